This design comes from an exercise in tuning for small area on the open sky130 flow, not from production work. In this exercise RTL edits were held to simulation tests only and were not proved equivalent to the original. The runs stand in the order in which they began. Some may have run side by side, so a run need not build on the results above it, and the first need not be the original design. Some runs may be left out. An edit can pass the tests and still lose a function that they never use. The flow treats the clock pin as an ideal source, which a real chip does not have.

$ cat flow/design.v
module Lab3_140L (
		input wire       rst,              
		input wire       clk,              
		input wire       bu_rx_data_rdy,   
		input wire [7:0] bu_rx_data,       
		output wire 	 L3_tx_data_rdy,   
		output wire[7:0] L3_tx_data,       
		output wire[4:0] L3_led,           
		output wire      oneSecPluse,      
		output wire[6:0] L3_segment1,      
		output wire[6:0] L3_segment2,      
		output wire[6:0] L3_segment3,      
		output wire[6:0] L3_segment4,      
		output wire[3:0] di_Mtens,         
		output wire[3:0] di_Mones,         
		output wire[3:0] di_Stens,         
		output wire[3:0] di_Sones,         
		output wire[3:0] di_AMtens,        
		output wire[3:0] di_AMones,        
		output wire[3:0] di_AStens,        
		output wire[3:0] di_ASones         
    );
    wire[7:0] rx_data;
    wire rx_data_rdy;
    wire alarm_ena;
    regrce #(8) Lab3U00 (
    .q(rx_data),
    .d(bu_rx_data),
    .ce(bu_rx_data_rdy),     
    .rst(rst),               
    .clk(clk)
    );
    regrce #(1) Lab3U01 (
    .q(rx_data_rdy),
    .d(bu_rx_data_rdy),
    .ce(1'b1),            
    .rst(rst),            
    .clk(clk)
    );
    wire l_oneSecPluse, l_oneSecStrb;
    Half_Sec_Pulse_Per_Sec #(.CLK_FREQ(12000)) secuu0 (
			.i_rst (rst),        
			.i_clk (clk),        
            .o_sec_tick (l_oneSecPluse),
			.o_sec_enab (l_oneSecStrb)
        );
    wire alarm_triggered;
    wire dicSelectLEDdisp, dicRun;
    wire dicDspMtens, dicDspMones, dicDspStens, dicDspSones;  
    wire dicStrMtens, dicStrMones, dicStrStens, dicStrSones;  
    wire dicLdMtens, dicLdMones, dicLdStens, dicLdSones;      
    wire dicAMtens, dicAMones, dicAStens, dicASones;
    dictrl dictrluu0(
        .dicSelectLEDdisp(dicSelectLEDdisp),
	    .dicRun(dicRun),              
	    .dicDspMtens(dicDspMtens),    
	    .dicDspMones(dicDspMones),    
	    .dicDspStens(dicDspStens),    
	    .dicDspSones(dicDspSones),    
	    .dicStrMtens(dicStrMtens),    
	    .dicStrMones(dicStrMones),    
	    .dicStrStens(dicStrStens),    
	    .dicStrSones(dicStrSones),    
        .dicLdMtens(dicLdMtens),
        .dicLdMones(dicLdMones),
        .dicLdStens(dicLdStens),
        .dicLdSones(dicLdSones),
	.dicAMtens(dicAMtens),
	.dicAMones(dicAMones),
	.dicAStens(dicAStens),
	.dicASones(dicASones),
	.alarm_ena(alarm_ena),	
        .rx_data_rdy(rx_data_rdy), 
        .rx_data(rx_data),         
        .rst(rst),
	    .clk(clk)
    );
   didp didpuu0(
	    .di_iMtens(di_Mtens),  
	    .di_iMones(di_Mones),  
	    .di_iStens(di_Stens),  
	    .di_iSones(di_Sones),  
	    .di_AMtens(di_AMtens),
	    .di_AMones(di_AMones),
	    .di_AStens(di_AStens),
	    .di_ASones(di_ASones),
        .o_oneSecPluse(oneSecPluse),
        .L3_led(L3_led),
        .ldMtens(dicLdMtens),  
        .ldMones(dicLdMones),  
        .ldStens(dicLdStens),  
        .ldSones(dicLdSones),  
	.aMtens(dicAMtens),
	.aMones(dicAMones),
	.aStens(dicAStens),
	.aSones(dicASones),
	.alarm_ena(alarm_ena),
	.alarm_triggered(alarm_triggered),
	    .ld_num(rx_data[3:0]), 
        .dicSelectLEDdisp(dicSelectLEDdisp),		
	    .dicRun(dicRun),                 
        .i_oneSecPluse(l_oneSecPluse),	 
	    .i_oneSecStrb(l_oneSecStrb),     
	    .rst(rst),
	    .clk(clk) 	  
	);
    bcd2segment dec0 (.segment(L3_segment1), .num(di_Sones), .enable( (alarm_triggered) ? (dicDspSones & oneSecPluse) : dicDspSones ) );
    bcd2segment dec1 (.segment(L3_segment2), .num(di_Stens), .enable( (alarm_triggered) ? (dicDspStens & oneSecPluse) : dicDspStens ) );
    bcd2segment dec2 (.segment(L3_segment3), .num(di_Mones), .enable( (alarm_triggered) ? (dicDspMones & oneSecPluse) : dicDspMones ) );
    bcd2segment dec3 (.segment(L3_segment4), .num(di_Mtens), .enable( (alarm_triggered) ? (dicDspMtens & oneSecPluse) : dicDspMtens ) );
    wire [7:0] c1 = (alarm_ena | dicStrMtens) ? {4'h3, di_AMtens} 		: "-";
    wire [7:0] c2 = (alarm_ena | dicStrMones) ? {4'h3, di_AMones} 		: "-";
    wire [7:0] c3 = (alarm_ena | dicStrMones) ? ":"               		: "-";
    wire [7:0] c4 = (alarm_ena | dicStrStens) ? {4'h3, di_AStens} 		: "-";
    wire [7:0] c5 = (alarm_ena | dicStrSones) ? {4'h3, di_ASones} 		: "-";
    wire [7:0] c6 = (alarm_ena)               ? (alarm_triggered ? "T" : "@")   : "-";
    wire delayStrb;
    delay16clks delay(
		.rdy(delayStrb)
		,.go(bu_rx_data[0])
		,.rst(rst)
		,.clk(clk));
    dispString dspStr (
		  .rdy(L3_tx_data_rdy)
        , .dOut(L3_tx_data)
		, .b0("A") 
		, .b1(c1)
		, .b2(c2)
		, .b3(c3)
		, .b4(c4) 
		, .b5(c5)
		, .b6(c6)
		, .b7(8'h0d)
		, .go(delayStrb)	
		, .rst(rst)
		, .clk(clk)
    );
endmodule  
module dictrl(
        output    dicSelectLEDdisp,  
	output 	  dicRun,            
	output 	  dicDspMtens,
	output 	  dicDspMones,
	output    dicDspStens,
	output 	  dicDspSones,
	output 	  dicStrMtens,
	output 	  dicStrMones,
	output    dicStrStens,
	output 	  dicStrSones,
        output    dicLdMtens,
        output    dicLdMones,
        output    dicLdStens,
        output    dicLdSones,
	output    dicAMtens,
	output    dicAMones,
	output    dicAStens,
	output    dicASones,
	output    alarm_ena,
        input 	    rx_data_rdy, 
        input [7:0] rx_data,     
        input 	  rst,
	input 	  clk
    );
    wire   det_cr;
    wire   det_S;
    wire   det_L;
    wire   det_A;
    wire   det_num0to5;
    wire   det_num0to9;
    wire   det_atSign;
    decodeKeys dek ( 
        .det_cr(det_cr),
	.det_S(det_S),      
	.det_L(det_L),
	.det_A(det_A),
	.det_num0to5(det_num0to5),
	.det_num(det_num0to9),  
        .det_N(dicSelectLEDdisp),
        .det_atSign(det_atSign),
	.charData(rx_data),      .charDataValid(rx_data_rdy)
    );
    dicClockFsm dicfsm (
            .dicRun(dicRun),
            .dicDspMtens(dicDspMtens), .dicDspMones(dicDspMones),
            .dicDspStens(dicDspStens), .dicDspSones(dicDspSones),
            .dicStrMtens(dicStrMtens), .dicStrMones(dicStrMones),
            .dicStrStens(dicStrStens), .dicStrSones(dicStrSones),
            .det_cr(det_cr),
            .det_S(det_S), 
	    .det_L(det_L),
	    .det_A(det_A),
            .det_num0to5(det_num0to5),
	    .det_num0to9(det_num0to9),
	    .det_atSign(det_atSign),
	    .dicLdMTens(dicLdMtens),
	    .dicLdMOnes(dicLdMones),
	    .dicLdSTens(dicLdStens),
	    .dicLdSOnes(dicLdSones),
	    .dicAMTens(dicAMtens),
	    .dicAMOnes(dicAMones),
	    .dicASTens(dicAStens),
	    .dicASOnes(dicASones),
	    .alarm_ena(alarm_ena),
            .rst(rst),
            .clk(clk)
    );
endmodule
module didp (
	    output [3:0] di_iMtens,   
	    output [3:0] di_iMones,   
	    output [3:0] di_iStens,   
	    output [3:0] di_iSones,   
	    output wire[3:0] di_AMtens,        
	    output wire[3:0] di_AMones,        
	    output wire[3:0] di_AStens,        
	    output wire[3:0] di_ASones,        
            output       o_oneSecPluse,
            output [4:0] L3_led,      
	    output reg alarm_triggered,
            input        ldMtens,
            input        ldMones,
            input        ldStens,
            input        ldSones,
	    input	 aMtens,
	    input	 aMones,
	    input	 aStens,
	    input	 aSones,
	    input [3:0]  ld_num,
	    input	 alarm_ena,
            input        dicSelectLEDdisp,
	    input 	     dicRun,       
            input        i_oneSecPluse,  
	    input 	     i_oneSecStrb,   
	    input 	     rst,
	    input 	     clk 	  
	);
    assign o_oneSecPluse = i_oneSecPluse & dicRun;
    wire clkSecStrb = i_oneSecStrb & dicRun;
    wire SonesIs9 = ~|(di_iSones ^ 4'd9);
    wire StensIs5 = ~|(di_iStens ^ 4'd5);
    wire MonesIs9 = ~|(di_iMones ^ 4'd9);
    wire MtensIs5 = ~|(di_iMtens ^ 4'd5);
    wire rollSones = SonesIs9;
    wire rollStens = StensIs5 & SonesIs9;
    wire rollMones = MonesIs9 & StensIs5 & SonesIs9;
    wire rollMtens = MtensIs5 & MonesIs9 & StensIs5 & SonesIs9;
    wire countEnSones = clkSecStrb;  
    wire countEnStens = clkSecStrb & SonesIs9;
    wire countEnMones = clkSecStrb & StensIs5 & SonesIs9;
    wire countEnMtens = clkSecStrb & MonesIs9 & StensIs5 & SonesIs9;
    wire [3:0] sOnesDin = ldSones ? ld_num : 4'b0;
    wire [3:0] sTensDin = ldStens ? ld_num : 4'b0;
    wire [3:0] mOnesDin = ldMones ? ld_num : 4'b0;
    wire [3:0] mTensDin = ldMtens ? ld_num : 4'b0;
    wire [3:0] asOnesDin = aSones ? ld_num : 4'b0;
    wire [3:0] asTensDin = aStens ? ld_num : 4'b0;
    wire [3:0] amOnesDin = aMones ? ld_num : 4'b0;
    wire [3:0] amTensDin = aMtens ? ld_num : 4'b0;
    countrce didpsones (.q(di_iSones),          .d(sOnesDin), 
                        .ld(rollSones|ldSones), .ce(countEnSones|ldSones), 
                        .rst(rst),              .clk(clk));
    countrce didpstens (.q(di_iStens),          .d(sTensDin), 
                        .ld(rollStens|ldStens), .ce(countEnStens|ldStens), 
                        .rst(rst),              .clk(clk));
    countrce didpmones (.q(di_iMones),          .d(mOnesDin), 
                        .ld(rollMones|ldMones), .ce(countEnMones|ldMones), 
                        .rst(rst),              .clk(clk));
    countrce didpmtens (.q(di_iMtens),          .d(mTensDin), 
                        .ld(rollMtens|ldMtens), .ce(countEnMtens|ldMtens), 
                        .rst(rst),              .clk(clk));
    regrce #(4) regdpsones (.q(di_ASones),          .d(asOnesDin), 
                       	    .ce(aSones), 
                       	    .rst(rst),              .clk(clk));
    regrce #(4) regdpstens (.q(di_AStens),          .d(asTensDin), 
                       	    .ce(aStens), 
                       	    .rst(rst),              .clk(clk));
    regrce #(4) regdpmones (.q(di_AMones),          .d(amOnesDin), 
                       	    .ce(aMones), 
                       	    .rst(rst),              .clk(clk));
    regrce #(4) regdpmtens (.q(di_AMtens),          .d(amTensDin), 
                       	    .ce(aMtens), 
                       	    .rst(rst),              .clk(clk));
    reg alarm_held;
    wire alarm_time_reached = ~rst & alarm_ena &
        ((~|(di_iMtens ^ di_AMtens) & ~|(di_iMones ^ di_AMones) & ~|(di_iStens ^ di_AStens) & ~|(di_iSones ^ di_ASones)) | alarm_held);
    always @(*) alarm_triggered = alarm_time_reached;
    always @(posedge clk)
        alarm_held <= alarm_time_reached;
    ledDisplay ledDisp00 (
        .L3_led(L3_led),
        .di_Mtens(di_iMtens),
        .di_Mones(di_iMones),
        .di_Stens(di_iStens),
        .di_Sones(di_iSones),
	.alarm_triggered(alarm_time_reached),
        .dicSelectLEDdisp(dicSelectLEDdisp),
        .oneSecPluse(o_oneSecPluse),
        .rst(rst),
        .clk(clk)
    );
endmodule
module ledDisplay (
        output[4:0] L3_led,
        input [3:0] di_Mtens,
        input [3:0] di_Mones,
        input [3:0] di_Stens,
        input [3:0] di_Sones,
	input  alarm_triggered,
        input  dicSelectLEDdisp,  
        input  oneSecPluse,
        input  rst,
        input  clk
    );
    wire [1:0] selLed;
    countrce #(2) blah(.q(selLed), .d(2'b00), .ld(1'b0), .ce(dicSelectLEDdisp), .rst(rst), .clk(clk));
    assign L3_led = (alarm_triggered) ? {oneSecPluse, oneSecPluse, oneSecPluse, oneSecPluse, oneSecPluse} :
    	            (( ~|(selLed ^ 2'b00) ) ? {oneSecPluse, di_Sones} :
    		    ( ~|(selLed ^ 2'b01) ) ? {oneSecPluse, di_Stens} :
    		    ( ~|(selLed ^ 2'b10) ) ? {oneSecPluse, di_Mones} :
      	                     		     {oneSecPluse, di_Mtens}) ;
endmodule
module dicClockFsm (
		output reg dicRun,      
		output reg dicDspMtens,
		output reg dicDspMones,
		output reg dicDspStens,
		output reg dicDspSones,
		output reg dicStrMtens,
		output reg dicStrMones,
		output reg dicStrStens,
		output reg dicStrSones,
		output reg dicLdMTens,  
		output reg dicLdMOnes,  
		output reg dicLdSTens,  
		output reg dicLdSOnes,  
		output reg dicAMTens,  
		output reg dicAMOnes,
		output reg dicASTens,
		output reg dicASOnes,
		output reg alarm_ena,
        	input      det_cr,
        	input      det_S,       
                input      det_L,       
		input      det_A,       
		input      det_num0to5,  
		input      det_num0to9,  
		input      det_atSign,  
		input      rst,
		input      clk
    );
    localparam
    STOP             = 4'b0000, 
    RUN              = 4'b0001,
    LOAD_TIME_1      = 4'b0010,
    LOAD_TIME_2      = 4'b0011,
    LOAD_TIME_3      = 4'b0100,
    LOAD_TIME_4      = 4'b0101,
    LOAD_TIME_5      = 4'b0110,
    LOAD_ALARM_1     = 4'b0111,
    LOAD_ALARM_2     = 4'b1000,
    LOAD_ALARM_3     = 4'b1001,
    LOAD_ALARM_4     = 4'b1010,
    LOAD_ALARM_5     = 4'b1011,
    LOAD_ALARM_6     = 4'b1100,
    DEACTIVATE_ALARM = 4'b1101,
    ACTIVATE_ALARM   = 4'b1110;
    reg [3:0] cState;
    reg [3:0] nState;
    reg [3:0] currentAlarmState;
    reg [3:0] nextAlarmState;
    reg runFlag;
    always @(*) begin
        if (rst)
	    begin
                nState = STOP;
	    end
        else begin
        case (cState)
            RUN:
   	    begin
		if(det_cr)
		   nState = STOP;
		else if(det_S)
		   nState = RUN;
		else if(det_L)
		   nState = LOAD_TIME_1;
		else if(det_A)
		   nState = LOAD_ALARM_1;
		else
		   nState = RUN;
   	    end
     	    STOP:
            begin
		if(det_S)
		   nState = RUN;
		else if(det_cr)
		   nState = STOP;
		else if(det_L)
		   nState = LOAD_TIME_1;
		else if(det_A)
		   nState = LOAD_ALARM_1;
		else
		   nState = STOP;
            end
	    LOAD_TIME_1:
	    begin
		if(det_num0to5)
		    nState = LOAD_TIME_2;
		else
		    nState = LOAD_TIME_1;
	    end
	    LOAD_TIME_2:
	    begin
		if(det_num0to9)
		    nState = LOAD_TIME_3;
		else
		    nState = LOAD_TIME_2;
	    end
	    LOAD_TIME_3:
	    begin
		if(det_num0to5)
		    nState = LOAD_TIME_4;
		else
		    nState = LOAD_TIME_3;
	    end
	    LOAD_TIME_4:
	    begin
		if(det_num0to9)
		    nState = LOAD_TIME_5;
		else
		    nState = LOAD_TIME_4;
	    end
	    LOAD_TIME_5:
	    begin
	        if(det_S)
		    nState = RUN;
		else if(det_cr)
		    nState = STOP;
		else
		    nState = LOAD_TIME_5;
	    end
	    LOAD_ALARM_1:
	    begin
	    	if(det_num0to5)
		    nState = LOAD_ALARM_2;
		else
		    nState = LOAD_ALARM_1;
	    end
	    LOAD_ALARM_2:
	    begin
	    	if(det_num0to9)
		    nState = LOAD_ALARM_3;
		else
		    nState = LOAD_ALARM_2;
	    end
	    LOAD_ALARM_3:
	    begin
	    	if(det_num0to5)
		    nState = LOAD_ALARM_4;
		else
		    nState = LOAD_ALARM_3;
	    end
	    LOAD_ALARM_4:
	    begin
	    	if(det_num0to9)
		    nState = LOAD_ALARM_5;
		else
		    nState = LOAD_ALARM_4;
	    end
	    LOAD_ALARM_5:
	    begin
	    	if(det_atSign)
		    nState = LOAD_ALARM_5;
		if(det_S)
		    nState = RUN;
		else if(det_cr)
		    nState = STOP;
		else if(det_A)
		    nState = LOAD_ALARM_1;
		else
		    nState = LOAD_ALARM_5;
	    end
	    default:
	    begin
		nState = STOP;
	    end
        endcase
        end
   end
    always @(*) begin
	dicRun = runFlag;
	dicDspMtens = 1;
	dicDspMones = 1;
	dicDspStens = 1;
	dicDspSones = 1;
	dicLdMTens = 0;
	dicLdMOnes = 0;
	dicLdSTens = 0;
	dicLdSOnes = 0;
	dicAMTens = 0;
	dicAMOnes = 0;
	dicASTens = 0;
	dicASOnes = 0;
	dicStrMtens = 0;
	dicStrMones = 0;
	dicStrStens = 0;
	dicStrSones = 0;
        case (cState)
        STOP:
	   begin
	        dicRun = 0;
	        dicDspSones = 1;
		dicDspStens = 1;
           	dicDspMones = 1;
           	dicDspMtens = 1;
           end
        RUN:
	   begin
           	dicRun = 1;
           	dicDspSones = 1;
           	dicDspStens = 1;
           	dicDspMones = 1;
           	dicDspMtens = 1;
           end
	LOAD_TIME_1:
	    begin
		dicLdMTens = det_num0to5;
		dicLdMOnes = 0;
		dicLdSTens = 0;
		dicLdSOnes = 0;
           	dicDspSones = 0;
           	dicDspStens = 0;
           	dicDspMones = 0;
           	dicDspMtens = 1;
	    end
	LOAD_TIME_2:
	    begin
		dicLdMTens = 0;
		dicLdMOnes = det_num0to9;
		dicLdSTens = 0;
		dicLdSOnes = 0;
           	dicDspSones = 0;
           	dicDspStens = 0;
           	dicDspMones = 1;
           	dicDspMtens = 1;
	    end
	LOAD_TIME_3:
	    begin
		dicLdMTens = 0;
		dicLdMOnes = 0;
		dicLdSTens = det_num0to5;
		dicLdSOnes = 0;
           	dicDspSones = 0;
           	dicDspStens = 1;
           	dicDspMones = 1;
           	dicDspMtens = 1;
	    end
	LOAD_TIME_4:
	    begin
		dicLdMTens = 0;
		dicLdMOnes = 0;
		dicLdSTens = 0;
		dicLdSOnes = det_num0to9;
           	dicDspSones = 1;
           	dicDspStens = 1;
           	dicDspMones = 1;
           	dicDspMtens = 1;
	    end
	LOAD_TIME_5:
	    begin
		dicLdMTens = 0;
		dicLdMOnes = 0;
		dicLdSTens = 0;
		dicLdSOnes = 0;
           	dicDspSones = 1;
           	dicDspStens = 1;
           	dicDspMones = 1;
           	dicDspMtens = 1;
	    end
	LOAD_ALARM_1:
	    begin
		dicAMTens = det_num0to5;
		dicAMOnes = 0;
		dicASTens = 0;
		dicASOnes = 0;
		dicStrMtens = 1;
		dicStrMones = 0;
		dicStrStens = 0;
		dicStrSones = 0;
           	dicDspSones = 1;
           	dicDspStens = 1;
           	dicDspMones = 1;
           	dicDspMtens = 1;
	    end
	LOAD_ALARM_2:
	    begin
		dicAMTens = 0;
		dicAMOnes = det_num0to9;
		dicASTens = 0;
		dicASOnes = 0;
		dicStrMtens = 1;
		dicStrMones = 1;
		dicStrStens = 0;
		dicStrSones = 0;
           	dicDspSones = 1;
           	dicDspStens = 1;
           	dicDspMones = 1;
           	dicDspMtens = 1;
	    end
	LOAD_ALARM_3:
	    begin
		dicAMTens = 0;
		dicAMOnes = 0;
		dicASTens = det_num0to5;
		dicASOnes = 0;
		dicStrMtens = 1;
		dicStrMones = 1;
		dicStrStens = 1;
		dicStrSones = 0;
           	dicDspSones = 1;
           	dicDspStens = 1;
           	dicDspMones = 1;
           	dicDspMtens = 1;
	    end
	LOAD_ALARM_4:
	    begin
		dicAMTens = 0;
		dicAMOnes = 0;
		dicASTens = 0;
		dicASOnes = det_num0to9;
		dicStrMtens = 1;
		dicStrMones = 1;
		dicStrStens = 1;
		dicStrSones = 1;
           	dicDspSones = 1;
           	dicDspStens = 1;
           	dicDspMones = 1;
           	dicDspMtens = 1;
	    end
	LOAD_ALARM_5:
	    begin
		dicAMTens = 0;
		dicAMOnes = 0;
		dicASTens = 0;
		dicASOnes = 0;
		dicStrMtens = 1;
		dicStrMones = 1;
		dicStrStens = 1;
		dicStrSones = 1;
           	dicDspSones = 1;
           	dicDspStens = 1;
           	dicDspMones = 1;
           	dicDspMtens = 1;
	    end
	LOAD_ALARM_6:
	    begin
		dicAMTens = 0;
		dicAMOnes = 0;
		dicASTens = 0;
		dicASOnes = 0;
		dicStrMtens = 1;
		dicStrMones = 1;
		dicStrStens = 1;
		dicStrSones = 1;
           	dicDspSones = 1;
           	dicDspStens = 1;
           	dicDspMones = 1;
           	dicDspMtens = 1;
	    end
       endcase
   end
   always @(*) begin
	if(rst)
	     nextAlarmState = DEACTIVATE_ALARM;
	else
	case(currentAlarmState)
	   default:
	     nextAlarmState = DEACTIVATE_ALARM;
	   DEACTIVATE_ALARM:
	     begin
	     if(det_atSign)
		nextAlarmState = ACTIVATE_ALARM;
	     else
		nextAlarmState = DEACTIVATE_ALARM;
	     end
	   ACTIVATE_ALARM:
	     begin
	     if(det_atSign)
		nextAlarmState = DEACTIVATE_ALARM;
	     else
		nextAlarmState = ACTIVATE_ALARM;
	     end
	endcase
   end
   always @(*) begin
	case(currentAlarmState)
	   default:
		alarm_ena = 0;
	   DEACTIVATE_ALARM:
	     begin
		alarm_ena = 0;
	     end
	   ACTIVATE_ALARM:
	     begin
		alarm_ena = 1;
	     end
	endcase
   end
   always @(posedge clk) begin
      cState <= nState;
      if (nState == STOP)
         runFlag <= 1'b0;
      else if (nState == RUN)
         runFlag <= 1'b1;
      currentAlarmState <= nextAlarmState;
   end
endmodule
module decodeKeys(
        output wire     det_esc,
        output wire     det_num,
        output wire     det_num0to5, 
        output wire     det_cr,
        output wire     det_atSign,
        output wire     det_A,
        output wire     det_L,
        output wire     det_N,
        output wire     det_S,
        input wire[7:0] charData,
        input wire      charDataValid
    );
   assign det_esc = ( ~|(charData ^ 8'd27) ) & charDataValid;
   assign det_num0to5 = ( (~|(charData ^ "0")) | (~|(charData ^ "1")) | (~|(charData ^ "2")) | (~|(charData ^ "3")) |
			  (~|(charData ^ "4")) | (~|(charData ^ "5")) ) & charDataValid;
   assign det_num = ( (~|(charData ^ "0")) | (~|(charData ^ "1")) | (~|(charData ^ "2")) | (~|(charData ^ "3")) |
		      (~|(charData ^ "4")) | (~|(charData ^ "5")) | (~|(charData ^ "6")) | (~|(charData ^ "7")) |
                      (~|(charData ^ "8")) | (~|(charData ^ "9")) ) & charDataValid;   
   assign det_cr =  ( ~|(charData ^ 8'd13) ) & charDataValid;
   assign det_A = ( (~|(charData ^ "a")) | (~|(charData ^ "A")) ) & charDataValid;
   assign det_L = ( (~|(charData ^ "L")) | (~|(charData ^ "l")) ) & charDataValid;
   assign det_N = ( (~|(charData ^ "n")) | (~|(charData ^ "N")) ) & charDataValid;
   assign det_S = ( (~|(charData ^ "s")) | (~|(charData ^ "S")) ) & charDataValid;
   assign det_atSign = ( ~|(charData ^ "@") ) & charDataValid;
endmodule
module countrce #(parameter WIDTH = 4)
   (
    output reg [WIDTH-1:0] q,
    input wire [WIDTH-1:0] d,
    input wire             ld,  
    input wire       ce,  
    input wire       rst,  
    input wire       clk
    );
    wire[WIDTH-1:0] temp;
    N_bit_counter #(WIDTH) counter(.result(temp), .r1(q), .up(1'b1));
    always @(posedge clk) begin
        if (rst)
            q <= {WIDTH{1'b0}};
        else begin
        if (~ce)
            q <= q;
        else
        if (ld)
            q <= d;
        else
            q <= temp;           
        end
   end
endmodule
module regrce #(parameter WIDTH = 1)
   (
    output reg [WIDTH-1:0] q,
    input wire [WIDTH-1:0] d,
    input wire		   ce,     
    input wire         rst,    
    input wire		   clk);
    always @(posedge clk) begin
        if (rst)
	        q <= {WIDTH{1'b0}};
        else begin
	    if (ce)
	        q <= d;
	    else
	        q <= q;
        end
    end
endmodule
module N_bit_counter #(parameter N = 4)(
output [N-1:0] result ,  
input  [N-1:0] r1     ,  
input          up
);
wire     [N-1:0]      ci       ;
assign result[0] = ~r1[0];
genvar i;
generate
    for (i = 1; i < N; i=i+1) 
    begin : counter_gen_label	
        assign ci[i] = (up)? &r1[i-1:0] : ~|r1[i-1:0];
        xor (result[i], r1[i], ci[i]);
    end
endgenerate
endmodule 
module Half_Sec_Pulse_Per_Sec(
			      input wire  i_rst,  
			      input wire  i_clk,  
			      output wire o_sec_tick,  
			      output wire o_sec_enab
			      );
parameter CLK_FREQ = 12000000;
localparam CLK_CYCLES_PER_HALF_SEC = CLK_FREQ/2;
localparam COUNTER_WIDTH = $clog2(CLK_CYCLES_PER_HALF_SEC+15);
reg [4-1:0] l_precount;
reg [COUNTER_WIDTH-1-4:0] l_count;    
reg [1:0] delay_line;								   
reg  sec_clk;    
assign o_sec_tick = sec_clk;
   reg sec_clkD;
   always @(posedge i_clk) begin
      sec_clkD <= sec_clk;
   end
   assign o_sec_enab = sec_clk & ~ sec_clkD;
wire [4-1:0] o_adder_div_precntr11;
defparam vbuf_precount_cntrl1.N = 4;
N_bit_counter vbuf_precount_cntrl1(
.result (o_adder_div_precntr11[4-1:0])       ,  
.r1 (l_precount[4-1:0])                      ,  
.up (1'b1)
);
wire [COUNTER_WIDTH-1-4:0] o_adder_div_cntr11;
defparam vbuf_count_cntrl1.N = COUNTER_WIDTH-4;
N_bit_counter vbuf_count_cntrl1(
.result (o_adder_div_cntr11[COUNTER_WIDTH-1-4:0])       ,  
.r1 (l_count[COUNTER_WIDTH-1-4:0])                      ,  
.up (1'b1)
);
wire [COUNTER_WIDTH-1:0] l_count_test = {l_count, l_precount} ^ (CLK_CYCLES_PER_HALF_SEC);
always@(posedge i_clk) begin
    if(i_rst) begin
        l_count <= 0;
		l_precount<=0;
        sec_clk <= 0;
		delay_line <= 2'b00;
    end
    else begin
        l_precount[3:0] <= o_adder_div_precntr11[3:0];
		delay_line[1:0] <= {delay_line[0], &l_precount};
	    l_count <= (~|(l_count_test))?                0: 
		           (delay_line[0] & ~delay_line[1])? o_adder_div_cntr11: l_count;
		sec_clk <= (~|(l_count_test))? ~sec_clk : sec_clk;
    end
end
endmodule
module bcd2segment (
 output wire [6:0] segment,   
 input  wire [3:0] num,       
 input wire enable            
 );
   wire [6:0] segmentUQ;
   assign segmentUQ[0] = ( (~|(num ^ 4'd0)) | (~|(num ^ 4'd2)) | (~|(num ^ 4'd3)) | (~|(num ^ 4'd5)) | (~|(num ^4'd6)) |
                         (~|(num ^ 4'd7)) | (~|(num ^ 4'd8)) | (~|(num ^ 4'd9)) | (~|(num ^ 4'd10))  | (~|(num ^ 4'd12)) |
                         (~|(num ^ 4'd14)) | (~|(num ^ 4'd15)) );
   assign segmentUQ[1] = ( (~|(num ^ 4'd0)) | (~|(num ^ 4'd1)) | (~|(num ^ 4'd2)) | (~|(num ^ 4'd3)) | (~|(num ^ 4'd4)) |
                           (~|(num ^ 4'd7)) | (~|(num ^ 4'd8)) | (~|(num ^ 4'd9)) | (~|(num ^ 4'd10)) | (~|(num ^ 4'd13)) );
   assign segmentUQ[2] = ( (~|(num ^ 4'd0))  | (~|(num ^ 4'd1))  | (~|(num ^ 4'd3))  | (~|(num ^ 4'd4)) |
                           (~|(num ^ 4'd5))  | (~|(num ^ 4'd6))  | (~|(num ^ 4'd7))  | (~|(num ^ 4'd8)) |
                           (~|(num ^ 4'd9))  | (~|(num ^ 4'd10)) | (~|(num ^ 4'd11)) | (~|(num ^ 4'd13)) );
   assign segmentUQ[3] = ( (~|(num ^ 4'd0)) | (~|(num ^ 4'd2)) | (~|(num ^ 4'd3)) | (~|(num ^ 4'd5)) | (~|(num ^ 4'd6)) |
                           (~|(num ^ 4'd8)) | (~|(num ^ 4'd11)) | (~|(num ^ 4'd12)) | (~|(num ^ 4'd13)) |
                           (~|(num ^ 4'd14)) );
   assign segmentUQ[4] = ( (~|(num ^ 4'd0)) | (~|(num ^ 4'd2)) | (~|(num ^ 4'd6)) | (~|(num ^ 4'd8)) | (~|(num ^ 4'd10)) |
                           (~|(num ^ 4'd11)) | (~|(num ^ 4'd12)) | (~|(num ^ 4'd13)) | (~|(num ^ 4'd14)) | (~|(num ^ 4'd15)) );
   assign segmentUQ[5] = ( (~|(num ^ 4'd0)) | (~|(num ^ 4'd4)) | (~|(num ^ 4'd5)) | (~|(num ^ 4'd6)) | (~|(num ^ 4'd8)) |
                           (~|(num ^ 4'd9)) | (~|(num ^ 4'd10)) | (~|(num ^ 4'd11)) | (~|(num ^ 4'd12)) | (~|(num ^ 4'd14)) |
                           (~|(num ^ 4'd15)) );
   assign segmentUQ[6] = ( (~|(num ^ 4'd2)) | (~|(num ^ 4'd3)) | (~|(num ^ 4'd4)) | (~|(num ^ 4'd5)) | (~|(num ^ 4'd6)) |
                           (~|(num ^ 4'd8)) | (~|(num ^ 4'd9)) | (~|(num ^ 4'd10)) | (~|(num ^ 4'd11)) | (~|(num ^ 4'd13)) |
                           (~|(num ^ 4'd14)) | (~|(num ^ 4'd15)) );
   assign segment = {7{enable}} & segmentUQ;
endmodule
module dispString(
		  output reg 	   rdy,
		  output wire [7:0] dOut,
		  input wire [7:0] b0,
		  input wire [7:0] b1,
		  input wire [7:0] b2,
		  input wire [7:0] b3,
		  input wire [7:0] b4,
		  input wire [7:0] b5,
		  input wire [7:0] b6,
		  input wire [7:0] b7,
		  input wire       go,
		  input wire 	   rst,
		  input wire 	   clk);
   reg [3:0] 			   cnt;
   always @(posedge clk) begin
    if (rst)
	   cnt <= 4'b0000;
    else begin
	if (go | (cnt != 4'b0000))
	   cnt <= cnt + 1;
	else
	   cnt <= cnt;
    end
    rdy <= cnt[0];
   end
   assign dOut = 
		  (cnt[3:1]==3'b000) ? b0 :
		  (cnt[3:1]==3'b001) ? b1 :
		  (cnt[3:1]==3'b010) ? b2 :
		  (cnt[3:1]==3'b011) ? b3 :
		  (cnt[3:1]==3'b100) ? b4 :
		  (cnt[3:1]==3'b101) ? b5 :
		  (cnt[3:1]==3'b110) ? b6 : b7;
endmodule  
module delay16clks(
		  output reg 	   rdy,
		  input wire       go,
		  input wire 	   rst,
		  input wire 	   clk);
   parameter WIDTH = 8;
   reg  [WIDTH-1:0] count;
   wire [WIDTH-1:0] count_next;   
   defparam uu0.N = WIDTH;
   N_bit_counter uu0(
   .result (count_next[WIDTH-1:0])       ,  
   .r1 (count[WIDTH-1:0])                  ,  
   .up (1'b1)
   );
   always @(posedge clk) begin
    if (rst)
	   count <= {WIDTH{1'b0}};
    else begin
	if (go)
	   count <= count_next;
	else if(|count)
	   count <= count_next;
    else 
       count <= {WIDTH{1'b0}};
    end
    rdy <= &count;
   end
endmodule  
$ cat flow/run.sh
#!/bin/bash
# synth_recipe.tcl (not shown) runs the flow's synth.tcl, then flattens the netlist and writes it again
# the make line also repeats each setting of config.mk as NAME=value (left out here)
make -C /OpenROAD-flow-scripts/flow DESIGN_CONFIG=/design/flow/config.mk WORK_HOME=/design/flow/orfs CLKGATE_MAP_FILE= SYNTH_SCRIPT=/design/flow/synth_recipe.tcl finish
$ cat flow/config.mk
export PLATFORM = sky130hd
export DESIGN_NAME = Lab3_140L
export DESIGN_NICKNAME = Lab3_140L
export VERILOG_FILES = /design/flow/design.v
export SDC_FILE = /design/flow/constraint.sdc
export NUM_CORES = 4
export LEC_CHECK = 0
export CAP_MARGIN = 20
export CORE_MARGIN = 2
export CORE_UTILIZATION = 40
export SLEW_MARGIN = 20
$ cat flow/constraint.sdc
create_clock -name core_clock -period 10.0 [get_ports {clk}]
set_input_delay 2.0000 -clock core_clock [delete_from_list [all_inputs] [get_ports {clk}]]
set_output_delay 2.0000 -clock core_clock [all_outputs]
set_load 0.01 [all_outputs]
==> results of run 1 <==
==> worst max-delay path by stage <==
stage,cells after the start,from,end
after CTS,6,rst,L3_tx_data[2]
after global placement,6,rst,L3_tx_data[2]
after global routing,6,rst,L3_tx_data[2]
after detailed placement,6,rst,L3_tx_data[2]
after floorplan,5,rst,L3_tx_data[2]
final,6,rst,L3_tx_data[2]
==> synthesized netlist by cell type, drive strengths merged (4+ instances only) <==
master | instances | share of area (%)
xnor2 | 16 | 2.3
o22a | 5 | 0.71
a31oi | 13 | 1.3
nor3b | 5 | 0.61
nand3 | 15 | 1.2
a311oi | 7 | 1.0
nand4 | 9 | 0.92
clkbuf | 43 | 2.6
nand3b | 4 | 0.49
and3b | 6 | 0.86
buf | 29 | 2.2
o31ai | 7 | 0.86
a211oi | 21 | 2.6
nand2 | 65 | 4.0
o22ai | 7 | 0.81
nor2 | 141 | 8.7
nor4 | 13 | 1.3
ha | 36 | 7.3
dfxtp | 82 | 27
a21oi | 66 | 5.4
and2 | 5 | 0.51
o211ai | 7 | 0.86
mux2i | 28 | 4.6
a21o | 4 | 0.49
nand2b | 10 | 1.0
nor2b | 22 | 2.2
o21ai | 45 | 3.7
inv | 25 | 1.5
xor2 | 21 | 3.0
and3 | 7 | 0.71
nor3 | 17 | 1.4
==> metrics by stage <==
step	worst slack (ns)	utilization (%)	hold slack, ns	cells	area, um2
after CTS	3.61	47.9	0.401	1056	7230
after global routing	3.50	47.9	0.408	1056	7230
after global placement	3.73	45.9	0.390	1041	6930
after detailed placement	3.63	45.9	0.393	1041	6930
final	3.61	47.9	0.397	1056	7230
after floorplan	4.74	-	0.368	839	6140
==> state kept, by name, summed over array words and instances (netlist names), 4 cells and up <==
signal / count
dictrluu0.dicfsm.cState: 4
dspStr.cnt: 4
didpuu0.regdpstens.q: 4
didpuu0.didpmones.q: 4
secuu0.l_count: 9
didpuu0.regdpsones.q: 4
didpuu0.regdpmtens.q: 4
didpuu0.didpsones.q: 4
didpuu0.regdpmones.q: 4
delay.count: 8
didpuu0.didpmtens.q: 4
secuu0.l_precount: 4
Lab3U00.q: 8
didpuu0.didpstens.q: 4
==> logic make-up after synthesis <==
| family | after synthesis | share of synthesized area [%] |
|---|---|---|
| AO/OA/AOI/OAI | 209 | 21.6 |
| XOR/XNOR | 37 | 5.28 |
| adder cells (fa/ha/maj) | 36 | 7.33 |
| buffers and inverters | 99 | 6.52 |
| flip-flops | 82 | 26.7 |
| multiplexers | 30 | 4.99 |
| other | 1 | 0.0611 |
| AND/OR/NAND/NOR | 345 | 27.5 |
==> metal layers <==
| metal | wire [um] | global-route usage [%] | part of all wire (%) |
|---|---|---|---|
| met3 | 901 | 2.84 | 5.2 |
| met1 | 7800 | 27.4 | 45 |
| met4 | 295 | 6.72 | 1.7 |
| met2 | 8310 | 35.0 | 48 |
| met5 | 0 | 0 | 0 |
==> cell type report <==
class / instances / area [um2] / share of cell area [%]
sequential: 82 / 1640 / 22.7
timing repair buffer: 86 / 851 / 11.8
clock buffer: 12 / 236 / 3.27
tap: 188 / 235 / 3.25
clock inverter: 3 / 65.1 / 0.900
inverter: 27 / 101 / 1.40
multi-input combinational: 658 / 4100 / 56.7
==> run_results.csv, run 1 <==
group,metric,value,unit
outcome,outcome,"timing/DRC/antenna clean",
floorplanning,row_count,45,
clocking,cts_resized,0,
final_layout,n_antenna_cell,0,
setup_path,crit_arrival,4.39,ns
synthesis,ys_warn_count,10,
setup_path,worstRegToRegCells,6,
sta,finalHoldViolCount,0,
sta,drv_slew,0,
route,via_per_inst,5.79,
clocking,clkSlewWorstSetupHoldPaths,0.06,ns
sta,tightestPinTransition,1.03,ns
route,firstDrtPassIters,5,
clocking,cts_hold_buf,0,
setup_path,critPathKind,"in2out",
final_layout,nNetsFinal,911,
clocking,cts_tree,"done",
route,wl,17.3,mm
setup_path,critPathSlowestCell,"or3_1",
setup_path,r2r_end,"dictrluu0.dicfsm.runFlag",
worst_hold_path,hold_path_end,"dspStr.rdy",
route,drtIter0Drc,448,
sta,fin_crit,6.39,ns
setup_path,worstSetupStartpointType,"input pin",
synthesis,syn_area,0.00614,mm2
place,hpwl,12.3,mm
worst_hold_path,holdPathStages,0,
floorplanning,dieArea,0.0164,mm2
floorplanning,top_level_ports,86,
synthesis,yosysUniqueCellTypes,72,
global_route,grt_pass1_vias,5559,
clocking,clk_path_buf_depth,2,
floorplanning,fp.dieH,128,um
worst_hold_path,hold_class,"reg2reg",
worst_hold_path,worstHoldStart,"dspStr.cnt[0]",
sta,rsz0062_at_grt,"no",
sta,max_freq,0.156,GHz
clocking,cts_sinks,82,
clocking,cts_max_level,3,
sta,tns,0,ns
sta,finClkSkew,0.00391,ns
global_route,grt_max_degree,64,
setup_path,reg2reg_from,"Lab3U00.q[0]",
final_layout,final_cell_mix,"140 x nor2_1, 83 x clkdlybuf4s50_1, 82 x dfxtp_1, 66 x a21oi_1, 65 x nand2_1",
sta,setup_viol,0,
final_layout,layout-area-overhead-vs-synth,17.7,%
place,io_buffers,84,
clocking,tritoncts.num_buffers,9,
synthesis,synth-edff-count,0,
synthesis,syn_avg_cell_area,7.32,um2
final_layout,final_common_cell,"nor2_1",
floorplanning,coreArea,0.0151,mm2
clocking,postCtsSetupBuffers,0,
synthesis,synthCells,839,
clocking,clockRootBuffer,"clkbuf_16",
setup_path,path_delay_family,"simple AND/OR/NAND/NOR gates",
global_route,grt_pass1_wl,27.8,mm
route,routed-via-count,6116,
route,wl_per_cell,16.4,um
global_route,grtUsageTotal,20.7,%
sta,fin_crit_sh,63.9,%
setup_path,crit_fanout,63,
final_layout,drive_gt1_share,2.88,%
synthesis,synth-seq-area-share,26.7,%
route,antenna_left,0,
run,maxCapViolations,0,
setup_path,worst-r2r-setup-slack,7.23,ns
setup_path,slowest_delay,0.65,ns
sta,slew_headroom,31.3,%
floorplanning,start_util,40.7,%
global_route,overflow,0,
synthesis,ys_ff_latch,82,
synthesis,ys.flop_type,"dfxtp_1",
synthesis,postSynth.asyncResetShare,0,%
clocking,clk_latency,0.34,ns
global_route,grt_antenna_before_repair,0,
route,route.detailed.drc,0,
setup_path,path_cells,"buf_2, buf_4, or3_1, and4_1, nor4_1, clkdlybuf4s50_1",
place,gp_congestion,0.921,
setup_path,worst-path-buf-inv,3,
floorplanning,fp.dieW,128,um
final_layout,fill_cells,1545,
setup_path,end_kind,"output port",
setup_path,cp.required,8.00,ns
Power of run 1 is not shown: the default activity estimate is doubtful for this run.
==> inputs of run 2 (changes only) <==
==> flow/design.v (replaced) <==
module Lab3_140L (
    input  wire       rst,
    input  wire       clk,
    input  wire       bu_rx_data_rdy,
    input  wire [7:0] bu_rx_data,
    output wire       L3_tx_data_rdy,
    output wire [7:0] L3_tx_data,
    output wire [4:0] L3_led,
    output wire       oneSecPluse,
    output wire [6:0] L3_segment1,
    output wire [6:0] L3_segment2,
    output wire [6:0] L3_segment3,
    output wire [6:0] L3_segment4,
    output wire [3:0] di_Mtens,
    output wire [3:0] di_Mones,
    output wire [3:0] di_Stens,
    output wire [3:0] di_Sones,
    output wire [3:0] di_AMtens,
    output wire [3:0] di_AMones,
    output wire [3:0] di_AStens,
    output wire [3:0] di_ASones
);
    wire [7:0] b = bu_rx_data;
    wire b_cmd = (b == 8'h0d) | (b == 8'h40) |
                 ((b[7:6] == 2'b01) & (b[4] == 1'b0) &
                  ((b[3:0] == 4'h1) | (b[3:0] == 4'hc) | (b[3:0] == 4'he))) |    
                 ((b[7:6] == 2'b01) & (b[4] == 1'b1) & (b[3:0] == 4'h3));        
    wire b_dig = (b[7:4] == 4'h3) & ~(b[3] & (b[2] | b[1]));
    reg [3:0] nib;
    reg       is_cmd, is_dig;
    always @(posedge clk) begin
        nib    <= b[3:0];
        is_cmd <= ~rst & bu_rx_data_rdy & b_cmd;
        is_dig <= ~rst & bu_rx_data_rdy & b_dig;
    end
    wire det_cr = is_cmd & (nib == 4'hd);
    wire det_S  = is_cmd & (nib == 4'h3);
    wire det_L  = is_cmd & (nib == 4'hc);
    wire det_A  = is_cmd & (nib == 4'h1);
    wire det_N  = is_cmd & (nib == 4'he);
    wire det_at = is_cmd & (nib == 4'h0);
    wire det_09 = is_dig;
    wire det_05 = is_dig & ~nib[3] & ~(nib[2] & nib[1]);
    reg [12:0] cnt;
    reg        sec_clk, sec_clkD;
    wire       wrap = cnt[12] & cnt[10] & cnt[9] & cnt[8] & cnt[7];    
    always @(posedge clk) begin
        if (rst) begin
            cnt     <= 13'd0;
            sec_clk <= 1'b0;
        end else begin
            cnt     <= wrap ? 13'd1 : cnt + 13'd1;
            sec_clk <= sec_clk ^ wrap;
        end
        sec_clkD <= sec_clk;
    end
    reg [2:0] step;
    reg       mode;
    reg       run;
    reg       ena;
    wire s_idle = (step == 3'd0);
    wire s1 = (step == 3'd1);
    wire s2 = (step == 3'd2);
    wire s3 = (step == 3'd3);
    wire s4 = (step == 3'd4);
    wire s5 = (step == 3'd5);
    wire dig_ok = (s1 | s3) ? det_05 : det_09;
    wire leave  = (s_idle | s5) & (det_S | det_cr);
    always @(posedge clk) begin
        if (rst) begin
            step <= 3'd0;
            mode <= 1'b0;
            run  <= 1'b0;
            ena  <= 1'b0;
        end else begin
            if (leave) begin
                step <= 3'd0;
                run  <= det_S;
            end else if (s_idle & det_L) begin
                step <= 3'd1;
                mode <= 1'b0;
            end else if ((s_idle | (s5 & mode)) & det_A) begin
                step <= 3'd1;
                mode <= 1'b1;
            end else if (~s_idle & ~s5 & dig_ok) begin
                step <= step + 3'd1;
            end
            if (det_at)
                ena <= ~ena;
        end
    end
    wire tl = ~mode & ~s_idle;    
    wire al =  mode & ~s_idle;    
    wire ldMt = ~mode & s1 & det_05;
    wire ldMo = ~mode & s2 & det_09;
    wire ldSt = ~mode & s3 & det_05;
    wire ldSo = ~mode & s4 & det_09;
    wire aMt  =  mode & s1 & det_05;
    wire aMo  =  mode & s2 & det_09;
    wire aSt  =  mode & s3 & det_05;
    wire aSo  =  mode & s4 & det_09;
    wire dspMo = ~(tl & s1);
    wire dspSt = ~(tl & (s1 | s2));
    wire dspSo = ~(tl & (s1 | s2 | s3));
    wire strMt = al;
    wire strMo = al & ~s1;
    wire strSt = al & ~s1 & ~s2;
    wire strSo = al & (s4 | s5);
    reg [3:0] so, mo, aso, amo;
    reg [2:0] st, mt, ast, amt;
    wire strb = sec_clk & ~sec_clkD & run;
    wire so9 = so[3] & so[0];
    wire st5 = st[2] & st[0];
    wire mo9 = mo[3] & mo[0];
    wire mt5 = mt[2] & mt[0];
    wire [3:0] so_inc = {(so[3] & ~so[0]) | (so[2] & so[1] & so[0]), so[2] ^ (so[1] & so[0]),
                         ~so[3] & (so[1] ^ so[0]), ~so[0]};
    wire [3:0] mo_inc = {(mo[3] & ~mo[0]) | (mo[2] & mo[1] & mo[0]), mo[2] ^ (mo[1] & mo[0]),
                         ~mo[3] & (mo[1] ^ mo[0]), ~mo[0]};
    wire [2:0] st_inc = {st[2] ? ~st[0] : (st[1] & st[0]), ~st[2] & (st[1] ^ st[0]), ~st[0]};
    wire [2:0] mt_inc = {mt[2] ? ~mt[0] : (mt[1] & mt[0]), ~mt[2] & (mt[1] ^ mt[0]), ~mt[0]};
    always @(posedge clk) begin
        if (rst) begin
            so <= 4'd0; st <= 3'd0; mo <= 4'd0; mt <= 3'd0;
            aso <= 4'd0; ast <= 3'd0; amo <= 4'd0; amt <= 3'd0;
        end else begin
            if (ldSo)                    so <= nib;
            else if (strb)               so <= so_inc;
            if (ldSt)                    st <= nib[2:0];
            else if (strb & so9)         st <= st_inc;
            if (ldMo)                    mo <= nib;
            else if (strb & so9 & st5)   mo <= mo_inc;
            if (ldMt)                    mt <= nib[2:0];
            else if (strb & so9 & st5 & mo9) mt <= mt_inc;
            if (aSo) aso <= nib;
            if (aSt) ast <= nib[2:0];
            if (aMo) amo <= nib;
            if (aMt) amt <= nib[2:0];
        end
    end
    assign di_Sones  = so;
    assign di_Stens  = {1'b0, st};
    assign di_Mones  = mo;
    assign di_Mtens  = {1'b0, mt};
    assign di_ASones = aso;
    assign di_AStens = {1'b0, ast};
    assign di_AMones = amo;
    assign di_AMtens = {1'b0, amt};
    reg  held;
    wire eq   = (so == aso) & (st == ast) & (mo == amo) & (mt == amt);
    wire trig = ena & (eq | held);
    always @(posedge clk)
        held <= trig;
    wire pulse = sec_clk & run;
    assign oneSecPluse = pulse;
    wire blink = ~trig | pulse;
    wire [6:0] seg_so = {
        (so[2] & ~so[0]) | (~so[2] & so[1]) | (so[2] & ~so[1]) | so[3],
        (so[2] & ~so[1]) | (so[2] & ~so[0]) | (~so[1] & ~so[0]) | so[3],
        (~so[2] & ~so[0]) | (so[1] & ~so[0]),
        (~so[2] & so[1]) | (~so[2] & ~so[0]) | (so[1] & ~so[0]) | (so[2] & ~so[1] & so[0]),
        ~so[1] | so[2] | so[0],
        (~so[1] & ~so[0]) | ~so[2] | (so[1] & so[0]),
        so[3] | (so[2] & so[0]) | (~so[2] & ~so[0]) | so[1]};
    wire [6:0] seg_mo = {
        (mo[2] & ~mo[0]) | (~mo[2] & mo[1]) | (mo[2] & ~mo[1]) | mo[3],
        (mo[2] & ~mo[1]) | (mo[2] & ~mo[0]) | (~mo[1] & ~mo[0]) | mo[3],
        (~mo[2] & ~mo[0]) | (mo[1] & ~mo[0]),
        (~mo[2] & mo[1]) | (~mo[2] & ~mo[0]) | (mo[1] & ~mo[0]) | (mo[2] & ~mo[1] & mo[0]),
        ~mo[1] | mo[2] | mo[0],
        (~mo[1] & ~mo[0]) | ~mo[2] | (mo[1] & mo[0]),
        mo[3] | (mo[2] & mo[0]) | (~mo[2] & ~mo[0]) | mo[1]};
    wire [6:0] seg_st = {
        st[1] | st[2],
        (~st[1] & ~st[0]) | st[2],
        ~st[2] & ~st[0],
        (~st[2] & ~st[0]) | st[1] | (st[2] & st[0]),
        st[0] | ~st[1],
        ~st[2] | ~st[0],
        (~st[2] & ~st[0]) | st[1] | (st[2] & st[0])};
    wire [6:0] seg_mt = {
        mt[1] | mt[2],
        (~mt[1] & ~mt[0]) | mt[2],
        ~mt[2] & ~mt[0],
        (~mt[2] & ~mt[0]) | mt[1] | (mt[2] & mt[0]),
        mt[0] | ~mt[1],
        ~mt[2] | ~mt[0],
        (~mt[2] & ~mt[0]) | mt[1] | (mt[2] & mt[0])};
    assign L3_segment1 = {7{dspSo & blink}} & seg_so;
    assign L3_segment2 = {7{dspSt & blink}} & seg_st;
    assign L3_segment3 = {7{dspMo & blink}} & seg_mo;
    assign L3_segment4 = {7{blink}} & seg_mt;
    reg [1:0] sel;
    always @(posedge clk)
        if (rst)        sel <= 2'd0;
        else if (det_N) sel <= sel + 2'd1;
    wire [3:0] led_dig = (sel == 2'd0) ? so : (sel == 2'd1) ? {1'b0, st} :
                         (sel == 2'd2) ? mo : {1'b0, mt};
    assign L3_led = trig ? {5{pulse}} : {pulse, led_dig};
    reg [7:0] dly;
    reg       dly_rdy;
    always @(posedge clk) begin
        if (rst)
            dly <= 8'd0;
        else if (bu_rx_data[0] | (dly != 8'd0))
            dly <= dly + 8'd1;
        dly_rdy <= &dly;
    end
    reg [3:0] sc;
    reg       tx_rdy;
    always @(posedge clk) begin
        if (rst)
            sc <= 4'd0;
        else if (dly_rdy | (sc != 4'd0))
            sc <= sc + 4'd1;
        tx_rdy <= sc[0];
    end
    assign L3_tx_data_rdy = tx_rdy;
    wire on_mt = ena | strMt;
    wire on_mo = ena | strMo;
    wire on_st = ena | strSt;
    wire on_so = ena | strSo;
    reg [7:0] tx;
    always @(*) begin
        case (sc[3:1])
            3'd0: tx = 8'h41;
            3'd1: tx = on_mt ? {5'b00110, amt} : 8'h2d;
            3'd2: tx = on_mo ? {4'b0011, amo} : 8'h2d;
            3'd3: tx = on_mo ? 8'h3a : 8'h2d;
            3'd4: tx = on_st ? {5'b00110, ast} : 8'h2d;
            3'd5: tx = on_so ? {4'b0011, aso} : 8'h2d;
            3'd6: tx = ena ? (trig ? 8'h54 : 8'h40) : 8'h2d;
            default: tx = 8'h0d;
        endcase
    end
    assign L3_tx_data = tx;
endmodule
--- a/flow/config.mk
+++ b/flow/config.mk
@@ -5,6 +5,7 @@
 export SDC_FILE = /design/flow/constraint.sdc
 export NUM_CORES = 4
 export LEC_CHECK = 0
+export ABC_AREA = 1
 export CAP_MARGIN = 20
 export CORE_MARGIN = 2
 export CORE_UTILIZATION = 40
==> run 2 against run 1 <==
  * Still clean
  * Clock skew grew 0.0017 ns
  * Synthesized area shrank 27%
  * Worst setup slack improved by 1.8 ns
  * Global-route usage grew 1.2 points
  * Fmax up 39%
  * Hold slack got worse by 0.0061 ns
  * Final area fell by 20%
  * Sequential share of layout area increased by 2.4 points
  * Highest routed layer unchanged
==> run_results.csv, run 2 <==
group,metric,value,unit
synthesis,ys.flop_type,"dfxtp_1",
clocking,tritoncts.num_buffers,9,
floorplanning,row_count,38,
sta,finClkSkew,0.00557,ns
final_layout,reg_top3,"cnt: 13 flops, dly: 8 flops",
setup_path,cp.required,8.00,ns
place,io_buffers,80,
synthesis,synth-seq-area-share,31.9,%
global_route,grtUsageTotal,21.9,%
outcome,outcome,"timing/DRC/antenna clean",
sta,fin_crit,4.61,ns
synthesis,synth_compound_area_share,15.9,%
global_route,overflow,0,
synthesis,synthAdderAreaFrac,6.93,%
setup_path,end_kind,"output port",
synthesis,synth-edff-count,0,
synthesis,synthSimpleGateAreaFrac,31.2,%
setup_path,worst-path-buf-inv,3,
global_route,grt_pass1_vias,4162,
final_layout,final_common_cell,"nand2_1",
setup_path,cp_common_cell,"nand2_1",
final_layout,layout-area-overhead-vs-synth,27.4,%
sta,slew_headroom,53.8,%
global_route,grt_max_degree,40,
synthesis,synth_xor_area_share,2.33,%
place,gp_congestion,0.935,
worst_hold_path,hold_class,"reg2reg",
synthesis,synth_largest_area_cell,"dfxtp_1",
setup_path,crit_fanout,9,
final_layout,n_antenna_cell,0,
clocking,clkSlewWorstSetupHoldPaths,0.06,ns
clocking,cts_max_level,3,
route,route.detailed.drc,0,
sta,drv_slew,0,
setup_path,slowest_delay,0.55,ns
global_route,grt_antenna_before_repair,1,
sta,tns,0,ns
clocking,postCtsSetupBuffers,0,
floorplanning,coreArea,0.0109,mm2
final_layout,multi_input_area,0.00257,mm2
sta,tightestPinTransition,0.691,ns
floorplanning,fp.dieH,110,um
synthesis,synth_top_area_share,31.9,%
sta,fin_crit_sh,46.1,%
clocking,cts_sinks,72,
clocking,clk_latency,0.33,ns
sta,max_freq,0.217,GHz
setup_path,path_cells,"inv_2, nand2_1, nand2_1, nor2_1, nand2_1, nor2_1, nand2_1, nand2_2, nand2_2, inv_2, nand2_1, nand2_1, clkdlybuf4s50_1",
final_layout,top_register,"cnt",
route,drtIter0Drc,297,
final_layout,drive_gt1_share,5.69,%
setup_path,path_delay_family,"simple AND/OR/NAND/NOR gates",
floorplanning,start_util,41.3,%
sta,setup_viol,0,
route,wl_per_cell,14.3,um
sta,finalHoldViolCount,0,
setup_path,crit_arrival,2.61,ns
synthesis,synth_top_family_by_area,"simple AND/OR/NAND/NOR gates",
synthesis,syn_avg_cell_area,6.50,um2
floorplanning,dieArea,0.0122,mm2
synthesis,ys_top_cells_by_count,"152 x nand2_1, 94 x inv_1, 86 x nor2_1",
route,antenna_left,0,
route,wl,13.0,mm
run,maxCapViolations,0,
synthesis,synthMuxAreaShare,0,%
place,hpwl,10.1,mm
final_layout,fill_cells,1093,
setup_path,worstSetupStartpointType,"flop",
final_layout,largest_reg_flops,13,
clocking,cts_tree,"done",
synthesis,postSynth.asyncResetShare,0,%
global_route,grt_pass1_wl,20.2,mm
final_layout,nNetsFinal,804,
final_layout,register_area,0.00144,mm2
floorplanning,fp.dieW,110,um
synthesis,synth.top_cells.by_area,"dfxtp_1 32%, nand2_1 13%, inv_1 7.8%, nor2_1 7.2%, o21ai_0 7.0%",
route,firstDrtPassIters,7,
clocking,clockRootBuffer,"clkbuf_16",
floorplanning,top_level_ports,86,
synthesis,ys_ff_latch,72,
synthesis,yosysUniqueCellTypes,37,
final_layout,final_cell_mix,"152 x nand2_1, 93 x inv_1, 86 x nor2_1, 80 x clkdlybuf4s50_1, 72 x dfxtp_1",
route,routed-via-count,4718,
clocking,clk_path_buf_depth,2,
setup_path,critPathSlowestCell,"clkdlybuf4s50_1",
clocking,cts_resized,0,
route,via_per_inst,5.17,
synthesis,syn_area,0.00451,mm2
sta,rsz0062_at_grt,"no",
synthesis,synth_most_common_cell,"nand2_1",
setup_path,critPathKind,"reg2out",
synthesis,synthCells,694,
clocking,cts_hold_buf,0,
synthesis,ys_warn_count,1,
==> run 2: cells by family (layout without fill, tap and decap cells) <==
family | after synthesis | count (layout)
compound gates | 133 | 133
xor+xnor | 12 | 12
fa+ha+maj | 25 | 25
buf+inv | 125 | 200
flops | 72 | 72
other cells | 1 | 5
simple gates | 326 | 326
==> run 2: stage by stage <==
stage	util (%)	instances	hold slack, ns	worst slack, ns	cell area [um2]
global route	52.6	913	0.409	5.23	5750
CTS	52.4	912	0.393	5.40	5730
floorplan	-	698	0.373	6.46	4530
detailed placement	49.1	896	0.385	5.66	5370
finish	52.6	913	0.391	5.39	5750
global placement	49.1	896	0.382	5.76	5370
==> run 2: area by class of cell <==
type                    count  area share (%)
clock buffers              11            4.39
clock inverters             5            1.78
inverters                 103            6.72
multi-input cells         501            44.6
flip-flops and latches     72            25.1
well taps                 140            3.04
repair buffers             81            14.4
==> run 2: worst paths after layout <==
path	cells past startpoint	slack [ns]	startpoint	endpoint
max	13	5.39	so[1]	L3_tx_data[4]
min	0	0.39	sec_clk	sec_clkD
max reg2reg	9	8.24	step[0]	step[0]
min reg2reg	0	0.39	sec_clk	sec_clkD
==> run 2: worst reg2reg max path: stages (launching register included) <==
cell and delay (ns):
dfxtp_1 0.39, inv_1 0.08, ha_1 0.23, nand2_1 0.13, inv_1 0.07, nor2_1 0.27, o21a_1 0.23, nand2_1 0.06
o21ai_0 0.14, inv_1 0.05
==> run 2: routing by layer <==
layer	part of all wire, %	GRT usage (%)
met5	0	0
met4	3.0	8.66
met3	5.9	4.47
met2	46	37.0
met1	46	27.3
Power of run 2 is not shown: the default activity estimate is doubtful for this run.
==> inputs of run 3 (changes only) <==
--- a/flow/config.mk
+++ b/flow/config.mk
@@ -8,5 +8,6 @@
 export ABC_AREA = 1
 export CAP_MARGIN = 20
 export CORE_MARGIN = 2
-export CORE_UTILIZATION = 40
+export CORE_UTILIZATION = 70
+export PLACE_DENSITY = 0.8
 export SLEW_MARGIN = 20
==> run 3 against run 2 <==
  * Fmax decreased by 1.3%
  * Still clean on timing, DRC and antenna
  * Final area fell by 4.9%
  * Global-route usage grew 16 points
  * Die area fell by 42%
  * Synthesized area unchanged
  * Clock skew increased by 0.0055 ns
  * Highest routed layer unchanged
  * First-iteration DRC count rose by 88%
  * Hold slack improved by 0.033 ns
  * Final cell count is 7.0% lower
  * Largest cell class unchanged
  * Routed wire length increased by 1.6%
==> run_results.csv, run 3 <==
group,metric,value,unit
global_route,grtUsageTotal,37.7,%
synthesis,ys.flop_type,"dfxtp_1",
final_layout,reg_top3,"cnt: 13 flops, dly: 8 flops",
place,gp_congestion,1.08,
synthesis,ys_ff_latch,72,
synthesis,synth_largest_area_cell,"dfxtp_1",
sta,tightestPinTransition,1.06,ns
place,hpwl,9.90,mm
synthesis,synth_top_area_share,31.9,%
final_layout,drive_gt1_share,5.57,%
sta,finClkSkew,0.0110,ns
synthesis,synth-seq-area-share,31.9,%
route,route.detailed.drc,0,
worst_hold_path,holdPathStages,0,
global_route,overflow,0,
global_route,grt_antenna_before_repair,0,
floorplanning,coreArea,0.00628,mm2
clocking,clkSlewWorstSetupHoldPaths,0.08,ns
sta,slew_headroom,28.9,%
floorplanning,fp.dieH,84.3,um
outcome,outcome,"timing/DRC/antenna clean",
clocking,postCtsSetupBuffers,0,
setup_path,end_kind,"output port",
global_route,grt_max_degree,40,
synthesis,syn_area,0.00451,mm2
place,io_buffers,80,
final_layout,final_common_cell,"nand2_1",
route,drtIter0Drc,557,
sta,fin_crit,4.67,ns
sta,drv_slew,0,
global_route,grt_pass1_vias,4733,
clocking,cts_resized,0,
synthesis,syn_avg_cell_area,6.50,um2
clocking,clk_latency,0.36,ns
floorplanning,dieArea,0.00711,mm2
clocking,clk_path_buf_depth,2,
clocking,cts_max_level,3,
route,wl,13.3,mm
sta,rsz0062_at_grt,"no",
floorplanning,fp.dieW,84.3,um
route,via_per_inst,5.93,
setup_path,crit_arrival,2.67,ns
setup_path,cp.required,8.00,ns
route,firstDrtPassIters,6,
clocking,cts_hold_buf,0,
final_layout,n_antenna_cell,0,
final_layout,layout-area-overhead-vs-synth,21.2,%
synthesis,synth-edff-count,0,
floorplanning,start_util,71.9,%
route,wl_per_cell,15.6,um
synthesis,yosysUniqueCellTypes,37,
sta,finalHoldViolCount,0,
final_layout,largest_reg_flops,13,
synthesis,ys_warn_count,1,
sta,fin_crit_sh,46.7,%
synthesis,synth.top_cells.by_area,"dfxtp_1 32%, nand2_1 13%, inv_1 7.8%, nor2_1 7.2%, o21ai_0 7.0%",
floorplanning,row_count,29,
synthesis,ys_top_cells_by_count,"152 x nand2_1, 94 x inv_1, 86 x nor2_1",
global_route,grt_pass1_wl,21.6,mm
synthesis,synthCells,694,
setup_path,worstSetupStartpointType,"flop",
synthesis,synth_most_common_cell,"nand2_1",
floorplanning,top_level_ports,86,
setup_path,crit_fanout,10,
final_layout,nNetsFinal,803,
clocking,clockRootBuffer,"clkbuf_8",
sta,tns,0,ns
setup_path,worstRegToRegCells,9,
run,maxCapViolations,0,
clocking,cts_tree,"done",
synthesis,postSynth.asyncResetShare,0,%
sta,max_freq,0.214,GHz
setup_path,worst-r2r-setup-slack,8.19,ns
route,routed-via-count,5033,
clocking,cts_sinks,72,
final_layout,top_register,"cnt",
final_layout,final_util,87.2,%
setup_path,critPathKind,"reg2out",
sta,setup_viol,0,
worst_hold_path,hold_class,"reg2reg",
clocking,tritoncts.num_buffers,9,
route,antenna_left,0,
final_layout,final_cell_mix,"152 x nand2_1, 94 x inv_1, 86 x nor2_1, 80 x clkdlybuf4s50_1, 72 x dfxtp_1",
final_layout,fill_cells,375,
run 3: cell counts after synthesis:
No cell type changed its count.
run 3: layer usage:
metal  GRT usage, %  vias up  part of all wire, %
li1               -     2377                    -
met1           43.7     2273                   37
met2           62.6      321                   48
met3           9.05       62                   10
met4           23.2        0                  4.8
met5              0        -                    0
run 3: final timing paths:
| kind | endpoint | start |
|---|---|---|
| worst min-delay path | tx_rdy | sc[0] |
| worst max register to register | step[0] | step[0] |
| worst max-delay path | L3_led[3] | so[0] |
| worst min register to register | tx_rdy | sc[0] |
run 3: worst max-delay path, stage by stage (launching register included):
cell and delay, ns:
dfxtp_1 0.55, inv_1 0.18, nand2_1 0.10, nand2_1 0.05, nor2_1 0.10, nand2_1 0.06
nor2_1 0.15, nand2_1 0.09, nand2_2 0.12, nand2_2 0.11, inv_2 0.11, nand2_2 0.08
nand2_1 0.08, clkdlybuf4s50_1 0.54
run 3: through the flow:
stage / hold slack (ns) / area [um2] / std cells / worst slack, ns
finish: 0.425 / 5470 / 849 / 5.33
global route: 0.431 / 5470 / 849 / 5.17
CTS: 0.415 / 5470 / 849 / 5.39
detailed placement: 0.396 / 5290 / 833 / 5.72
global placement: 0.396 / 5290 / 833 / 5.88
floorplan: 0.373 / 4530 / 698 / 6.46
run 3: cells by family after synthesis:
| logic type | count (synthesis) | share of synthesized area [%] |
|---|---|---|
| compound gates | 133 | 15.9 |
| xor+xnor | 12 | 2.33 |
| fa+ha+maj | 25 | 6.93 |
| buf+inv | 125 | 11.6 |
| flops | 72 | 31.9 |
| other cells | 1 | 0.0831 |
| simple gates | 326 | 31.2 |
run 3: final cells by class:
cell class / count / area (um2) / area share [%]
tap: 77 / 96.3 / 1.76
timing repair buffer: 80 / 801 / 14.6
clock buffer: 10 / 138 / 2.52
inverter: 103 / 387 / 7.07
multi-input combinational: 501 / 2570 / 46.9
sequential: 72 / 1440 / 26.3
clock inverter: 6 / 42.5 / 0.777
Power of run 3 is not shown: the default activity estimate is doubtful for this run.
==> inputs of run 4 (changes only) <==
==> flow/flow/run.sh (new file) <==
#!/bin/bash
# Own layout flow: the standard synthesis, an area-oriented re-mapping of the combinational
# logic (registers kept as they are, proven equivalent), then the standard layout steps with
# buf_1 port buffers and a clock tree without dummy loads.
set -uo pipefail
W=$(pwd)
R=$W/orfs/results/$FLOW_PLATFORM/Lab3_140L/base
LIB=$FLOW_HOME/platforms/$FLOW_PLATFORM/lib/sky130_fd_sc_hd__tt_025C_1v80.lib
YOSYS=$(command -v yosys || echo $FLOW_HOME/../tools/install/yosys/bin/yosys)
source flow/knobs.sh

bash standard.sh synth > synth.log 2>&1 || exit 1

# area re-mapping of the combinational logic
DU=$(sed -n '/DONT_USE_CELLS/,/^#/p' $FLOW_HOME/platforms/$FLOW_PLATFORM/config.mk | grep -o "sky130_fd_sc_hd__[a-z0-9_]*" | sed 's/^/-dont_use /' | tr '\n' ' ')
cp $R/1_2_yosys.v $W/std_synth.v
echo "$ABC_SCRIPT" > $W/reabc.abc
cat > $W/reabc.ys <<EOY
read_liberty -ignore_miss_func -overwrite $LIB
read_verilog $W/std_synth.v
hierarchy -top $FLOW_TOP
setattr -mod -set keep_hierarchy 1 sky130_fd_sc_hd__dfxtp_1
flatten
delete t:\\\$scopeinfo
rename -hide w:*.* w:_*
opt -full
abc -liberty $LIB $DU -script $W/reabc.abc
opt_clean -purge
read_liberty -lib -overwrite $LIB
hilomap -hicell sky130_fd_sc_hd__conb_1 HI -locell sky130_fd_sc_hd__conb_1 LO
insbuf -buf sky130_fd_sc_hd__buf_1 A X
opt_clean -purge
check -assert -mapped $FLOW_TOP
stat -liberty $LIB
write_verilog -noattr -noexpr -nohex -nodec -selected $W/reabc.v
EOY
cat > $W/equiv.ys <<EOY
read_liberty -ignore_miss_func -overwrite $LIB
read_verilog $W/std_synth.v
rename $FLOW_TOP gold
read_verilog $W/reabc.v
rename $FLOW_TOP gate
flatten gold gate
delete t:\\\$scopeinfo
opt_clean
equiv_make gold gate eq
hierarchy -top eq
equiv_simple
equiv_induct
equiv_status -assert
EOY
if $YOSYS -l $W/reabc.log -q $W/reabc.ys > /dev/null 2>&1 && \
   $YOSYS -l $W/equiv.log -q $W/equiv.ys > /dev/null 2>&1 && \
   [ "$(grep -c 'dfxtp' $W/reabc.v)" = "$(grep -c 'dfxtp' $W/std_synth.v)" ]; then
  echo "re-mapped netlist used" > $W/reabc.status
  cp $W/reabc.v $R/1_2_yosys.v
  rm -f $R/1_synth.odb $R/1_synth.sdc
else
  echo "re-mapping failed: standard netlist kept" > $W/reabc.status
fi

bash standard.sh "${EXTRA[@]}" finish > layout.log 2>&1
==> flow/flow/knobs.sh (new file) <==
ABC_SCRIPT='strash; &get -n; &deepsyn -T 30; &put; dch -f; &get -n; &nf -R 1000; &put; topo'
EXTRA=("BUFFER_PORTS_ARGS=-buffer_cell sky130_fd_sc_hd__buf_1"
       "CTS_ARGS=-sink_clustering_enable -repair_clock_nets -dont_use_dummy_load")
==> flow/standard.sh (new file) <==
#!/bin/bash
# synth_recipe.tcl (not shown) runs the flow's synth.tcl, then flattens the netlist and writes it again
# the make line also repeats each setting of config.mk as NAME=value (left out here)
make -C /OpenROAD-flow-scripts/flow DESIGN_CONFIG=/design/flow/config.mk WORK_HOME=/design/flow/orfs CLKGATE_MAP_FILE= SYNTH_SCRIPT=/design/flow/synth_recipe.tcl "${@:-finish}"
removed: flow/run.sh
==> run 4 against run 3 <==
  * Still clean on timing, DRC and antenna
  * Critical path depth down 2
  * Global-route usage down 3.4 points
  * Sequential cell count unchanged
  * Worst setup slack lost 1.1 ns
  * Final area fell by 26%
  * Sequential share of layout area grew 9.5 points
  * First-iteration DRC count down 6.1%
  * Die area down 21%
  * Clock skew up 0.010 ns
  * Utilization decreased by 3.1 points
  * Hold slack worse by 0.044 ns
  * Largest cell class unchanged
==> run_results.csv, run 4 <==
group,metric,value,unit
worst_hold_path,hold_path_end,"sec_clkD",
clocking,cts_max_level,3,
sta,drv_slew,0,
run,maxCapViolations,0,
setup_path,worstRegToRegCells,9,
sta,finalHoldViolCount,0,
clocking,cts_sinks,72,
clocking,clkSlewWorstSetupHoldPaths,0.06,ns
route,wl,9.74,mm
final_layout,nNetsFinal,546,
setup_path,reg2reg_from,"sec_clk",
worst_hold_path,holdPathStages,0,
final_layout,n_antenna_cell,0,
global_route,grtUsageTotal,34.3,%
final_layout,final_cell_mix,"80 x buf_1, 72 x dfxtp_1, 56 x nor2_1, 48 x a21oi_1, 29 x nand2_1",
sta,rsz0062_at_grt,"no",
place,gp_congestion,0.948,
final_layout,top_register,"cnt",
route,antenna_left,0,
floorplanning,coreArea,0.00479,mm2
global_route,use_met3,7.63,%
clocking,cts_hold_buf,0,
floorplanning,top_level_ports,86,
setup_path,end_kind,"output port",
global_route,grt_pass1_vias,3223,
route,drtIter0Drc,523,
global_route,grt_antenna_before_repair,0,
synthesis,syn_avg_cell_area,7.84,um2
clocking,clk_latency,0.35,ns
global_route,use_met1,40.4,%
sta,fin_crit,5.77,ns
setup_path,critPathKind,"reg2out",
global_route,overflow,0,
sta,tns,0,ns
setup_path,crit_arrival,3.77,ns
final_layout,fill_cells,307,
final_layout,final_common_cell,"buf_1",
clocking,cts_resized,0,
setup_path,cp.required,8.00,ns
clocking,postCtsSetupBuffers,0,
final_layout,drive_gt1_share,1.88,%
setup_path,worst-r2r-setup-slack,7.48,ns
route,routed-via-count,3861,
synthesis,synthCells,451,
clocking,cts_tree,"done",
place,io_buffers,80,
route,route.detailed.drc,0,
worst_hold_path,worstHoldStart,"sec_clk",
clocking,tritoncts.num_buffers,9,
setup_path,crit_fanout,13,
floorplanning,fp.dieH,75.1,um
global_route,grt_max_degree,39,
final_layout,reg_top3,"cnt: 13 flops, dly: 8 flops",
global_route,grt_pass1_wl,14.7,mm
final_layout,largest_reg_flops,13,
sta,setup_viol,0,
outcome,outcome,"timing/DRC/antenna clean",
setup_path,r2r_end,"mt[2]",
sta,max_freq,0.173,GHz
final_layout,multi_input_area,0.00197,mm2
worst_hold_path,hold_class,"reg2reg",
synthesis,ys_warn_count,1,
final_layout,register_area,0.00144,mm2
global_route,grt_busiest_layer,"met2",
sta,finClkSkew,0.0211,ns
sta,slew_headroom,56.0,%
clocking,clk_path_buf_depth,2,
floorplanning,dieArea,0.00564,mm2
global_route,use_met2,59.1,%
setup_path,worstSetupStartpointType,"flop",
floorplanning,row_count,25,
sta,fin_crit_sh,57.7,%
floorplanning,fp.dieW,75.1,um
clocking,clockRootBuffer,"clkbuf_8",
route,wl_per_cell,16.2,um
place,hpwl,7.16,mm
route,via_per_inst,6.44,
floorplanning,start_util,73.9,%
synthesis,syn_area,0.00354,mm2
final_layout,layout-area-overhead-vs-synth,13.7,%
route,firstDrtPassIters,6,
sta,tightestPinTransition,0.658,ns
run 4: per-stage QoR:
step	area (um2)	utilization [%]	std cells	setup slack [ns]	hold slack, ns
2_1_floorplan	3540	-	451	5.10	0.363
3_3_place_gp	3900	81.5	591	4.79	0.371
3_5_place_dp	3900	81.5	591	4.67	0.378
4_1_cts	4020	84.1	600	4.32	0.384
5_1_grt	4020	84.1	600	3.92	0.400
6_report	4020	84.1	600	4.23	0.381
run 4: area by class of cell:
cell class / count / share of cell area (%)
Clock buffer: 9 / 3.08
Inverter: 25 / 2.33
Multi-Input combinational cell: 346 / 49.0
Sequential cell: 72 / 35.8
Tap cell: 67 / 2.08
Timing Repair Buffer: 81 / 7.65
run 4: worst max path at each step:
stage | start | to | slack [ns] | cells past startpoint
2_1_floorplan | mo[1] | L3_segment1[3] | 5.10 | 10
3_3_place_gp | flop | L3_segment1[3] | 4.79 | 11
3_5_place_dp | mo[1] | L3_segment1[3] | 4.67 | 11
4_1_cts | mo[1] | L3_segment1[3] | 4.32 | 11
5_1_grt | mo[1] | L3_segment1[3] | 3.92 | 11
6_report | mo[1] | L3_segment1[3] | 4.23 | 11
run 4: per-layer routing:
| layer | vias up | part of all wire, % |
|---|---|---|
| li1 | 1821 | - |
| met1 | 1756 | 39 |
| met2 | 242 | 48 |
| met3 | 42 | 10 |
| met4 | 0 | 3.3 |
| met5 | - | 0 |
run 4: critical path, stage by stage, from the launching register on:
cell and delay (ns):
dfxtp_1 0.57, clkinv_1 0.17, o2bb2ai_1 0.15, or4_1 0.50, nor4_1 0.18, a41oi_1 0.16, nand2b_1 0.26, nor2_1 0.56
a21o_1 0.31, or2_0 0.34, nor3_1 0.10, buf_1 0.14
Power of run 4 is not shown: the default activity estimate is doubtful for this run.
==> inputs of run 5 (changes only) <==
--- a/flow/design.v
+++ b/flow/design.v
@@ -29,7 +29,7 @@
     reg [3:0] nib;
     reg       is_cmd, is_dig;
     always @(posedge clk) begin
-        nib    <= b[3:0];
+        nib    <= rst ? 4'd0 : b[3:0];
         is_cmd <= ~rst & bu_rx_data_rdy & b_cmd;
         is_dig <= ~rst & bu_rx_data_rdy & b_dig;
     end
@@ -41,15 +41,16 @@
     wire det_at = is_cmd & (nib == 4'h0);
     wire det_09 = is_dig;
     wire det_05 = is_dig & ~nib[3] & ~(nib[2] & nib[1]);
-    reg [12:0] cnt;
+    reg [12:0] lf;
     reg        sec_clk, sec_clkD;
-    wire       wrap = cnt[12] & cnt[10] & cnt[9] & cnt[8] & cnt[7];    
+    wire       wrap = ((lf & 13'h1df9) == (13'h13e1 & 13'h1df9));
+    wire       lf_fb = lf[12] ^ lf[9] ^ lf[4] ^ lf[2] ^ wrap;
     always @(posedge clk) begin
         if (rst) begin
-            cnt     <= 13'd0;
+            lf      <= 13'h03e1;
             sec_clk <= 1'b0;
         end else begin
-            cnt     <= wrap ? 13'd1 : cnt + 13'd1;
+            lf      <= {lf[11:0], lf_fb};
             sec_clk <= sec_clk ^ wrap;
         end
         sec_clkD <= sec_clk;
@@ -119,24 +120,18 @@
                          ~mo[3] & (mo[1] ^ mo[0]), ~mo[0]};
     wire [2:0] st_inc = {st[2] ? ~st[0] : (st[1] & st[0]), ~st[2] & (st[1] ^ st[0]), ~st[0]};
     wire [2:0] mt_inc = {mt[2] ? ~mt[0] : (mt[1] & mt[0]), ~mt[2] & (mt[1] ^ mt[0]), ~mt[0]};
-    always @(posedge clk) begin
-        if (rst) begin
-            so <= 4'd0; st <= 3'd0; mo <= 4'd0; mt <= 3'd0;
-            aso <= 4'd0; ast <= 3'd0; amo <= 4'd0; amt <= 3'd0;
-        end else begin
-            if (ldSo)                    so <= nib;
-            else if (strb)               so <= so_inc;
-            if (ldSt)                    st <= nib[2:0];
-            else if (strb & so9)         st <= st_inc;
-            if (ldMo)                    mo <= nib;
-            else if (strb & so9 & st5)   mo <= mo_inc;
-            if (ldMt)                    mt <= nib[2:0];
-            else if (strb & so9 & st5 & mo9) mt <= mt_inc;
-            if (aSo) aso <= nib;
-            if (aSt) ast <= nib[2:0];
-            if (aMo) amo <= nib;
-            if (aMt) amt <= nib[2:0];
-        end
+    wire       l_so = ldSo | rst, l_st = ldSt | rst, l_mo = ldMo | rst, l_mt = ldMt | rst;
+    wire       c_so = strb, c_st = strb & so9, c_mo = strb & so9 & st5, c_mt = strb & so9 & st5 & mo9;
+    wire       l_aso = aSo | rst, l_ast = aSt | rst, l_amo = aMo | rst, l_amt = aMt | rst;
+    always @(posedge clk) begin
+        so  <= ({4{l_so}} & nib) | ({4{~l_so & c_so}} & so_inc) | ({4{~l_so & ~c_so}} & so);
+        st  <= ({3{l_st}} & nib[2:0]) | ({3{~l_st & c_st}} & st_inc) | ({3{~l_st & ~c_st}} & st);
+        mo  <= ({4{l_mo}} & nib) | ({4{~l_mo & c_mo}} & mo_inc) | ({4{~l_mo & ~c_mo}} & mo);
+        mt  <= ({3{l_mt}} & nib[2:0]) | ({3{~l_mt & c_mt}} & mt_inc) | ({3{~l_mt & ~c_mt}} & mt);
+        aso <= ({4{l_aso}} & nib) | ({4{~l_aso}} & aso);
+        ast <= ({3{l_ast}} & nib[2:0]) | ({3{~l_ast}} & ast);
+        amo <= ({4{l_amo}} & nib) | ({4{~l_amo}} & amo);
+        amt <= ({3{l_amt}} & nib[2:0]) | ({3{~l_amt}} & amt);
     end
     assign di_Sones  = so;
     assign di_Stens  = {1'b0, st};
@@ -199,12 +194,14 @@
     assign L3_led = trig ? {5{pulse}} : {pulse, led_dig};
     reg [7:0] dly;
     reg       dly_rdy;
+    wire      dly_z7 = ~|dly[6:0];
+    wire      dly_fb = dly_z7 ? (~dly[7] & bu_rx_data[0]) : (dly[7] ^ dly[3] ^ dly[2] ^ dly[1]);
     always @(posedge clk) begin
         if (rst)
             dly <= 8'd0;
-        else if (bu_rx_data[0] | (dly != 8'd0))
-            dly <= dly + 8'd1;
-        dly_rdy <= &dly;
+        else
+            dly <= {dly[6:0], dly_fb};
+        dly_rdy <= dly_z7 & dly[7];
     end
     reg [3:0] sc;
     reg       tx_rdy;
--- a/flow/flow/run.sh
+++ b/flow/flow/run.sh
@@ -19,7 +19,7 @@
 read_liberty -ignore_miss_func -overwrite $LIB
 read_verilog $W/std_synth.v
 hierarchy -top $FLOW_TOP
-setattr -mod -set keep_hierarchy 1 sky130_fd_sc_hd__dfxtp_1
+setattr -mod -set keep_hierarchy 1 sky130_fd_sc_hd__*df* sky130_fd_sc_hd__*dl*
 flatten
 delete t:\\\$scopeinfo
 rename -hide w:*.* w:_*
@@ -51,7 +51,7 @@
 EOY
 if $YOSYS -l $W/reabc.log -q $W/reabc.ys > /dev/null 2>&1 && \
    $YOSYS -l $W/equiv.log -q $W/equiv.ys > /dev/null 2>&1 && \
-   [ "$(grep -c 'dfxtp' $W/reabc.v)" = "$(grep -c 'dfxtp' $W/std_synth.v)" ]; then
+   [ "$(grep -cE '^ *sky130_fd_sc_hd__[a-z]*(df|dl)' $W/reabc.v)" = "$(grep -cE '^ *sky130_fd_sc_hd__[a-z]*(df|dl)' $W/std_synth.v)" ]; then
   echo "re-mapped netlist used" > $W/reabc.status
   cp $W/reabc.v $R/1_2_yosys.v
   rm -f $R/1_synth.odb $R/1_synth.sdc
==> flow/flow/knobs.sh (replaced) <==
ABC_SCRIPT='strash; &get -n; &deepsyn -T 30; &put; dch -f; &get -n; &nf -R 1000; &put; topo'
EXTRA=("BUFFER_PORTS_ARGS=-buffer_cell sky130_fd_sc_hd__buf_1"
       "CTS_ARGS=-sink_clustering_enable -repair_clock_nets -dont_use_dummy_load -buf_list sky130_fd_sc_hd__clkbuf_16 -sink_clustering_size 100 -sink_clustering_max_diameter 500")
==> run 5 against run 4 <==
  * Sequential cell count is the same
  * Final area hardly changed
  * Die area shrank 2.8%
  * Critical path depth down 1
  * Via count decreased by 6.3%
  * First-iteration DRC count is 9.0% lower
  * Final cell count fell by 7.3%
  * Sequential share of layout area grew 3.5 points
==> run_results.csv, run 5 <==
group,metric,value,unit
floorplanning,dieArea,0.00548,mm2
outcome,outcome,"timing/DRC/antenna clean",
final_layout,nNetsFinal,502,
sta,fin_crit_sh,53.9,%
sta,hold_ws,0.388,ns
run,maxCapViolations,0,
place,gp_congestion,0.954,
global_route,grt_pass1_vias,3185,
global_route,grt_antenna_before_repair,0,
setup_path,critPathKind,"reg2out",
sta,finalHoldViolCount,0,
floorplanning,start_util,72.7,%
synthesis,syn_area,0.00343,mm2
setup_path,crit_fanout,11,
global_route,grt_pass1_wl,15.2,mm
synthesis,syn_avg_cell_area,8.44,um2
synthesis,synthCells,407,
synthesis,ys_warn_count,1,
route,wl_per_cell,17.9,um
setup_path,path_cells,"xor2_1, a221oi_1, and3_1, a41o_1, nand2_1, nor2_1, a31oi_1, o21ai_0, a31oi_1, buf_1",
place,io_buffers,80,
setup_path,critPathSlowestCell,"dfxtp_1",
clocking,cts_resized,0,
clocking,clk_path_buf_depth,2,
route,wl,9.93,mm
clocking,cts_sinks,72,
worst_hold_path,hold_class,"reg2reg",
floorplanning,fp.dieH,74.0,um
setup_path,crit_arrival,3.39,ns
sta,slew_headroom,39.4,%
global_route,overflow,0,
setup_path,worst-r2r-setup-slack,7.37,ns
clocking,postCtsSetupBuffers,0,
sta,max_freq,0.185,GHz
setup_path,worstRegToRegCells,8,
route,route.detailed.drc,0,
sta,rsz0062_at_grt,"no",
worst_hold_path,worstHoldStart,"sec_clk",
route,firstDrtPassIters,6,
setup_path,cp.required,8.00,ns
global_route,grtUsageTotal,37.0,%
global_route,grt_max_degree,40,
sta,finClkSkew,0.0142,ns
worst_hold_path,holdPathStages,0,
floorplanning,row_count,25,
final_layout,drive_gt1_share,2.04,%
clocking,tritoncts.num_buffers,9,
clocking,clk_latency,0.33,ns
setup_path,end_kind,"output port",
clocking,clkSlewWorstSetupHoldPaths,0.05,ns
floorplanning,fp.dieW,74.0,um
floorplanning,coreArea,0.00472,mm2
setup_path,path_delay_family,"compound AO/OA/AOI/OAI gates",
sta,tightestPinTransition,0.902,ns
clocking,cts_hold_buf,0,
sta,setup_viol,0,
route,routed-via-count,3617,
route,via_per_inst,6.51,
setup_path,slowest_delay,0.57,ns
final_layout,n_antenna_cell,0,
setup_path,worstSetupStartpointType,"flop",
floorplanning,top_level_ports,86,
route,drtIter0Drc,476,
route,antenna_left,0,
setup_path,reg2reg_from,"step[0]",
final_layout,layout-area-overhead-vs-synth,17.1,%
setup_path,worst-path-buf-inv,1,
worst_hold_path,hold_path_end,"sec_clkD",
sta,drv_slew,0,
setup_path,cp_common_cell,"a31oi_1",
clocking,cts_tree,"done",
clocking,clockRootBuffer,"clkbuf_16",
sta,tns,0,ns
final_layout,final_cell_mix,"80 x buf_1, 58 x dfxtp_1, 48 x nor2_1, 38 x a21oi_1, 29 x nand2_1",
place,hpwl,6.45,mm
setup_path,r2r_end,"mt[2]",
final_layout,final_common_cell,"buf_1",
clocking,cts_max_level,3,
sta,fin_crit,5.39,ns
==> run 5: cell types whose count changed in the layout (fill, tap and decap cells not counted), moves of 10 or more <==
cell      delta
nor3_1      -14
a21oi_1     -10
dfxtp_1     -14
a22o_1      -10
and3_1      -11
edfxtp_1    +14
nor2b_1     +13
==> run 5: per-layer routing <==
metal / share of wire (%) / global-route usage, % / routed length, um
met4: 5.2 / 21.8 / 515
met2: 49 / 59.9 / 4820
met1: 36 / 44.9 / 3600
met5: 0 / 0 / 0
met3: 10 / 8.94 / 992
==> run 5: layout make-up <==
cell class,count,area [um2]
Multi-Input combinational cell,300,1720
Fill cell,280,703
Inverter,27,101
Sequential cell,72,1580
Tap cell,67,83.8
Clock buffer,9,225
Timing Repair Buffer,81,308
==> run 5: metrics by stage <==
stage / util (%) / setup WS [ns] / instances / cell area [um2]
after CTS: 85.1 / 4.65 / 556 / 4020
after floorplan: - / 5.35 / 407 / 3430
after detailed placement: 80.3 / 4.98 / 547 / 3790
after global placement: 80.3 / 5.22 / 547 / 3790
final: 85.1 / 4.61 / 556 / 4020
after global routing: 85.1 / 4.25 / 556 / 4020
==> run 5: worst reg2reg max path: stages, from the launching register on <==
cell and delay (ns):
dfxtp_1 0.55, clkinv_1 0.22, nor4b_1 0.38, nand2_1 0.19
o31ai_1 0.76, nor2_1 0.10, o21ai_0 0.10, a21oi_1 0.06
a21o_1 0.16
==> run 5: worst max-delay path by stage <==
stage	endpoint	startpoint	slack (ns)	depth (start not counted)
after detailed placement	L3_segment2[3]	mo[3]	4.98	10
after CTS	L3_segment2[3]	mo[3]	4.65	10
final	L3_segment2[0]	mo[3]	4.61	10
after floorplan	L3_segment2[3]	mo[3]	5.35	10
after global routing	L3_segment2[3]	mo[3]	4.25	10
after global placement	L3_segment2[3]	mo[3]	5.22	10
Power of run 5 is not shown: the default activity estimate is doubtful for this run.
==> inputs of run 6 (changes only) <==
==> flow/flow/knobs.sh (replaced) <==
ABC_SCRIPT='strash; &get -n; &deepsyn -T 30; &put; dch -f; amap; topo'
EXTRA=("BUFFER_PORTS_ARGS=-buffer_cell sky130_fd_sc_hd__buf_1"
       "CTS_ARGS=-sink_clustering_enable -repair_clock_nets -dont_use_dummy_load -buf_list sky130_fd_sc_hd__clkbuf_4 -root_buf sky130_fd_sc_hd__clkbuf_8")
==> run 6 against run 5 <==
  * Routed wire length decreased by 2.3%
  * Critical path type unchanged
  * Critical path depth increased by 3
  * Synthesized area decreased by 0.77%
  * Sequential share of layout area increased by 1.3 points
  * Utilization decreased by 2.7 points
  * Worst setup slack got worse by 0.50 ns
  * Still clean
==> run_results.csv, run 6 <==
group,metric,value,unit
outcome,outcome,"timing/DRC/antenna clean",
final_layout,multi_input_area,0.00154,mm2
final_layout,final_cell_mix,"98 x nor2_1, 80 x buf_1, 69 x clkinv_1, 58 x dfxtp_1, 37 x o21ai_0",
clocking,tritoncts.num_buffers,9,
sta,tns,0,ns
final_layout,drive_gt1_share,1.88,%
clocking,clk_latency,0.35,ns
sta,fin_crit,5.89,ns
clocking,cts_sinks,72,
sta,tightestPinTransition,0.661,ns
clocking,clk_path_buf_depth,2,
setup_path,worstSetupStartpointType,"flop",
clocking,cts_max_level,3,
place,gp_congestion,0.999,
setup_path,crit_start,"mt[0]",
final_layout,nNetsFinal,546,
clocking,cts_resized,0,
worst_hold_path,hold_class,"reg2reg",
route,antenna_left,0,
sta,finalHoldViolCount,0,
route,wl,9.71,mm
setup_path,worst-r2r-setup-slack,7.36,ns
setup_path,reg2reg_from,"sec_clk",
sta,max_freq,0.170,GHz
place,place_ws,4.58,ns
worst_hold_path,worstHoldStart,"sec_clk",
final_layout,register_area,0.00158,mm2
route,drtIter0Drc,443,
global_route,grtUsageTotal,36.9,%
route,firstDrtPassIters,5,
sta,fin_crit_sh,58.9,%
floorplanning,coreArea,0.00472,mm2
clocking,cts_tree,"done",
sta,final.setup.worst_slack,4.11,ns
synthesis,ys_warn_count,1,
global_route,grt_antenna_before_repair,0,
place,hpwl,7.07,mm
floorplanning,fp.dieH,73.8,um
setup_path,critPathKind,"reg2out",
synthesis,synthCells,451,
final_layout,final_common_cell,"nor2_1",
final_layout,layout-area-overhead-vs-synth,14.2,%
route,route.detailed.drc,0,
sta,drv_slew,0,
floorplanning,dieArea,0.00544,mm2
route,via_per_inst,6.05,
floorplanning,row_count,25,
place,io_buffers,80,
global_route,grt_pass1_wl,15.0,mm
synthesis,syn_area,0.00341,mm2
global_route,grt_pass1_vias,3187,
run,maxCapViolations,0,
setup_path,cp.required,8.00,ns
route,wl_per_cell,16.2,um
setup_path,critPathSlowestCell,"nor2_1",
sta,slew_headroom,55.8,%
setup_path,end_kind,"output port",
setup_path,crit_arrival,3.89,ns
floorplanning,start_util,72.1,%
global_route,overflow,0,
sta,finClkSkew,0.0183,ns
final_layout,fill_cells,314,
synthesis,syn_avg_cell_area,7.55,um2
global_route,grt_max_degree,34,
final_layout,n_antenna_cell,0,
sta,rsz0062_at_grt,"no",
setup_path,path_cells,"clkinv_1, nand2_1, o21ai_0, or4_1, nor4_1, a31oi_1, nor2b_1, clkinv_1, nor2_1, a31o_1, or2_0, a31oi_1, buf_1",
route,routed-via-count,3629,
sta,setup_viol,0,
clocking,clkSlewWorstSetupHoldPaths,0.07,ns
clocking,clockRootBuffer,"clkbuf_8",
final_layout,stdcell_count,600,
floorplanning,fp.dieW,73.8,um
floorplanning,top_level_ports,86,
place,dp_cells,591,
setup_path,crit_fanout,11,
clocking,cts_hold_buf,0,
clocking,postCtsSetupBuffers,0,
setup_path,slowest_delay,0.55,ns
[run 6: changes by cell type in the layout (fill, tap and decap cells not counted), moves of 5 or more]
cell / before / now
a21oi_1: 38 / 33
a22oi_1: 6 / 1
a41oi_1: 5 / 0
clkbuf_16: 9 / 0
clkbuf_8: 0 / 9
clkinv_1: 27 / 69
nand2_1: 29 / 23
nor2_1: 48 / 98
nor2b_1: 22 / 13
o21ai_0: 23 / 37
o22ai_1: 8 / 15
xnor2_1: 6 / 0
xor2_1: 7 / 0
[run 6: final cells by class]
| cell class | instances | share of cell area, % |
|---|---|---|
| sequential | 72 | 40.6 |
| tap | 67 | 2.15 |
| clock buffer | 9 | 3.18 |
| inverter | 69 | 6.65 |
| timing repair buffer | 81 | 7.91 |
| multi-input combinational | 302 | 39.5 |
[run 6: routing by layer]
metal	GRT usage, %	routed length [um]
met3	11.1	936
met2	58.2	4530
met5	0	0
met4	17.8	496
met1	45.9	3740
[run 6: final timing paths]
check,to,cells after the start
setup reg to reg,mt[1],13
hold / removal,sec_clkD,0
setup / recovery,L3_segment2[0],13
hold reg to reg,sec_clkD,0
[run 6: stage by stage]
step,hold slack (ns),instance area [um2],utilization [%]
4_1_cts,0.395,3890,82.4
6_report,0.400,3890,82.4
3_3_place_gp,0.372,3770,79.8
2_1_floorplan,0.361,3410,-
3_5_place_dp,0.377,3770,79.8
5_1_grt,0.412,3890,82.4
[run 6: worst max-delay path, delay by kind of cell, from the launching register on]
family	cells	cell delay (ns)
buf+inv	3	0.51
simple gates	6	1.93
compound gates	4	0.71
flops	1	0.40
Power of run 6 is not shown: the default activity estimate is doubtful for this run.
==> inputs of run 7 (changes only) <==
==> flow/flow/run.sh (replaced) <==
#!/bin/bash
# Own layout flow:
#  1. the standard synthesis (standard.sh synth), unchanged;
#  2. the combinational logic between the registers mapped again with a few area-oriented ABC
#     scripts; registers, their cells and names are kept as the standard synthesis made them.
#     Each result must be proven equivalent to the standard netlist (Yosys equiv_*); the
#     smallest proven one replaces it, else the standard netlist is kept;
#  3. the standard layout steps (standard.sh finish) with buf_1 port buffers and, before CTS,
#     a small clock buffer tree of our own (flow/clock.tcl).
# Each tool writes its full output to a log file of its own in this folder.
set -uo pipefail
W=$(pwd)
R=$W/orfs/results/$FLOW_PLATFORM/Lab3_140L/base
LIB=$FLOW_HOME/platforms/$FLOW_PLATFORM/lib/sky130_fd_sc_hd__tt_025C_1v80.lib
YOSYS=$(command -v yosys || echo $FLOW_HOME/../tools/install/yosys/bin/yosys)
source flow/knobs.sh

bash standard.sh synth > synth.log 2>&1 || exit 1

DU=$(sed -n '/DONT_USE_CELLS/,/^#/p' $FLOW_HOME/platforms/$FLOW_PLATFORM/config.mk | grep -o "sky130_fd_sc_hd__[a-z0-9_]*" | sed 's/^/-dont_use /' | tr '\n' ' ')
cp $R/1_2_yosys.v $W/std_synth.v
nseq() { grep -cE '^ *sky130_fd_sc_hd__[a-z]*(df|dl)' "$1"; }

remap() {  # remap TAG "ABC script"
  local t=$1
  echo "$2" > $W/reabc_$t.abc
  cat > $W/reabc_$t.ys <<EOY
read_liberty -ignore_miss_func -overwrite $LIB
read_verilog $W/std_synth.v
hierarchy -top $FLOW_TOP
setattr -mod -set keep_hierarchy 1 sky130_fd_sc_hd__*df* sky130_fd_sc_hd__*dl*
flatten
delete t:\\\$scopeinfo
rename -hide w:*.* w:_*
opt -full
abc -liberty $LIB $DU -script $W/reabc_$t.abc
opt_clean -purge
read_liberty -lib -overwrite $LIB
hilomap -hicell sky130_fd_sc_hd__conb_1 HI -locell sky130_fd_sc_hd__conb_1 LO
insbuf -buf sky130_fd_sc_hd__buf_1 A X
opt_clean -purge
check -assert -mapped $FLOW_TOP
tee -o $W/reabc_$t.area stat -liberty $LIB $FLOW_TOP
write_verilog -noattr -noexpr -nohex -nodec -selected $W/reabc_$t.v
EOY
  cat > $W/equiv_$t.ys <<EOY
read_liberty -ignore_miss_func -overwrite $LIB
read_verilog $W/std_synth.v
rename $FLOW_TOP gold
read_verilog $W/reabc_$t.v
rename $FLOW_TOP gate
flatten gold gate
delete t:\\\$scopeinfo
opt_clean
equiv_make gold gate eq
hierarchy -top eq
equiv_simple
equiv_induct
equiv_status -assert
EOY
  if $YOSYS -l $W/reabc_$t.log -q $W/reabc_$t.ys > /dev/null 2>&1 && \
     $YOSYS -l $W/equiv_$t.log -q $W/equiv_$t.ys > /dev/null 2>&1 && \
     [ "$(nseq $W/reabc_$t.v)" = "$(nseq $W/std_synth.v)" ]; then
    grep 'Chip area' $W/reabc_$t.area | awk '{print $NF}' > $W/reabc_$t.ok
  fi
}

i=0
for s in "${ABC_SCRIPTS[@]}"; do
  remap $i "$s" &
  i=$((i + 1))
done
wait

best=""; best_area=""
for f in $W/reabc_*.ok; do
  [ -f "$f" ] || continue
  a=$(cat $f)
  if [ -z "$best" ] || awk -v a=$a -v b=$best_area 'BEGIN{exit !(a < b)}'; then
    best=${f%.ok}; best_area=$a
  fi
done
if [ -n "$best" ]; then
  echo "re-mapped netlist used: $(basename $best).v, area $best_area" > $W/reabc.status
  cp $best.v $R/1_2_yosys.v
  rm -f $R/1_synth.odb $R/1_synth.sdc
else
  echo "re-mapping failed: standard netlist kept" > $W/reabc.status
fi

bash standard.sh "${EXTRA[@]}" "PRE_CTS_TCL=$W/flow/clock.tcl" finish > layout.log 2>&1
==> flow/flow/clock.tcl (new file) <==
# Clock distribution, run before CTS (which then finds the clock already buffered):
# the clock port drives one root buffer, which drives 5 clkbuf_8, each placed at the
# centre of a cluster of registers (k-means on the placed positions) and driving that cluster.
set block [ord::get_db_block]
set dbu [[ord::get_db_tech] getDbUnitsPerMicron]
set k 5
set pins {}; set px {}; set py {}
foreach it [[$block findNet clk] getITerms] {
  set b [[$it getInst] getBBox]
  lappend pins "[[$it getInst] getName]/[[$it getMTerm] getName]"
  lappend px [expr {([$b xMin] + [$b xMax]) / 2.0}]
  lappend py [expr {([$b yMin] + [$b yMax]) / 2.0}]
}
set n [llength $pins]
# initial centres: registers spread along the x order
set order [lsort -real -indices $px]
set cx {}; set cy {}
for {set j 0} {$j < $k} {incr j} {
  set i [lindex $order [expr {int(($j + 0.5) * $n / $k)}]]
  lappend cx [lindex $px $i]; lappend cy [lindex $py $i]
}
for {set iter 0} {$iter < 30} {incr iter} {
  set asg {}
  for {set i 0} {$i < $n} {incr i} {
    set best 0; set bd 1e30
    for {set j 0} {$j < $k} {incr j} {
      set d [expr {abs([lindex $px $i] - [lindex $cx $j]) + abs([lindex $py $i] - [lindex $cy $j])}]
      if {$d < $bd} { set bd $d; set best $j }
    }
    lappend asg $best
  }
  for {set j 0} {$j < $k} {incr j} {
    set sx 0; set sy 0; set m 0
    for {set i 0} {$i < $n} {incr i} {
      if {[lindex $asg $i] == $j} { set sx [expr {$sx + [lindex $px $i]}]; set sy [expr {$sy + [lindex $py $i]}]; incr m }
    }
    if {$m > 0} { lset cx $j [expr {$sx / $m}]; lset cy $j [expr {$sy / $m}] }
  }
}
for {set j 0} {$j < $k} {incr j} {
  set lp {}
  for {set i 0} {$i < $n} {incr i} { if {[lindex $asg $i] == $j} { lappend lp [get_pins [lindex $pins $i]] } }
  if {[llength $lp] == 0} continue
  puts "clock buffer $j: [llength $lp] registers"
  insert_buffer -buffer_cell sky130_fd_sc_hd__clkbuf_8 -net clk -load_pins $lp \
    -location [list [expr {[lindex $cx $j] / $dbu}] [expr {[lindex $cy $j] / $dbu}]] \
    -buffer_name clkbuf_r$j -net_name clk_r$j
}
# the clock port drives only the root buffer, which drives the cluster buffers
set sx 0; set sy 0
for {set j 0} {$j < $k} {incr j} { set sx [expr {$sx + [lindex $cx $j]}]; set sy [expr {$sy + [lindex $cy $j]}] }
insert_buffer -buffer_cell sky130_fd_sc_hd__clkbuf_4 -net clk \
  -location [list [expr {$sx / $k / $dbu}] [expr {$sy / $k / $dbu}]] -buffer_name clkbuf_root -net_name clk_root
==> flow/flow/knobs.sh (replaced) <==
ABC_SCRIPTS=(
  'strash; &get -n; &deepsyn -T 30 -S 1; &put; dch -f; amap; topo'
  'strash; &get -n; &deepsyn -T 30 -S 2; &put; dch -f; &get -n; &nf -R 1000; &put; topo'
  'strash; dc2; &get -n; &deepsyn -T 30 -S 3; &put; dch -f; amap; topo'
)
EXTRA=("BUFFER_PORTS_ARGS=-buffer_cell sky130_fd_sc_hd__buf_1")
==> run 7 against run 6 <==
  * Still clean on timing, DRC and antenna
  * Synthesized cell count stayed put
  * First-iteration DRC count is 26% higher
  * Critical path depth is 1 higher
  * Critical endpoint is now L3_segment1[3]
==> run_results.csv, run 7 <==
group,metric,value,unit
outcome,outcome,"timing/DRC/antenna clean",
global_route,grt_pass1_wl,16.2,mm
setup_path,end_kind,"output port",
sta,tightestPinTransition,0.723,ns
final_layout,fill_cells,301,
route,drtIter0Drc,556,
setup_path,worstRegToRegCells,12,
place,place_ws,4.76,ns
sta,fin_crit,5.80,ns
setup_path,crit_fanout,11,
sta,drv_slew,0,
setup_path,worst-path-buf-inv,5,
setup_path,slowest_delay,0.55,ns
sta,rsz0062_at_grt,"no",
global_route,grt_pass1_vias,3401,
sta,finClkSkew,0.0255,ns
route,antenna_left,0,
clocking,cts_hold_buf,0,
setup_path,path_cells,"clkinv_1, a21oi_1, o221ai_1, a2111oi_0, a31oi_1, nor2b_1, clkinv_1, nor2_1, a21oi_1, clkinv_1, nor2_1, clkinv_1, a211oi_1, buf_1",
floorplanning,fp.dieH,73.7,um
clocking,postCtsSetupBuffers,0,
setup_path,critPathKind,"reg2out",
final_layout,layout-area-overhead-vs-synth,12.4,%
route,via_per_inst,6.43,
final_layout,final_area,0.00382,mm2
route,wl,10.4,mm
final_layout,final_common_cell,"nor2_1",
global_route,grt_antenna_before_repair,0,
sta,fin_crit_sh,58.0,%
floorplanning,coreArea,0.00469,mm2
synthesis,ys_warn_count,1,
global_route,grt_max_degree,34,
place,gp_congestion,1.01,
global_route,grtUsageTotal,37.8,%
setup_path,cp.required,8.00,ns
clocking,cts_resized,0,
synthesis,synthCells,451,
setup_path,cp_common_cell,"clkinv_1",
setup_path,reg2reg_from,"sec_clk",
setup_path,crit_arrival,3.80,ns
route,wl_per_cell,17.8,um
setup_path,critPathSlowestCell,"nor2_1",
final_layout,register_area,0.00158,mm2
global_route,overflow,0,
place,io_buffers,80,
synthesis,syn_area,0.00340,mm2
setup_path,r2r_end,"mt[1]",
final_layout,nNetsFinal,543,
run,maxCapViolations,0,
final_layout,drive_gt1_share,1.32,%
worst_hold_path,hold_path_end,"sec_clkD",
final_layout,n_antenna_cell,0,
sta,tns,0,ns
place,placedInstanceArea,0.00375,mm2
sta,final.setup.worst_slack,4.20,ns
floorplanning,top_level_ports,86,
sta,slew_headroom,51.3,%
clocking,clk_latency,0.40,ns
worst_hold_path,holdPathStages,0,
place,hpwl,7.72,mm
sta,max_freq,0.172,GHz
route,firstDrtPassIters,6,
final_layout,multi_input_area,0.00155,mm2
route,routed-via-count,3757,
floorplanning,dieArea,0.00544,mm2
sta,finalHoldViolCount,0,
worst_hold_path,hold_class,"reg2reg",
floorplanning,row_count,25,
setup_path,worstSetupStartpointType,"flop",
worst_hold_path,worstHoldStart,"sec_clk",
floorplanning,start_util,72.5,%
final_layout,final_cell_mix,"104 x nor2_1, 80 x buf_1, 64 x clkinv_1, 58 x dfxtp_1, 33 x a21oi_1",
route,route.detailed.drc,0,
sta,hold_ws,0.391,ns
clocking,clkSlewWorstSetupHoldPaths,0.10,ns
synthesis,syn_avg_cell_area,7.55,um2
sta,setup_viol,0,
setup_path,path_delay_family,"compound AO/OA/AOI/OAI gates",
floorplanning,fp.dieW,73.7,um
setup_path,worst-r2r-setup-slack,7.22,ns
-- run 7: changes by cell type in the layout (fill, tap and decap cells not counted), moves of 5 or more --
cell,previous run,this run
o32ai_1,3,8
nor2_1,98,104
o22ai_1,15,9
clkinv_1,69,64
o21ai_0,37,31
-- run 7: worst max-delay path by stage --
stage          start              to  slack [ns]  depth (start not counted)
2_1_floorplan  mo[3]  L3_segment2[3]        5.24                         14
3_3_place_gp   mo[3]  L3_segment1[3]        4.92                         16
3_5_place_dp   mo[3]  L3_segment1[3]        4.76                         16
4_1_cts        mo[3]  L3_segment1[3]        4.74                         16
5_1_grt        mo[3]  L3_segment1[1]        3.88                         16
6_report       st[2]  L3_segment1[3]        4.20                         14
-- run 7: layout make-up, clock buffers not listed --
cell class | count | share of cell area [%]
inverter | 64 | 6.28
multi-input combinational | 307 | 40.6
sequential | 72 | 41.3
tap | 54 | 1.77
timing repair buffer | 81 | 8.05
-- run 7: metal layers --
metal | global-route usage [%] | up-vias | wire [um]
met5 | 0 | - | 0
met3 | 4.12 | 53 | 1200
met1 | 49.3 | 1671 | 3900
met4 | 14.3 | 0 | 422
met2 | 64.5 | 321 | 4870
li1 | - | 1712 | -
-- run 7: through the flow --
step / util, % / cells
floorplan: - / 451
global placement: 79.9 / 578
detailed placement: 79.9 / 578
CTS: 81.5 / 584
global route: 81.5 / 584
finish: 81.5 / 584
Power of run 7 is not shown: the default activity estimate is doubtful for this run.
==> inputs of run 8 (changes only) <==
--- a/flow/flow/clock.tcl
+++ b/flow/flow/clock.tcl
@@ -1,6 +1,6 @@
-# Clock distribution, run before CTS (which then finds the clock already buffered):
-# the clock port drives one root buffer, which drives 5 clkbuf_8, each placed at the
-# centre of a cluster of registers (k-means on the placed positions) and driving that cluster.
+# Clock distribution, run before CTS (which then finds the clock already buffered): the clock
+# port drives one root clkbuf_4, which drives 5 clkbuf_8, each placed at the centre of a cluster
+# of registers (k-means on the placed positions, clusters of equal size) and driving that cluster.
 set block [ord::get_db_block]
 set dbu [[ord::get_db_tech] getDbUnitsPerMicron]
 set k 5
@@ -20,14 +20,19 @@
   lappend cx [lindex $px $i]; lappend cy [lindex $py $i]
 }
 for {set iter 0} {$iter < 30} {incr iter} {
-  set asg {}
+  # balanced assignment: pairs (register, centre) taken in order of distance,
+  # each centre taking at most ceil(n / k) registers
+  set cap [expr {($n + $k - 1) / $k}]
+  set pairs {}
   for {set i 0} {$i < $n} {incr i} {
-    set best 0; set bd 1e30
     for {set j 0} {$j < $k} {incr j} {
-      set d [expr {abs([lindex $px $i] - [lindex $cx $j]) + abs([lindex $py $i] - [lindex $cy $j])}]
-      if {$d < $bd} { set bd $d; set best $j }
+      lappend pairs [list [expr {abs([lindex $px $i] - [lindex $cx $j]) + abs([lindex $py $i] - [lindex $cy $j])}] $i $j]
     }
-    lappend asg $best
+  }
+  set asg [lrepeat $n -1]; set cnt [lrepeat $k 0]
+  foreach p [lsort -real -index 0 $pairs] {
+    lassign $p d i j
+    if {[lindex $asg $i] < 0 && [lindex $cnt $j] < $cap} { lset asg $i $j; lset cnt $j [expr {[lindex $cnt $j] + 1}] }
   }
   for {set j 0} {$j < $k} {incr j} {
     set sx 0; set sy 0; set m 0
==> flow/flow/knobs.sh (replaced) <==
ABC_SCRIPTS=(
  'strash; &get -n; &deepsyn -T 60 -S 1; &put; dch -f; amap; topo'
  'strash; &get -n; &deepsyn -T 60 -S 2; &put; dch -f; amap; topo'
  'strash; &get -n; &deepsyn -T 60 -S 3; &put; dch -f; amap; topo'
  'strash; &get -n; &deepsyn -T 60 -S 4; &put; dch -f; amap; topo'
)
EXTRA=("BUFFER_PORTS_ARGS=-buffer_cell sky130_fd_sc_hd__buf_1")
==> run 8 against run 7 <==
  * Final cell count is 1.4% lower
  * Hold slack improved by 0.023 ns
  * Critical path depth decreased by 2
  * Synthesized area shrank 0.44%
  * Via count is 4.0% lower
  * Final area down 0.39%
  * Routed wire length shrank 7.8%
  * Worst setup slack got worse by 0.41 ns
  * Utilization decreased by 0.32 points
  * First-iteration DRC count down 30%
  * Fmax fell by 6.6%
  * Global-route usage shrank 3.4 points
  * Largest cell class unchanged
==> run_results.csv, run 8 <==
group,metric,value,unit
outcome,outcome,"timing/DRC/antenna clean",
route,firstDrtPassIters,5,
worst_hold_path,worstHoldStart,"sec_clk",
sta,final.setup.worst_slack,3.79,ns
synthesis,syn_avg_cell_area,7.65,um2
setup_path,slowest_delay,0.62,ns
floorplanning,coreArea,0.00469,mm2
place,place_ws,4.41,ns
synthesis,synthCells,443,
final_layout,n_antenna_cell,0,
place,io_buffers,80,
run,maxCapViolations,0,
route,via_per_inst,6.26,
route,wl_per_cell,16.6,um
sta,max_freq,0.161,GHz
global_route,use_met2,58.9,%
global_route,grt_busiest_layer,"met2",
setup_path,end_kind,"output port",
global_route,grt_pass1_wl,14.8,mm
clocking,clk_latency,0.39,ns
route,routed-via-count,3607,
setup_path,crit_fanout,11,
setup_path,crit_arrival,4.21,ns
setup_path,crit_start,"so[1]",
sta,finalHoldViolCount,0,
sta,fin_crit,6.21,ns
global_route,grt_antenna_before_repair,0,
final_layout,final_cell_mix,"104 x nor2_1, 80 x buf_1, 60 x clkinv_1, 58 x dfxtp_1, 33 x o21ai_0",
clocking,cts_resized,0,
synthesis,ys_warn_count,1,
setup_path,path_cells,"clkinv_1, a22oi_1, o221ai_1, a2111oi_0, a31oi_1, nor2_1, clkinv_1, nor2_1, a21o_1, or2_0, nor2_1, buf_1",
global_route,use_met3,3.57,%
sta,fin_crit_sh,62.1,%
floorplanning,fp.dieW,73.6,um
final_layout,layout-area-overhead-vs-synth,12.4,%
setup_path,cp_common_cell,"nor2_1",
clocking,cts_hold_buf,0,
route,antenna_left,0,
final_layout,final_common_cell,"nor2_1",
floorplanning,fp.dieH,73.6,um
clocking,clkSlewWorstSetupHoldPaths,0.10,ns
place,hpwl,7.35,mm
floorplanning,start_util,72.2,%
setup_path,critPathSlowestCell,"a2111oi_0",
floorplanning,row_count,25,
global_route,grt_max_degree,34,
worst_hold_path,hold_class,"reg2reg",
sta,setup_viol,0,
global_route,grtUsageTotal,34.4,%
route,drtIter0Drc,390,
sta,tightestPinTransition,0.677,ns
sta,tns,0,ns
route,wl,9.58,mm
sta,drv_slew,0,
sta,rsz0062_at_grt,"no",
setup_path,critPathKind,"reg2out",
setup_path,worst-path-buf-inv,3,
final_layout,stdcell_count,576,
floorplanning,top_level_ports,86,
floorplanning,dieArea,0.00541,mm2
place,gp_congestion,1.01,
clocking,postCtsSetupBuffers,0,
sta,slew_headroom,54.7,%
setup_path,worstSetupStartpointType,"flop",
route,route.detailed.drc,0,
setup_path,path_delay_family,"compound AO/OA/AOI/OAI gates",
final_layout,nNetsFinal,535,
final_layout,final_util,81.2,%
setup_path,reg2reg_from,"sec_clk",
place,dp_cells,570,
final_layout,drive_gt1_share,1.34,%
global_route,use_met1,45.8,%
sta,finClkSkew,0.0129,ns
setup_path,cp.required,8.00,ns
global_route,grt_pass1_vias,3149,
global_route,overflow,0,
synthesis,syn_area,0.00339,mm2
run 8: final timing paths:
check | end | slack [ns] | cells after the start
worst min-delay path | sec_clkD | 0.41 | 0
worst max register to register | mt[2] | 7.30 | 15
worst max-delay path | L3_segment1[6] | 3.79 | 12
worst min register to register | sec_clkD | 0.41 | 0
run 8: cell type report, clock buffers not listed:
class,instances,area [um2]
flip-flops and latches,72,1580
repair buffers,81,308
fillers,337,882
well taps,54,67.6
inverters,60,225
multi-input cells,303,1550
run 8: metrics by stage:
stage	hold slack (ns)	instance area, um2
after CTS	0.385	3810
final	0.414	3810
after global placement	0.375	3730
after detailed placement	0.384	3730
after global routing	0.413	3810
after floorplan	0.361	3390
run 8: per-layer routing:
layer,routed length [um],vias to the layer above
met5,0,-
met4,318,0
met3,802,42
met2,4630,242
met1,3830,1632
li1,-,1691
Power of run 8 is not shown: the default activity estimate is doubtful for this run.
==> inputs of run 9 (changes only) <==
--- a/flow/design.v
+++ b/flow/design.v
@@ -33,12 +33,12 @@
         is_cmd <= ~rst & bu_rx_data_rdy & b_cmd;
         is_dig <= ~rst & bu_rx_data_rdy & b_dig;
     end
-    wire det_cr = is_cmd & (nib == 4'hd);
-    wire det_S  = is_cmd & (nib == 4'h3);
-    wire det_L  = is_cmd & (nib == 4'hc);
-    wire det_A  = is_cmd & (nib == 4'h1);
-    wire det_N  = is_cmd & (nib == 4'he);
-    wire det_at = is_cmd & (nib == 4'h0);
+    wire det_cr = is_cmd & nib[3] & nib[0];               
+    wire det_S  = is_cmd & ~nib[3] & nib[1];              
+    wire det_L  = is_cmd & nib[3] & ~nib[1] & ~nib[0];    
+    wire det_A  = is_cmd & ~nib[3] & ~nib[1] & nib[0];    
+    wire det_N  = is_cmd & nib[3] & nib[1];               
+    wire det_at = is_cmd & ~nib[3] & ~nib[0];             
     wire det_09 = is_dig;
     wire det_05 = is_dig & ~nib[3] & ~(nib[2] & nib[1]);
     reg [12:0] lf;
@@ -59,12 +59,12 @@
     reg       mode;
     reg       run;
     reg       ena;
-    wire s_idle = (step == 3'd0);
-    wire s1 = (step == 3'd1);
-    wire s2 = (step == 3'd2);
-    wire s3 = (step == 3'd3);
-    wire s4 = (step == 3'd4);
-    wire s5 = (step == 3'd5);
+    wire s_idle = ~step[2] & ~step[1] & ~step[0];
+    wire s1 = ~step[2] & ~step[1] & step[0];
+    wire s2 = step[1] & ~step[0];
+    wire s3 = step[1] & step[0];
+    wire s4 = step[2] & ~step[0];
+    wire s5 = step[2] & step[0];
     wire dig_ok = (s1 | s3) ? det_05 : det_09;
     wire leave  = (s_idle | s5) & (det_S | det_cr);
     always @(posedge clk) begin
==> run 9 against run 8 <==
  * Critical path type unchanged
  * Sequential share of layout area increased by 0.44 points
  * Final cell count decreased by 1.9%
  * Highest routed layer unchanged
  * Synthesized area decreased by 1.2%
  * Largest cell class unchanged
==> run_results.csv, run 9 <==
group,metric,value,unit
outcome,outcome,"timing/DRC/antenna clean",
place,hpwl,6.99,mm
final_layout,n_antenna_cell,0,
final_layout,layout-area-overhead-vs-synth,12.6,%
sta,fin_crit,5.66,ns
place,gp_congestion,1.07,
clocking,cts_hold_buf,0,
synthesis,synthCells,432,
route,wl,9.28,mm
route,wl_per_cell,16.4,um
final_layout,fill_cells,316,
route,antenna_left,0,
sta,final.setup.worst_slack,4.34,ns
route,drtIter0Drc,395,
route,routed-via-count,3550,
global_route,overflow,0,
sta,fin_crit_sh,56.6,%
final_layout,drive_gt1_share,1.37,%
synthesis,syn_area,0.00335,mm2
place,dp_cells,559,
sta,max_freq,0.177,GHz
global_route,grt_pass1_vias,3311,
floorplanning,coreArea,0.00466,mm2
setup_path,end_kind,"output port",
setup_path,crit_arrival,3.66,ns
floorplanning,dieArea,0.00535,mm2
sta,tightestPinTransition,0.763,ns
sta,finClkSkew,0.0116,ns
sta,setup_viol,0,
final_layout,final_cell_mix,"90 x nor2_1, 80 x buf_1, 59 x clkinv_1, 58 x dfxtp_1, 31 x o21ai_0",
setup_path,worstSetupStartpointType,"flop",
global_route,grt_antenna_before_repair,0,
floorplanning,fp.dieH,73.2,um
floorplanning,top_level_ports,86,
clocking,postCtsSetupBuffers,0,
setup_path,crit_fanout,11,
clocking,clk_latency,0.38,ns
floorplanning,row_count,25,
route,firstDrtPassIters,6,
sta,slew_headroom,48.6,%
place,place_ws,4.86,ns
sta,rsz0062_at_grt,"no",
run,maxCapViolations,0,
final_layout,stdcell_count,565,
floorplanning,fp.dieW,73.2,um
final_layout,nNetsFinal,524,
floorplanning,start_util,71.8,%
sta,tns,0,ns
clocking,cts_resized,0,
global_route,grt_max_degree,34,
place,io_buffers,80,
route,route.detailed.drc,0,
setup_path,critPathKind,"reg2out",
sta,drv_slew,0,
synthesis,syn_avg_cell_area,7.75,um2
worst_hold_path,hold_class,"reg2reg",
route,via_per_inst,6.28,
synthesis,ys_warn_count,1,
setup_path,cp.required,8.00,ns
final_layout,final_common_cell,"nor2_1",
clocking,clkSlewWorstSetupHoldPaths,0.10,ns
global_route,grtUsageTotal,34.9,%
sta,finalHoldViolCount,0,
global_route,grt_pass1_wl,14.9,mm
-- run 9: cell types whose count changed in the layout (fill, tap and decap cells not counted), sizes merged, moves of 4 or more --
cell    previous run  this run
a211oi             4         8
a21oi             32        24
a31oi              9         4
nand2             20        30
nand3              7         2
nor2             104        90
nor3              14        20
nor4               2         7
-- run 9: path summary, 6_finish.rpt --
path | endpoint | from | depth (start not counted) | slack (ns)
max | L3_segment2[0] | so[0] | 15 | 4.34
min | sec_clkD | sec_clk | 0 | 0.40
max reg2reg | mt[1] | sec_clk | 15 | 6.88
min reg2reg | sec_clkD | sec_clk | 0 | 0.40
-- run 9: critical path, cell delays in order, from the launching register on --
cell	delay, ns
dfxtp_1	0.45
clkinv_1	0.23
o22ai_1	0.17
a221oi_1	0.07
o2111ai_1	0.09
nor4_1	0.07
a41oi_1	0.35
nor2_1	0.17
nand2_1	0.11
clkinv_1	0.23
a21oi_1	0.27
clkinv_1	0.20
nor2_1	0.29
a31oi_1	0.19
a21oi_1	0.22
buf_1	0.17
-- run 9: routing by layer --
metal	track usage (%)	wire length, um	vias to the layer above
li1	-	-	1664
met4	13.2	408	0
met3	3.87	782	48
met1	42.7	3490	1606
met2	62.8	4600	232
met5	0	0	-
-- run 9: final cells by class, clock buffers not listed --
cell class                 instances  area, um2  share of cell area, %
timing repair buffer              81        308                   8.16
tap                               54       67.6                   1.79
multi-input combinational        293       1520                   40.2
sequential                        72       1580                   42.0
inverter                          59        221                   5.87
-- run 9: metrics by stage --
step                      hold slack (ns)  utilization (%)  instance area [um2]
after floorplan                     0.365                -                 3350
after global placement              0.375             79.2                 3690
after detailed placement            0.382             79.2                 3690
after CTS                           0.382             80.9                 3770
after global routing                0.408             80.9                 3770
final                               0.396             80.9                 3770
Power of run 9 is not shown: the default activity estimate is doubtful for this run.
==> inputs of run 10 (changes only) <==
--- a/flow/design.v
+++ b/flow/design.v
@@ -26,10 +26,11 @@
                   ((b[3:0] == 4'h1) | (b[3:0] == 4'hc) | (b[3:0] == 4'he))) |    
                  ((b[7:6] == 2'b01) & (b[4] == 1'b1) & (b[3:0] == 4'h3));        
     wire b_dig = (b[7:4] == 4'h3) & ~(b[3] & (b[2] | b[1]));
-    reg [3:0] nib;
+    reg  [3:0] nib_n;              
+    wire [3:0] nib = ~nib_n;
     reg       is_cmd, is_dig;
     always @(posedge clk) begin
-        nib    <= rst ? 4'd0 : b[3:0];
+        nib_n  <= ~(rst ? 4'd0 : b[3:0]);
         is_cmd <= ~rst & bu_rx_data_rdy & b_cmd;
         is_dig <= ~rst & bu_rx_data_rdy & b_dig;
     end
@@ -41,16 +42,18 @@
     wire det_at = is_cmd & ~nib[3] & ~nib[0];             
     wire det_09 = is_dig;
     wire det_05 = is_dig & ~nib[3] & ~(nib[2] & nib[1]);
-    reg [12:0] lf;
+    localparam [12:0] LFP = 13'h1555;
+    reg  [12:0] lf;
+    wire [12:0] lfv = lf ^ LFP;
     reg        sec_clk, sec_clkD;
-    wire       wrap = ((lf & 13'h1df9) == (13'h13e1 & 13'h1df9));
-    wire       lf_fb = lf[12] ^ lf[9] ^ lf[4] ^ lf[2] ^ wrap;
+    wire       wrap = ((lfv & 13'h1df9) == (13'h13e1 & 13'h1df9));
+    wire       lf_fb = lfv[12] ^ lfv[9] ^ lfv[4] ^ lfv[2] ^ wrap;
     always @(posedge clk) begin
         if (rst) begin
-            lf      <= 13'h03e1;
+            lf      <= 13'h03e1 ^ LFP;
             sec_clk <= 1'b0;
         end else begin
-            lf      <= {lf[11:0], lf_fb};
+            lf      <= {lfv[11:0], lf_fb} ^ LFP;
             sec_clk <= sec_clk ^ wrap;
         end
         sec_clkD <= sec_clk;
@@ -192,16 +195,18 @@
     wire [3:0] led_dig = (sel == 2'd0) ? so : (sel == 2'd1) ? {1'b0, st} :
                          (sel == 2'd2) ? mo : {1'b0, mt};
     assign L3_led = trig ? {5{pulse}} : {pulse, led_dig};
-    reg [7:0] dly;
-    reg       dly_rdy;
-    wire      dly_z7 = ~|dly[6:0];
-    wire      dly_fb = dly_z7 ? (~dly[7] & bu_rx_data[0]) : (dly[7] ^ dly[3] ^ dly[2] ^ dly[1]);
+    localparam [7:0] DP = 8'h55;
+    reg  [7:0] dly;
+    wire [7:0] dlyv = dly ^ DP;
+    reg        dly_rdy;
+    wire       dly_z7 = ~|dlyv[6:0];
+    wire       dly_fb = dly_z7 ? (~dlyv[7] & bu_rx_data[0]) : (dlyv[7] ^ dlyv[3] ^ dlyv[2] ^ dlyv[1]);
     always @(posedge clk) begin
         if (rst)
-            dly <= 8'd0;
+            dly <= DP;
         else
-            dly <= {dly[6:0], dly_fb};
-        dly_rdy <= dly_z7 & dly[7];
+            dly <= {dlyv[6:0], dly_fb} ^ DP;
+        dly_rdy <= dly_z7 & dlyv[7];
     end
     reg [3:0] sc;
     reg       tx_rdy;
--- a/flow/flow/run.sh
+++ b/flow/flow/run.sh
@@ -69,6 +69,7 @@
 for s in "${ABC_SCRIPTS[@]}"; do
   remap $i "$s" &
   i=$((i + 1))
+  if (( i % ${NUM_CORES:-4} == 0 )); then wait; fi
 done
 wait
 
==> flow/flow/knobs.sh (replaced) <==
ABC_SCRIPTS=()
for s in 1 2 3 4 5 6 7 8; do
  ABC_SCRIPTS+=("strash; &get -n; &deepsyn -T 60 -S $s; &put; dch -f; amap; topo")
done
EXTRA=("BUFFER_PORTS_ARGS=-buffer_cell sky130_fd_sc_hd__buf_1")
==> run 10 against run 9 <==
  * Utilization rose by 0.16 points
  * Routed wire length down 2.0%
  * Final area is 0.20% higher
  * Register-to-register slack got worse by 0.09 ns
  * Clock skew is 0.0010 ns higher
  * Sequential cell count unchanged
  * Final cell count rose by 1.8%
  * Critical endpoint is now L3_segment1[0]
==> run_results.csv, run 10 <==
group,metric,value,unit
outcome,outcome,"timing/DRC/antenna clean",
setup_path,crit_fanout,11,
sta,tns,0,ns
sta,fin_crit_sh,56.6,%
setup_path,worstRegToRegCells,15,
sta,drv_slew,0,
global_route,use_met2,57.1,%
sta,fin_crit,5.66,ns
global_route,grt_pass1_wl,14.1,mm
synthesis,synthCells,442,
route,via_per_inst,6.13,
final_layout,n_antenna_cell,0,
clocking,postCtsSetupBuffers,0,
route,wl_per_cell,15.8,um
final_layout,final_util,81.0,%
global_route,use_met1,43.0,%
clocking,clkSlewWorstSetupHoldPaths,0.10,ns
floorplanning,coreArea,0.00466,mm2
global_route,grt_max_degree,24,
place,gp_congestion,1.06,
floorplanning,dieArea,0.00536,mm2
clocking,clk_latency,0.40,ns
global_route,grt_busiest_layer,"met2",
final_layout,nNetsFinal,534,
sta,finalHoldViolCount,0,
setup_path,crit_arrival,3.66,ns
sta,max_freq,0.177,GHz
final_layout,drive_gt1_share,1.54,%
route,antenna_left,0,
setup_path,path_delay_family,"compound AO/OA/AOI/OAI gates",
route,firstDrtPassIters,5,
global_route,grt_antenna_before_repair,0,
setup_path,worst-path-buf-inv,3,
setup_path,worst-r2r-setup-slack,6.79,ns
setup_path,slowest_delay,0.61,ns
setup_path,end_kind,"output port",
floorplanning,top_level_ports,86,
route,route.detailed.drc,0,
floorplanning,row_count,25,
worst_hold_path,hold_class,"reg2reg",
worst_hold_path,worstHoldStart,"sec_clk",
setup_path,cp.required,8.00,ns
route,wl,9.09,mm
sta,hold_ws,0.389,ns
setup_path,worstSetupStartpointType,"flop",
setup_path,r2r_end,"mt[1]",
setup_path,critPathKind,"reg2out",
synthesis,syn_area,0.00335,mm2
sta,setup_viol,0,
global_route,use_met3,3.87,%
synthesis,syn_avg_cell_area,7.58,um2
setup_path,reg2reg_from,"so[0]",
setup_path,path_cells,"clkinv_1, nand2_1, o21ai_0, a221o_1, a2111oi_0, a31oi_1, nor3_2, a31oi_1, o21ai_0, nor2_1, clkinv_1, o21ai_0, buf_1",
sta,tightestPinTransition,0.693,ns
worst_hold_path,hold_path_end,"sec_clkD",
clocking,cts_resized,0,
place,io_buffers,80,
global_route,grtUsageTotal,33.0,%
final_layout,fill_cells,335,
synthesis,ys_warn_count,1,
final_layout,layout-area-overhead-vs-synth,12.7,%
sta,slew_headroom,53.6,%
setup_path,critPathSlowestCell,"nor3_2",
setup_path,cp_common_cell,"o21ai_0",
route,drtIter0Drc,368,
worst_hold_path,holdPathStages,0,
run,maxCapViolations,0,
place,hpwl,6.76,mm
final_layout,final_cell_mix,"108 x nor2_1, 80 x buf_1, 60 x clkinv_1, 58 x dfxtp_1, 36 x nand2_1",
final_layout,final_common_cell,"nor2_1",
sta,finClkSkew,0.0126,ns
clocking,cts_hold_buf,0,
sta,rsz0062_at_grt,"no",
floorplanning,start_util,71.9,%
floorplanning,fp.dieH,73.2,um
global_route,grt_pass1_vias,3045,
floorplanning,fp.dieW,73.2,um
global_route,overflow,0,
route,routed-via-count,3523,
## run 10: area by class of cell, clock buffers not listed
cell class | count | area, um2 | share of cell area [%]
repair buffers | 81 | 308 | 8.15
well taps | 54 | 67.6 | 1.79
multi-input cells | 302 | 1520 | 40.2
flip-flops and latches | 72 | 1580 | 41.9
inverters | 60 | 225 | 5.96
## run 10: worst register-to-register path: cells and delay by family (launching register included)
family	cells	cell delay, ns
simple gates	7	1.48
buf+inv	6	0.93
flops	1	0.44
compound gates	2	0.19
## run 10: how the worst max path moves through the flow
| stage | end | depth (start not counted) | startpoint | slack [ns] |
|---|---|---|---|---|
| 2_1_floorplan | L3_segment1[0] | 12 | so[1] | 5.11 |
| 6_report | L3_segment1[0] | 13 | so[1] | 4.34 |
| 3_5_place_dp | L3_segment1[0] | 13 | so[1] | 4.52 |
| 4_1_cts | L3_segment1[0] | 13 | so[1] | 4.50 |
| 3_3_place_gp | L3_segment1[0] | 13 | so[1] | 4.80 |
| 5_1_grt | L3_segment1[0] | 13 | so[1] | 4.18 |
## run 10: metal layers
| metal | vias up | part of all wire [%] |
|---|---|---|
| li1 | 1695 | - |
| met1 | 1590 | 40 |
| met2 | 207 | 48 |
| met3 | 31 | 8.9 |
| met4 | 0 | 3.0 |
| met5 | - | 0 |
## run 10: through the flow
stage,cells,setup WS [ns],area (um2)
after floorplan,442,5.11,3350
after global placement,569,4.80,3700
after detailed placement,569,4.52,3700
after CTS,575,4.50,3770
after global routing,575,4.18,3780
final,575,4.34,3780
Power of run 10 is not shown: the default activity estimate is doubtful for this run.
==> inputs of run 11 (changes only) <==
--- a/flow/design.v
+++ b/flow/design.v
@@ -28,11 +28,12 @@
     wire b_dig = (b[7:4] == 4'h3) & ~(b[3] & (b[2] | b[1]));
     reg  [3:0] nib_n;              
     wire [3:0] nib = ~nib_n;
-    reg       is_cmd, is_dig;
-    always @(posedge clk) begin
-        nib_n  <= ~(rst ? 4'd0 : b[3:0]);
-        is_cmd <= ~rst & bu_rx_data_rdy & b_cmd;
-        is_dig <= ~rst & bu_rx_data_rdy & b_dig;
+    reg        is_cmd_n, is_dig_n;   
+    wire       is_cmd = ~is_cmd_n, is_dig = ~is_dig_n;
+    always @(posedge clk) begin
+        nib_n    <= ~(rst ? 4'd0 : b[3:0]);
+        is_cmd_n <= ~(~rst & bu_rx_data_rdy & b_cmd);
+        is_dig_n <= ~(~rst & bu_rx_data_rdy & b_dig);
     end
     wire det_cr = is_cmd & nib[3] & nib[0];               
     wire det_S  = is_cmd & ~nib[3] & nib[1];              
==> run 11 against run 10 <==
  * Critical path type unchanged
  * Critical path depth unchanged
  * Final area decreased by 1.7%
  * Clock skew decreased by 0.0050 ns
  * Still clean on timing, DRC and antenna
  * Utilization increased by 2.5 points
  * Critical endpoint is now L3_segment2[3]
  * Global-route usage increased by 3.6 points
  * Fmax decreased by 6.5%
  * Final cell count decreased by 2.3%
  * Synthesized cell count decreased by 2.5%
  * Worst setup slack got worse by 0.39 ns
  * Sequential share of layout area increased by 0.72 points
  * Register-to-register slack improved by 0.05 ns
  * Via count increased by 1.7%
  * Highest routed layer unchanged
==> run_results.csv, run 11 <==
group,metric,value,unit
route,wl,9.51,mm
floorplanning,dieArea,0.00527,mm2
setup_path,worstSetupStartpointType,"flop",
sta,drv_slew,0,
floorplanning,fp.dieH,72.6,um
clocking,clk_latency,0.38,ns
worst_hold_path,hold_class,"reg2reg",
place,hpwl,7.25,mm
final_layout,final_cell_mix,"102 x nor2_1, 80 x buf_1, 58 x dfxtp_1, 57 x clkinv_1, 37 x nand2_1",
sta,tns,0,ns
floorplanning,coreArea,0.00444,mm2
sta,fin_crit,6.06,ns
sta,fin_crit_sh,60.6,%
global_route,grt_pass1_wl,15.4,mm
sta,setup_viol,0,
sta,tightestPinTransition,0.861,ns
route,drtIter0Drc,514,
run,maxCapViolations,0,
clocking,cts_hold_buf,0,
final_layout,fill_cells,282,
final_layout,layout-area-overhead-vs-synth,12.7,%
route,wl_per_cell,16.9,um
global_route,grtUsageTotal,36.6,%
place,io_buffers,80,
sta,max_freq,0.165,GHz
route,route.detailed.drc,0,
setup_path,end_kind,"output port",
route,routed-via-count,3583,
global_route,grt_max_degree,24,
place,gp_congestion,0.970,
route,firstDrtPassIters,5,
global_route,overflow,0,
setup_path,critPathKind,"reg2out",
sta,finClkSkew,0.00755,ns
final_layout,multi_input_area,0.00147,mm2
outcome,outcome,"timing/DRC/antenna clean",
synthesis,syn_avg_cell_area,7.64,um2
setup_path,crit_fanout,11,
final_layout,nNetsFinal,523,
synthesis,synthCells,431,
final_layout,final_common_cell,"nor2_1",
global_route,grt_pass1_vias,3313,
sta,slew_headroom,41.1,%
sta,finalHoldViolCount,0,
final_layout,n_antenna_cell,0,
final_layout,final_util,83.6,%
final_layout,register_area,0.00158,mm2
floorplanning,top_level_ports,86,
clocking,cts_resized,0,
floorplanning,row_count,24,
clocking,clkSlewWorstSetupHoldPaths,0.09,ns
route,via_per_inst,6.38,
sta,rsz0062_at_grt,"no",
route,antenna_left,0,
final_layout,drive_gt1_share,1.37,%
setup_path,cp.required,8.00,ns
setup_path,crit_arrival,4.06,ns
floorplanning,fp.dieW,72.6,um
clocking,postCtsSetupBuffers,0,
synthesis,ys_warn_count,1,
floorplanning,start_util,74.1,%
global_route,grt_antenna_before_repair,0,
synthesis,syn_area,0.00329,mm2
-- run 11: metal layers --
layer / vias up / routed length [um] / track usage, %
met3: 47 / 958 / 4.97
met1: 1611 / 3570 / 45.5
met5: - / 0 / 0
met2: 266 / 4620 / 64.8
met4: 0 / 355 / 13.6
li1: 1659 / - / -
-- run 11: area by class of cell, clock buffers not listed --
class | instances | share of cell area, %
repair buffers | 81 | 8.29
multi-input cells | 294 | 39.6
inverters | 57 | 5.76
well taps | 52 | 1.75
flip-flops and latches | 72 | 42.6
-- run 11: critical path, stage by stage (launching register included) --
cell	delay, ns
dfxtp_1	0.39
clkinv_1	0.21
a21oi_1	0.18
o221ai_1	0.11
a2111oi_0	0.42
a31oi_1	0.21
nor2b_1	0.24
clkinv_1	0.19
nor2_1	0.62
a31o_1	0.39
nor2_1	0.14
nor2_1	0.32
a31oi_1	0.09
buf_1	0.15
-- run 11: path summary, 6_finish.rpt --
kind | from | end | slack [ns] | cells past startpoint
hold / removal | lf[1] | lf[2] | 0.38 | 1
setup reg to reg | nib_n[1] | mt[1] | 6.84 | 8
hold reg to reg | lf[1] | lf[2] | 0.38 | 1
setup / recovery | mo[1] | L3_segment2[3] | 3.94 | 13
-- run 11: per-stage QoR --
stage	hold slack [ns]	instances	cell area (um2)	setup WS, ns
floorplan	0.352	431	3290	5.10
global placement	0.357	556	3640	4.78
detailed placement	0.366	556	3640	4.56
CTS	0.366	562	3710	4.54
global route	0.393	562	3710	3.70
finish	0.383	562	3710	3.94
Power of run 11 is not shown: the default activity estimate is doubtful for this run.
==> inputs of run 12 (changes only) <==
==> flow/flow/knobs.sh (replaced) <==
ABC_SCRIPTS=()
for s in 1 2 3 4 5 6 7 8 9 10 11 12 13 14 15 16; do
  ABC_SCRIPTS+=("strash; &get -n; &deepsyn -T 60 -S $s; &put; dch -f; amap; topo")
done
EXTRA=("BUFFER_PORTS_ARGS=-buffer_cell sky130_fd_sc_hd__buf_1")
==> run 12 against run 11 <==
  * Utilization unchanged
  * Synthesized cell count unchanged
  * Fmax unchanged
  * Via count unchanged
  * Global-route usage unchanged
  * Synthesized area unchanged
  * Critical path depth unchanged
  * Sequential cell count unchanged
==> run_results.csv, run 12 <==
group,metric,value,unit
floorplanning,fp.dieH,72.6,um
setup_path,end_kind,"output port",
setup_path,crit_fanout,11,
clocking,clk_latency,0.38,ns
clocking,postCtsSetupBuffers,0,
final_layout,final_cell_mix,"102 x nor2_1, 80 x buf_1, 58 x dfxtp_1, 57 x clkinv_1, 37 x nand2_1",
sta,rsz0062_at_grt,"no",
worst_hold_path,holdPathStages,1,
sta,fin_crit,6.06,ns
setup_path,cp_common_cell,"nor2_1",
floorplanning,fp.dieW,72.6,um
final_layout,fill_cells,282,
sta,drv_slew,0,
route,via_per_inst,6.38,
route,wl_per_cell,16.9,um
setup_path,slowest_delay,0.62,ns
sta,finClkSkew,0.00755,ns
clocking,cts_resized,0,
setup_path,critPathKind,"reg2out",
sta,tightestPinTransition,0.861,ns
sta,max_freq,0.165,GHz
setup_path,path_cells,"clkinv_1, a21oi_1, o221ai_1, a2111oi_0, a31oi_1, nor2b_1, clkinv_1, nor2_1, a31o_1, nor2_1, nor2_1, a31oi_1, buf_1",
global_route,grt_pass1_vias,3313,
final_layout,layout-area-overhead-vs-synth,12.7,%
final_layout,n_antenna_cell,0,
clocking,clkSlewWorstSetupHoldPaths,0.09,ns
route,route.detailed.drc,0,
final_layout,nNetsFinal,523,
setup_path,reg2reg_from,"nib_n[1]",
clocking,cts_hold_buf,0,
place,io_buffers,80,
sta,setup_viol,0,
setup_path,worstRegToRegCells,8,
global_route,grt_max_degree,24,
route,drtIter0Drc,514,
sta,slew_headroom,41.1,%
setup_path,crit_arrival,4.06,ns
global_route,grt_antenna_before_repair,0,
global_route,overflow,0,
sta,finalHoldViolCount,0,
worst_hold_path,worstHoldStart,"lf[1]",
setup_path,crit_start,"mo[1]",
sta,fin_crit_sh,60.6,%
synthesis,syn_area,0.00329,mm2
synthesis,ys_warn_count,1,
route,firstDrtPassIters,5,
global_route,grt_pass1_wl,15.4,mm
floorplanning,coreArea,0.00444,mm2
sta,tns,0,ns
synthesis,synthCells,431,
place,gp_congestion,0.970,
setup_path,cp.required,8.00,ns
worst_hold_path,hold_class,"reg2reg",
setup_path,worstSetupStartpointType,"flop",
final_layout,drive_gt1_share,1.37,%
outcome,outcome,"timing/DRC/antenna clean",
floorplanning,start_util,74.1,%
place,hpwl,7.25,mm
setup_path,critPathSlowestCell,"nor2_1",
floorplanning,row_count,24,
global_route,grtUsageTotal,36.6,%
final_layout,final_common_cell,"nor2_1",
floorplanning,top_level_ports,86,
run,maxCapViolations,0,
synthesis,syn_avg_cell_area,7.64,um2
route,routed-via-count,3583,
floorplanning,dieArea,0.00527,mm2
route,antenna_left,0,
route,wl,9.51,mm
[run 12: per-layer routing]
metal  GRT usage (%)  part of all wire, %
met5               0                    0
met1            45.5                   38
met3            4.97                   10
met2            64.8                   49
met4            13.6                  3.7
[run 12: stage by stage]
| step | hold slack [ns] | util (%) | instance area [um2] | worst slack [ns] | std cells |
|---|---|---|---|---|---|
| finish | 0.383 | 83.6 | 3710 | 3.94 | 562 |
| global route | 0.393 | 83.6 | 3710 | 3.70 | 562 |
| CTS | 0.366 | 83.6 | 3710 | 4.54 | 562 |
| detailed placement | 0.366 | 81.8 | 3640 | 4.56 | 556 |
| global placement | 0.357 | 81.8 | 3640 | 4.78 | 556 |
| floorplan | 0.352 | - | 3290 | 5.10 | 431 |
[run 12: area by class of cell, clock buffers not listed]
cell class | instances | area (um2) | area share [%]
well taps | 52 | 65.1 | 1.75
inverters | 57 | 214 | 5.76
repair buffers | 81 | 308 | 8.29
multi-input cells | 294 | 1470 | 39.6
flip-flops and latches | 72 | 1580 | 42.6
[run 12: worst paths after layout]
path / end / slack (ns)
worst max-delay path: L3_segment2[3] / 3.94
worst min-delay path: lf[2] / 0.38
worst max register to register: mt[1] / 6.84
worst min register to register: lf[2] / 0.38
[run 12: worst max-delay path, delay by kind of cell (launching register included)]
family / cells / cell delay [ns]
buffers and inverters: 3 / 0.55
AO/OA/AOI/OAI: 6 / 1.40
flip-flops: 1 / 0.39
AND/OR/NAND/NOR: 4 / 1.32
Power of run 12 is not shown: the default activity estimate is doubtful for this run.

## port drivers added, routing unchanged
The flow's constraints put no driver on any port. The routed layouts listed below were extracted and timed again, unchanged, in two steps. Step 1 assumes that a clkbuf_16 drives the clock port and a buf_2 every other input. Step 2 also shifts input and output timing later by t, the mid clock arrival at the registers, as if the neighbouring blocks saw the same clock. Slacks: ideal ports / drivers / drivers and shift; pairs: ideal ports / drivers.
run	t (ns)	slack for setup (ns)	slew at the worst register clock pin (ns)	worst data-port slew with drivers (ns)
run 1	0.371	3.608 / 3.585 / 3.585	0.06 / 0.06	0.03
run 2	0.364	5.390 / 5.356 / 5.720	0.06 / 0.06	0.03
run 3	0.386	5.330 / 5.299 / 5.627	0.09 / 0.09	0.06
run 4	0.367	4.228 / 4.198 / 4.565	0.08 / 0.08	0.04
run 5	0.359	4.608 / 4.573 / 4.932	0.05 / 0.05	0.03
run 6	0.367	4.109 / 4.078 / 4.446	0.08 / 0.08	0.03
run 7	0.410	4.195 / 4.171 / 4.581	0.10 / 0.10	0.04
run 8	0.410	3.786 / 3.761 / 4.172	0.10 / 0.10	0.03
run 9	0.403	4.337 / 4.310 / 4.713	0.10 / 0.10	0.03
run 10	0.414	4.336 / 4.312 / 4.726	0.10 / 0.10	0.04
run 11	0.403	3.945 / 3.918 / 4.321	0.09 / 0.09	0.04
run 12	0.403	3.945 / 3.918 / 4.321	0.09 / 0.09	0.04
After both steps every run listed still meets setup and hold. The setup slack of run 1, which loses most, moves by -0.023 ns with the drivers and by -0.023 ns with both steps.
